This is an optimization exercise on Yosys and OpenROAD, whose aim is small area, not a production implementation.
Only simulation tests tie the RTL to the original design; equivalence was not proved.
Runs are listed by start time; runs that overlapped did not see each other's results, and the first one shown may already differ from the original design.
Not every run is shown, and edits may drop behaviour that the tests do not exercise.
Power and IR drop assume default switching activity.

<file path="lvl1.mem">
001 001 001 001 001 001 001 001 001 001 001 001 001 001 001 001 001 001 001 001
001 001 001 001 001 001 001 001 001 001 001 001 001 001 001 001 001 001 001 001
001 001 001 000 000 000 000 000 000 000 000 000 000 000 000 000 000 000 001 001
001 001 001 000 000 000 000 000 000 000 000 000 000 000 000 000 000 000 001 001
001 001 001 000 000 000 000 000 000 000 000 000 000 000 000 000 000 000 001 001
001 001 001 000 000 000 000 000 000 000 000 000 000 001 001 011 011 011 001 001
001 001 001 000 000 000 000 000 000 000 000 000 000 001 001 011 011 011 001 001
001 001 001 000 000 000 000 000 000 001 001 001 001 001 001 001 001 001 001 001
001 001 001 010 010 010 010 010 010 001 001 001 001 001 001 001 001 001 001 001
001 001 001 000 000 000 000 000 000 000 000 000 000 001 001 001 001 001 001 001
001 001 001 001 001 001 000 000 000 000 000 000 000 001 001 001 001 001 001 001
001 001 001 001 001 001 001 001 001 001 001 001 001 001 001 001 001 001 001 001
001 001 001 001 001 001 001 001 001 001 001 001 001 001 001 001 001 001 001 001
001 001 001 001 001 001 001 001 001 001 001 001 001 001 001 001 001 001 001 001
001 001 001 001 001 001 001 001 001 001 001 001 001 001 001 001 001 001 001 001
</file>
<file path="lvl2.mem">
001 001 001 001 001 001 001 001 001 001 001 001 001 001 001 001 001 001 001 001
001 001 001 001 001 001 001 001 001 001 001 001 001 001 001 001 001 001 001 001
001 001 001 001 001 001 001 001 001 001 001 001 000 000 000 000 000 000 000 001
001 001 001 001 001 001 001 001 001 001 001 001 000 000 000 000 000 000 000 001
001 001 001 001 001 001 001 001 001 001 001 001 000 000 000 000 000 000 000 001
001 000 000 000 000 000 000 000 000 000 000 000 000 001 010 010 010 010 000 001
001 000 000 000 000 000 000 000 000 000 011 011 011 001 000 000 000 000 000 001
001 000 000 000 000 000 000 000 000 000 011 011 011 001 000 000 000 000 000 001
001 000 000 000 000 000 000 000 000 001 001 001 001 001 000 010 010 010 001 001
001 001 010 010 010 000 000 000 000 000 000 000 000 000 000 000 000 000 001 001
001 001 000 000 000 000 000 000 000 000 000 000 000 000 000 000 000 000 001 001
001 001 001 001 001 010 010 010 010 010 010 001 001 001 001 001 001 001 001 001
001 001 001 001 001 000 000 000 000 000 000 001 001 001 001 001 001 001 001 001
001 001 001 001 001 001 001 001 001 001 001 001 001 001 001 001 001 001 001 001
001 001 001 001 001 001 001 001 001 001 001 001 001 001 001 001 001 001 001 001
</file>
<file path="lvl3.mem">
001 001 001 001 001 001 001 001 001 001 001 001 001 001 001 001 001 001 001 001
001 000 000 000 000 000 000 000 000 000 000 000 000 000 000 000 000 000 000 001
001 000 000 000 000 000 000 000 000 000 000 000 000 000 000 000 000 000 000 001
001 011 011 011 000 000 000 000 000 000 000 000 000 000 000 000 000 000 000 001
001 011 011 011 000 000 000 000 000 000 000 000 000 000 000 000 000 000 000 001
001 001 001 001 010 010 010 010 010 010 000 000 000 010 010 010 010 010 010 001
001 001 001 001 000 000 000 000 000 000 000 000 000 000 000 000 000 000 000 001
001 000 000 000 000 000 000 000 000 000 000 000 000 000 000 000 000 000 000 001
001 000 000 000 000 000 000 000 000 000 000 000 000 000 001 001 001 001 001 001
001 000 000 000 000 000 000 000 000 000 000 000 000 000 001 001 001 001 001 001
001 000 000 000 100 000 000 000 000 000 000 000 000 100 001 001 001 001 001 001
001 000 000 000 000 001 001 001 001 001 001 001 001 000 001 001 001 001 001 001
001 000 000 000 000 001 001 001 001 001 001 001 001 000 001 001 001 001 001 001
001 000 000 000 000 001 001 001 001 001 001 001 001 001 001 001 001 001 001 001
001 001 001 001 001 001 001 001 001 001 001 001 001 001 001 001 001 001 001 001
</file>
<file path="lvl4.mem">
001 001 001 001 001 001 001 001 001 001 001 001 001 001 001 001 001 001 001 001
001 000 000 000 000 000 000 001 001 001 001 001 001 001 001 001 001 001 001 001
001 000 000 000 000 000 000 000 000 001 000 000 000 000 000 000 000 000 000 001
001 010 010 010 001 000 000 000 000 001 000 000 000 000 000 000 000 000 000 001
001 000 000 000 001 000 000 000 000 001 000 000 000 000 000 001 000 000 000 001
001 001 001 001 001 000 000 000 000 001 000 000 000 000 000 001 000 000 000 001
001 000 000 000 001 010 000 000 000 001 000 000 000 000 000 001 000 000 000 001
001 000 000 000 000 000 000 000 000 001 010 010 010 000 000 001 000 000 000 001
001 000 000 001 001 001 001 001 001 001 000 000 000 000 000 001 000 000 000 001
001 000 000 000 000 000 000 000 000 000 000 000 000 000 000 001 000 000 000 001
001 000 000 000 000 000 000 000 000 000 000 000 001 001 001 001 000 000 000 001
001 000 000 000 000 000 000 000 000 000 000 000 001 001 001 001 000 000 000 001
001 000 000 000 000 000 000 000 010 010 010 010 001 011 011 011 000 000 000 001
001 100 000 000 000 000 000 000 000 000 000 100 001 011 011 011 000 000 000 001
001 001 001 001 001 001 001 001 001 001 001 001 001 001 001 001 001 001 001 001
</file>
<file path="run.sh">
#!/bin/bash
# synth_recipe.tcl (not shown) runs the flow's synth.tcl, then flattens the netlist and writes it again
# the make line also repeats each setting of config.mk as NAME=value (left out here)
make -C /OpenROAD-flow-scripts/flow DESIGN_CONFIG=/design/flow/config.mk WORK_HOME=/design/flow/orfs CLKGATE_MAP_FILE= SYNTH_SCRIPT=/design/flow/synth_recipe.tcl finish
</file>
<file path="config.mk">
export PLATFORM = sky130hd
export DESIGN_NAME = sk_top
export DESIGN_NICKNAME = sk_top
export VERILOG_FILES = /design/flow/design.v
export SDC_FILE = /design/flow/constraint.sdc
export NUM_CORES = 4
export LEC_CHECK = 0
export CAP_MARGIN = 20
export CORE_MARGIN = 2
export CORE_UTILIZATION = 40
export SLEW_MARGIN = 20
</file>
<file path="constraint.sdc">
create_clock -name core_clock -period 10.0 [get_ports {ClkPort}]
set_input_delay 2.0000 -clock core_clock [delete_from_list [all_inputs] [get_ports {ClkPort}]]
set_output_delay 2.0000 -clock core_clock [all_outputs]
set_load 0.01 [all_outputs]
</file>
<file path="design.v">
`timescale 1ns / 1ps
module clk(
        input ClkPort,
        input rst,
        output sim_clk,
        output sim_tick
    );
    localparam TICK_BIT = 14;
    reg [26:0] clk_ctr;
    always @(posedge ClkPort)
        if (rst)
            clk_ctr <= 0;
        else
            clk_ctr <= clk_ctr + 1;
    assign sim_clk = clk_ctr[TICK_BIT];
    assign sim_tick = (clk_ctr[TICK_BIT:0] == {1'b0, {TICK_BIT{1'b1}}});
endmodule
`timescale 1ns / 1ps
module set_ptr (
        input [9:0] x, y,
        output [5:0] row_ptr, col_ptr,
        output valid
    );
    localparam ROW_MAX = 14;
    localparam COL_MAX = 19;
    localparam LEFT = 144;
    localparam TOP = 35;
    assign row_ptr = (y - TOP) >> 5;    
    assign col_ptr = (x - LEFT) >> 5;
    assign valid = (row_ptr >= 0 && row_ptr <= ROW_MAX) &&
           (col_ptr >= 0 && col_ptr <= COL_MAX);
endmodule
module level_rd (
        input [2:0] level_num,
        input [9:0] x, y,
        output [2:0] data
    );
    reg [2:0] level1 [0:299];
    reg [2:0] level2 [0:299];
    reg [2:0] level3 [0:299];
    reg [2:0] level4 [0:299];
    initial begin
        $readmemb("lvl1.mem", level1);
        $readmemb("lvl2.mem", level2);
        $readmemb("lvl3.mem", level3);
        $readmemb("lvl4.mem", level4);
    end
    wire [5:0] row_ptr, col_ptr;
    wire valid;
    set_ptr sp(
                .x(x),
                .y(y),
                .row_ptr(row_ptr),
                .col_ptr(col_ptr),
                .valid(valid)
            );
    wire [8:0] addr;
    assign addr = row_ptr * 20 + col_ptr;
    assign data = !valid
           ? 3'd0
           : level_num == 0
           ? level1[addr]
           : level_num == 1
           ? level2[addr]
           : level_num == 2
           ? level3[addr]
           : level4[addr];
endmodule
module level(
        input [2:0] level_num,
        input [9:0] x1,
        input [9:0] y1,
        output [2:0] data1,
        input [9:0] x2,
        input [9:0] y2,
        output [2:0] data2,
        input [9:0] x3,
        input [9:0] y3,
        output [2:0] data3,
        input [9:0] x4,
        input [9:0] y4,
        output [2:0] data4
    );
    level_rd rd1(.level_num(level_num), .x(x1), .y(y1), .data(data1));
    level_rd rd2(.level_num(level_num), .x(x2), .y(y2), .data(data2));
    level_rd rd3(.level_num(level_num), .x(x3), .y(y3), .data(data3));
    level_rd rd4(.level_num(level_num), .x(x4), .y(y4), .data(data4));
endmodule
`timescale 1ns / 1ps
module game_controller(
        input clk,
        input rst,
        input sim_tick,
        input reset,
        input playerWin,
        input levelSelect,
        input [1:0] levelSelectNum,
        output [31:0] initPlayerState,
        output [31:0] initLizardState,
        output [20:0] initBlockState,
        output [31:0] initCampfireState,
        output reg [2:0] level_num,
        output reg nextLevel
    );
    localparam LEFT = 144;
    localparam TOP = 35;
    function [9:0] grid_x;
        input [5:0] col;
        grid_x = ((col - 1) << 5) + LEFT;
    endfunction
    function [9:0] grid_y;
        input [5:0] row;
        grid_y = ((row - 1) << 5) + TOP + 31;
    endfunction
    localparam level1 = 3'd0,
               level2 = 3'd1,
               level3 = 3'd2,
               level4 = 3'd3;
    localparam LVL_MAX = 3'd3;
    wire [2:0] state;
    assign state = level_num;
    reg [9:0] player_xPos, player_yPos;
    reg [4:0] player_xSpeed, player_ySpeed;
    reg player_xDir, player_yDir;
    reg [9:0] lizard_xPos, lizard_yPos;
    reg [4:0] lizard_xSpeed;
    reg lizard_xDir, lizard_yDir;
    reg [9:0] blockX, blockY;
    reg blockVisible;
    reg [9:0] campfireX, campfireY;
    always @(posedge clk) begin
        if (rst) begin
            nextLevel <= 0;
            level_num <= 0;
        end
        else if (sim_tick) begin
            if (levelSelect) begin
                nextLevel <= 0;
                level_num <= {1'b0, levelSelectNum};
            end
            else if (playerWin) begin
                nextLevel <= 1;  
                level_num <= level_num == LVL_MAX
                          ? 0
                          : level_num + 1;
            end
            else
                nextLevel <= 0;
        end
    end
    always @(posedge clk) begin
        if (rst) begin
            player_xPos <= 0;
            player_yPos <= 0;
            player_xSpeed <= 0;
            player_ySpeed <= 0;
            player_xDir <= 0;
            player_yDir <= 0;
            lizard_xPos <= 0;
            lizard_yPos <= 0;
            lizard_xSpeed <= 0;
            lizard_xDir <= 0;
            lizard_yDir <= 0;
            blockX <= 0;
            blockY <= 0;
            blockVisible <= 0;
            campfireX <= 0;
            campfireY <= 0;
        end
        else if (sim_tick && reset) begin
            case (state)
                level1: begin
                    player_xPos <= grid_x(13);
                    player_yPos <= grid_y(11);
                    player_xSpeed <= 5'd4;
                    player_ySpeed <= 5'd0;
                    player_xDir <= 1'b0;
                    player_yDir <= 1'b0;
                    lizard_xPos <= 0;
                    lizard_yPos <= 0;
                    lizard_xSpeed <= 5'd0;
                    lizard_xDir <= 1'b1;
                    blockX <= 0;
                    blockY <= 0;
                    blockVisible <= 1'b0;
                    campfireX <= 0;
                    campfireY <= 0;
                end
                level2: begin
                    player_xPos <= grid_x(6);
                    player_yPos <= grid_y(13);
                    player_xSpeed <= 5'd4;
                    player_ySpeed <= 5'd0;
                    player_xDir <= 1'b0;
                    player_yDir <= 1'b0;
                    lizard_xPos <= 0;
                    lizard_yPos <= 0;
                    lizard_xSpeed <= 5'd0;
                    lizard_xDir <= 1'b1;
                    blockX <= 0;
                    blockY <= 0;
                    blockVisible <= 1'b0;
                    campfireX <= 0;
                    campfireY <= 0;
                end
                level3:  begin
                    player_xPos <= grid_x(2);
                    player_yPos <= grid_y(14);
                    player_xSpeed <= 5'd4;
                    player_ySpeed <= 5'd0;
                    player_xDir <= 1'b1;
                    player_yDir <= 1'b0;
                    lizard_xPos <= grid_x(6);
                    lizard_yPos <= grid_y(11);
                    lizard_xSpeed <= 5'd3;
                    lizard_xDir <= 1'b1;
                    blockX <= grid_x(14);
                    blockY <= grid_y(5);
                    blockVisible <= 1'b0;
                    campfireX <= 0;
                    campfireY <= 0;
                end
                level4: begin
                    player_xPos <= grid_x(4);
                    player_yPos <= grid_y(5);
                    player_xSpeed <= 5'd4;
                    player_ySpeed <= 5'd0;
                    player_xDir <= 1'b0;
                    player_yDir <= 1'b0;
                    lizard_xPos <= grid_x(3);
                    lizard_yPos <= grid_y(14);
                    lizard_xSpeed <= 5'd3;
                    lizard_xDir <= 1'b1;
                    blockX <= grid_x(16);
                    blockY <= grid_y(4);
                    blockVisible <= 1'b0;
                    campfireX <= 0;
                    campfireY <= 0;
                end
            endcase
        end
    end
    assign initPlayerState = {player_xPos, player_yPos, player_xSpeed, player_ySpeed, player_xDir, player_yDir};
    assign initLizardState = {lizard_xPos, lizard_yPos, lizard_xSpeed, 5'b0, lizard_xDir, 1'b0};
    assign initBlockState = {blockX, blockY, blockVisible};
    assign initCampfireState = {campfireX, campfireY, 12'b0};
endmodule
`timescale 1ns / 1ps
module lizard_resolver(
        input clk,
        input rst,
        input en,
        input [9:0] lizard_xPos, lizard_yPos,
        input [4:0] lizard_xSpeed,
        input lizard_xDir,
        input [2:0] blockType,
        output reg [9:0] x, y,
        output reg valid,
        output reg [1:0] col
    );
    localparam LIZARD_WIDTH = 32,
               LIZARD_HEIGHT = 32;
    localparam idle = 2'd0,
               check_left = 2'd1,
               check_right = 2'd2,
               done = 2'd3;
    reg [2:0] state;
    reg [9:0] nextX;
    reg collided;
    always @(posedge clk) begin
        if (rst) begin
            state <= idle;
            x <= 0;
            y <= 0;
            valid <= 0;
            col <= 0;
            nextX = 0;
            collided = 0;
        end
        else begin
            case (state)
                idle: begin
                    if (en) begin
                        col <= 0;
                        valid <= 0;
                        nextX = lizard_xDir == 1'b0
                        ? lizard_xPos - lizard_xSpeed
                        : lizard_xPos + lizard_xSpeed;
                        x <= nextX;
                        y <= lizard_yPos;
                        state <= check_left;
                    end
                end
                check_left: begin
                    state <= check_right;
                    x <= nextX + (LIZARD_WIDTH - 1);
                    y <= lizard_yPos;
                end
                check_right: begin
                    state <= done;
                    valid <= 1;
                end
                done: begin
                    if (!en)
                        state <= idle;
                end
            endcase
            if (state >= check_left && state <= check_right) begin
                case (blockType)
                    3'd1: collided = 1;
                    3'd4: collided = 1;
                    default: collided = 0;
                endcase
                if (collided)
                    if (lizard_xDir == 1'b0)
                        col[1] <= 1;
                    else
                        col[0] <= 1;
            end
        end
    end
endmodule
module blade_resolver(
        input clk,
        input rst,
        input en,
        input [9:0] blade_xPos, blade_yPos,
        input [4:0] blade_xSpeed,
        input blade_xDir,
        input [9:0] block_xPos, block_yPos,
        output reg blockCol,
        input [9:0] lizard_xPos, lizard_yPos,
        output reg lizardKillCol,
        input [2:0] blockType,
        output reg [9:0] x, y,
        output reg valid,
        output reg col
    );
    function detect_AABB_collision;
        input [9:0] x1, y1, x2, y2;
        input [9:0] width1, height1, width2, height2;
        reg AToRightOfB;
        reg AToLeftOfB;
        reg AAboveB;
        reg ABelowB;
        begin
            AToRightOfB = x1 > (x2 + width2 - 1);
            AToLeftOfB = (x1 + width1 - 1) < x2;
            AAboveB = y1 < (y2 - height2 + 1);
            ABelowB = (y1 - height1 + 1) > y2;
            detect_AABB_collision = !(AToRightOfB || AToLeftOfB || AAboveB || ABelowB);
        end
    endfunction
    localparam BLADE_WIDTH = 28,
               BLADE_HEIGHT = 16;
    localparam idle = 3'd0,
               check_bl = 3'd1,
               check_ul = 3'd2,
               check_ur = 3'd3,
               check_br = 3'd4,
               done = 3'd5;
    reg [2:0] state;
    reg [9:0] bNextX;
    reg collided;
    reg collidedWithBlock;
    reg collidedWithLizard;
    always @(posedge clk) begin
        if (rst) begin
            state <= idle;
            x <= 0;
            y <= 0;
            valid <= 0;
            col <= 0;
            blockCol <= 0;
            lizardKillCol <= 0;
            bNextX = 0;
            collided = 0;
            collidedWithBlock = 0;
            collidedWithLizard = 0;
        end
        else begin
            case (state)
                idle: begin
                    if (en) begin
                        col <= 0;
                        blockCol <= 0;
                        lizardKillCol <= 0;
                        valid <= 0;
                        bNextX = blade_xDir == 1'b0
                        ? blade_xPos - blade_xSpeed
                        : blade_xPos + blade_xSpeed;
                        x <= bNextX;
                        y <= blade_yPos;   
                        state <= check_bl;
                    end
                end
                check_bl: begin
                    state <= check_ul;
                    x <= bNextX;
                    y <= blade_yPos - (BLADE_HEIGHT - 1);
                end
                check_ul: begin
                    state <= check_ur;
                    x <= bNextX + (BLADE_WIDTH - 1);
                    y <= blade_yPos - (BLADE_HEIGHT - 1);
                end
                check_ur: begin
                    state <= check_br;
                    x <= bNextX + (BLADE_WIDTH - 1);
                    y <= blade_yPos;
                end
                check_br: begin
                    state <= done;
                    valid <= 1;
                end
                done: begin
                    if (!en)
                        state <= idle;
                end
            endcase
            if (state >= check_bl && state <= check_br) begin
                case (blockType)
                    3'd0: collided = 0;
                    3'd3: collided = 0;
                    3'd4: collided = 0;
                    default: collided = 1;
                endcase
                if (state == check_bl) begin
                    collidedWithBlock = detect_AABB_collision(
                            x, y, block_xPos, block_yPos, BLADE_WIDTH, BLADE_HEIGHT, 32, 32
                        );
                    collidedWithLizard = detect_AABB_collision(
                            x, y, lizard_xPos, lizard_yPos, BLADE_WIDTH, BLADE_HEIGHT, 32, 32
                        );
                end
                if (collided || collidedWithBlock || collidedWithLizard)
                    col <= 1;
                if (collidedWithBlock) begin
                    blockCol <= 1;
                end
                if (collidedWithLizard) begin
                    lizardKillCol <= 1;
                end
            end
        end
    end
endmodule
module player_resolver(
        input clk,
        input rst,
        input en,
        input [9:0] player_xPos, player_yPos,
        input [4:0] player_xSpeed, player_ySpeed,
        input player_xDir, player_yDir,
        input [9:0] block_xPos, block_yPos,
        input [9:0] lizard_xPos, lizard_yPos,
        input [2:0] blockType,
        output reg [9:0] x, y,
        output reg valid,
        output reg [3:0] col,
        output reg playerKill,
        output reg playerWin
    );
    function detect_AABB_collision;
        input [9:0] x1, y1, x2, y2;
        input [9:0] width1, height1, width2, height2;
        reg AToRightOfB;
        reg AToLeftOfB;
        reg AAboveB;
        reg ABelowB;
        begin
            AToRightOfB = x1 > (x2 + width2 - 1);
            AToLeftOfB = (x1 + width1 - 1) < x2;
            AAboveB = y1 < (y2 - height2 + 1);
            ABelowB = (y1 - height1 + 1) > y2;
            detect_AABB_collision = !(AToRightOfB || AToLeftOfB || AAboveB || ABelowB);
        end
    endfunction
    localparam TOP_COL = 4'd3,
               RIGHT_COL = 4'd2,
               BOT_COL = 4'd1,
               LEFT_COL = 4'd0;
    reg [3:0] state;
    reg [9:0] nextX, nextY;
    reg [9:0] xCheck, yCheck;
    reg checkingHor;
    reg collided;
    reg collidedWithBlock;
    reg collidedWithLizard;
    localparam
        idle = 4'd0,
        horizontal = 4'd1,
        vertical = 4'd2,
        check_bl = 4'd3,     
        check_ul = 4'd4,    
        check_ur = 4'd5,    
        check_br = 4'd6,    
        checked = 4'd7,
        done = 4'd8;
    localparam left = 1'b0,
               right = 1'b1,
               down = 1'b0,
               up = 1'b1;
    always @ (posedge clk) begin
        if (rst) begin
            state <= idle;
            x <= 0;
            y <= 0;
            valid <= 0;
            col <= 0;
            playerKill <= 0;
            playerWin <= 0;
            nextX = 0;
            nextY = 0;
            checkingHor <= 0;
            collided = 0;
            collidedWithBlock = 0;
            collidedWithLizard = 0;
        end
        else begin
            case (state)
                idle: begin
                    if (en) begin
                        state <= horizontal;
                        valid <= 0;
                        col <= 4'b0000;
                        playerKill <= 0;
                        playerWin <= 0;
                    end
                end
                horizontal: begin
                    nextX = player_xDir == left
                    ? player_xPos - player_xSpeed
                    : player_xPos + player_xSpeed;
                    nextY = player_yPos;
                    x <= nextX;
                    y <= nextY;
                    state <= check_bl;
                    checkingHor <= 1;
                end
                vertical: begin
                    nextX = player_xPos;
                    nextY = player_yDir == down
                    ? player_yPos + player_ySpeed
                    : player_yPos - player_ySpeed;
                    x <= nextX;            
                    y <= nextY;
                    state <= check_bl;
                    checkingHor <= 0;
                end
                check_bl: begin
                    state <= check_ul;
                    x <= nextX;            
                    y <= nextY - 10'd31;
                end
                check_ul: begin
                    state <= check_ur;
                    x <= nextX + 10'd31;   
                    y <= nextY - 10'd31;
                end
                check_ur: begin
                    state <= check_br;
                    x <= nextX + 10'd31;   
                    y <= nextY;
                end
                check_br: state <= checked;
                checked: begin
                    if (checkingHor == 1)
                        state <= vertical;
                    else begin
                        valid <= 1;
                        state <= done;
                    end
                end
                done: begin
                    if (!en) begin
                        state <= idle;
                    end
                end
            endcase
            if (state >= check_bl && state <= check_br) begin
                case (blockType)
                    3'd1: collided = 1;
                    3'd2: begin
                        if (player_yDir == down)
                            collided = 1;
                        else
                            collided = 0;
                    end
                    3'd3: playerWin <= 1;
                    default: collided = 0;
                endcase
                if (state == check_bl) begin
                    collidedWithBlock = detect_AABB_collision(
                            x, y, block_xPos, block_yPos, 10'd32, 10'd32, 10'd32, 10'd32
                        );
                    collidedWithLizard = detect_AABB_collision(
                            x, y, lizard_xPos, lizard_yPos, 10'd32, 10'd32, 10'd32, 10'd32
                        );
                end
                if (collided || collidedWithBlock)
                    if (checkingHor)
                        if (player_xDir == left)
                            col[LEFT_COL] <= 1;
                        else
                            col[RIGHT_COL] <= 1;
                    else
                        if (player_yDir == down)
                            col[BOT_COL] <= 1;
                        else
                            col[TOP_COL] <= 1;
                if (collidedWithLizard)
                    playerKill <= 1;
            end
        end
    end
endmodule
module collision_resolver(
        input clk,
        input rst,
        input sim_clk,
        input [31:0] playerState,
        output reg [3:0] playerCol,
        output reg playerKill,
        output reg playerWin,
        input [26:0] bladeState,
        output reg bladeCol,
        input [31:0] lizardState,
        output reg [1:0] lizardCol,
        output reg lizardKillCol,
        input [19:0] blockPos,
        output reg blockCol,
        input [2:0] blockType1,
        output [9:0] x1, y1,
        input [2:0] blockType2,
        output [9:0] x2, y2,
        input [2:0] blockType3,
        output [9:0] x3, y3
    );
    reg [9:0] player_xPos, player_yPos;
    reg [4:0] player_xSpeed, player_ySpeed;
    reg player_xDir, player_yDir;
    wire tempPlayerKill;
    wire tempPlayerWin;
    wire [3:0] temp_col;
    reg playerEn;
    wire playerValid;
    reg [9:0] blade_xPos, blade_yPos;
    reg [4:0] blade_xSpeed;
    reg blade_xDir;
    wire tempBladeCol;
    reg bladeEn;
    wire bladeValid;
    reg [9:0] lizard_xPos, lizard_yPos;
    reg [4:0] lizard_xSpeed;
    reg lizard_xDir;
    wire [1:0] tempLizardCol;
    wire tempLizardKillCol;
    reg lizardEn;
    wire lizardValid;
    reg [9:0] lizard_nextX;
    reg [9:0] block_xPos, block_yPos;
    wire tempBlockCol;
    reg sim_clk_s, sim_clk_ss;
    always @(posedge clk) begin
        if (rst) begin
            sim_clk_s <= 0;
            sim_clk_ss <= 0;
        end
        else begin
            sim_clk_s <= sim_clk;
            sim_clk_ss <= sim_clk_s;
        end
    end
    localparam
        init = 3'd0,
        send = 3'd3;
    reg [2:0] state;
    always @(posedge clk) begin
        if (rst) begin
            state <= init;
            playerEn <= 0;
            bladeEn <= 0;
            lizardEn <= 0;
            player_xPos <= 0;
            player_yPos <= 0;
            player_xSpeed <= 0;
            player_ySpeed <= 0;
            player_xDir <= 0;
            player_yDir <= 0;
            blade_xPos <= 0;
            blade_yPos <= 0;
            blade_xSpeed <= 0;
            blade_xDir <= 0;
            lizard_xPos <= 0;
            lizard_yPos <= 0;
            lizard_xSpeed <= 0;
            lizard_xDir <= 0;
            lizard_nextX <= 0;
            block_xPos <= 0;
            block_yPos <= 0;
            playerCol <= 0;
            bladeCol <= 0;
            lizardCol <= 0;
            lizardKillCol <= 0;
            playerKill <= 0;
            playerWin <= 0;
            blockCol <= 0;
        end
        else begin
            case (state)
                init: begin
                    player_xPos <= playerState[31:22];
                    player_yPos <= playerState[21:12];
                    player_xSpeed <= playerState[11:7];
                    player_ySpeed <= playerState[6:2];
                    player_xDir <= playerState[1];
                    player_yDir <= playerState[0];
                    blade_xPos <= bladeState[26:17];
                    blade_yPos <= bladeState[16:7];
                    blade_xSpeed <= bladeState[6:2];
                    blade_xDir <= bladeState[1];
                    lizard_xPos <= lizardState[31:22];
                    lizard_yPos <= lizardState[21:12];
                    lizard_xSpeed <= lizardState[11:7];
                    lizard_xDir <= lizardState[1];
                    lizard_nextX <= lizardState[1] == 1'b0
                    ? lizardState[31:22] - lizardState[11:7]
                    : lizardState[31:22] + lizardState[11:7];
                    block_xPos <= blockPos[19:10];
                    block_yPos <= blockPos[9:0];
                    playerEn <= 1;
                    bladeEn <= 1;
                    lizardEn <= 1;
                    state <= send;
                end
                send: begin
                    if (sim_clk_ss && playerValid && bladeValid && lizardValid) begin
                        playerCol <= temp_col;
                        bladeCol <= tempBladeCol;
                        lizardCol <= tempLizardCol;
                        lizardKillCol <= tempLizardKillCol;
                        playerKill <= tempPlayerKill;
                        playerWin <= tempPlayerWin;
                        blockCol <= tempBlockCol;
                        playerEn <= 0;
                        bladeEn <= 0;
                        lizardEn <= 0;
                        state <= init;
                    end
                end
            endcase
        end
    end
    player_resolver pc(.clk(clk),
                       .rst(rst),
                       .en(playerEn),
                       .player_xPos(player_xPos),
                       .player_yPos(player_yPos),
                       .player_xSpeed(player_xSpeed),
                       .player_ySpeed(player_ySpeed),
                       .player_xDir(player_xDir),
                       .player_yDir(player_yDir),
                       .playerKill(tempPlayerKill),
                       .playerWin(tempPlayerWin),
                       .lizard_xPos(lizard_nextX),
                       .lizard_yPos(lizard_yPos),
                       .block_xPos(block_xPos),
                       .block_yPos(block_yPos),
                       .blockType(blockType1),
                       .valid(playerValid),
                       .col(temp_col),
                       .x(x1),
                       .y(y1));
    blade_resolver br(.clk(clk),
                      .rst(rst),
                      .en(bladeEn),
                      .blade_xPos(blade_xPos),
                      .blade_yPos(blade_yPos),
                      .blade_xSpeed(blade_xSpeed),
                      .blade_xDir(blade_xDir),
                      .lizard_xPos(lizard_nextX),
                      .lizard_yPos(lizard_yPos),
                      .lizardKillCol(tempLizardKillCol),
                      .block_xPos(block_xPos),
                      .block_yPos(block_yPos),
                      .blockCol(tempBlockCol),
                      .blockType(blockType2),
                      .x(x2),
                      .y(y2),
                      .valid(bladeValid),
                      .col(tempBladeCol)
                     );
    lizard_resolver lr(.clk(clk),
                       .rst(rst),
                       .en(lizardEn),
                       .lizard_xPos(lizard_xPos),
                       .lizard_yPos(lizard_yPos),
                       .lizard_xSpeed(lizard_xSpeed),
                       .lizard_xDir(lizard_xDir),
                       .blockType(blockType3),
                       .x(x3),
                       .y(y3),
                       .valid(lizardValid),
                       .col(tempLizardCol)
                      );
endmodule
`timescale 1ns / 1ps
module player(
        input clk,
        input rst,
        input sim_tick,
        input reset,
        input jump_r,
        input playerKill,
        input [3:0] playerCol,
        input [31:0] initPlayerState,
        output [31:0] playerState,
        output reg playerDead
    );
    reg [9:0] xPos, yPos;
    reg [4:0] xSpeed, ySpeed;
    reg xDir, yDir;
    localparam left = 1'b0,
               right = 1'b1,
               down = 1'b0,
               up = 1'b1;
    localparam GRAVITY = 1;
    localparam BOT_COL = 4'd1;
    wire HOR_COL;
    wire VERT_COL;
    assign HOR_COL = playerCol[0] || playerCol[2];
    assign VERT_COL = playerCol[1] || playerCol[3];
    reg airborne;
    always @(posedge clk) begin
        if (rst) begin
            xPos <= 10'd176;
            yPos <= 10'd99;
            xSpeed <= 5'd4;
            ySpeed <= 5'd0;
            xDir <= right;
            yDir <= down;
            airborne <= 0;
            playerDead <= 0;
        end
        else if (sim_tick) begin
        if (reset) begin
            xPos <= initPlayerState[31:22];
            yPos <= initPlayerState[21:12];
            xSpeed <= initPlayerState[11:7];
            ySpeed <= initPlayerState[6:2];
            xDir <= initPlayerState[1];
            yDir <= initPlayerState[0];
            playerDead <= 0;
        end
        else begin
            xPos <= xDir == left
                 ? xPos - xSpeed
                 : xPos + xSpeed;
            yPos <= yDir == down
                 ? yPos + ySpeed:
                 yPos - ySpeed;
            if (jump_r && !airborne && (playerCol[BOT_COL] || ySpeed == 0)) begin
                ySpeed <= 17;  
                yDir <= up;
                airborne <= 1;
            end
            else begin
                if (yDir == down)
                    ySpeed <= ySpeed + GRAVITY;
                else begin
                    if (ySpeed > GRAVITY)
                        ySpeed <= ySpeed - GRAVITY;
                    else begin
                        ySpeed <= 0;
                        yDir <= down;
                    end
                end
            end
            if (HOR_COL) begin
                xPos <= xDir == left
                     ? xPos - xSpeed + (32 - ((xPos - xSpeed - 144) & 31))
                     : xPos + xSpeed - ((xPos + xSpeed - 144) & 31) - 1;
                xDir <= xDir == left ? right : left;
            end
            if (VERT_COL) begin
                if (playerCol[BOT_COL]) begin
                    yPos <= yPos + ySpeed - ((yPos + ySpeed - 35) & 31) - 1;
                    ySpeed <= 0;
                    airborne <= 0;
                end
                else begin
                    yPos <= yPos - ySpeed + (32 - (((yPos - ySpeed - 35) & 31) + 1));
                    ySpeed <= 0;
                    yDir <= down;
                end
            end
            if (playerKill)
                playerDead <= 1;
        end
        end
    end
    assign playerState = {xPos, yPos, xSpeed, ySpeed, xDir, yDir};
endmodule
`timescale 1ns / 1ps
module blade(
        input clk,
        input rst,
        input sim_tick,
        input shoot,
        input [9:0] player_xPos, player_yPos,
        input [4:0] player_xSpeed,
        input player_xDir,
        input bladeCol,
        output [26:0] bladeState
    );
    reg [9:0] xPos, yPos;
    reg [4:0] xSpeed;   
    reg xDir;
    reg isActive;
    reg [9:0] nextX;
    localparam X_OFFSET = 40,
               Y_OFFSET = 8,
               X_SPEED_OFFSET = 8;
    localparam init = 1'b0,
               move = 1'b1;
    reg state;
    always @(posedge clk) begin
        if (rst) begin
            state <= init;
            xPos <= 0;
            yPos <= 0;
            xSpeed <= 0;
            xDir <= 0;
            isActive <= 0;
        end
        else if (sim_tick) begin
        case (state)
            init: begin
                if (shoot) begin
                    xPos <= player_xDir == 1'b0
                    ? player_xPos - X_OFFSET - 28
                    : player_xPos + X_OFFSET;
                    yPos <= player_yPos - Y_OFFSET;
                    xSpeed <= player_xSpeed + X_SPEED_OFFSET;
                    xDir <= player_xDir;
                    isActive <= 1;
                    state <= move;
                end
            end
            move: begin
                nextX = xDir == 1'b0
                ? xPos - xSpeed
                : xPos + xSpeed;
                xPos <= nextX;
                if (nextX < 144 || nextX > 783 || bladeCol) begin
                    xPos <= 0;
                    yPos <= 0;
                    xSpeed <= 0;
                    isActive <= 0;
                    state <= init;
                end
            end
        endcase
        end
    end
    assign bladeState = {xPos, yPos, xSpeed, xDir, isActive};
endmodule
`timescale 1ns / 1ps
module lizard(
        input clk,
        input rst,
        input sim_tick,
        input reset,
        input [1:0] lizardCol,        
        input lizardKillCol,
        input [31:0] initLizardState,
        output [31:0] lizardState     
    );
    reg [9:0] xPos, yPos;             
    reg [4:0] xSpeed;                 
    reg xDir;                         
    localparam left = 1'b0,           
               right = 1'b1;          
    wire HOR_COL;                     
    assign HOR_COL = lizardCol[0] || lizardCol[1];   
    always @(posedge clk) begin
        if (rst) begin
            xPos <= 10'd200;               
            yPos <= 10'd150;               
            xSpeed <= 5'd3;                
            xDir <= right;                 
        end
        else if (sim_tick) begin
        if (reset) begin
            xPos <= initLizardState[31:22];
            yPos <= initLizardState[21:12];
            xSpeed <= initLizardState[11:7];
            xDir <= initLizardState[1];
        end
        else begin
            xPos <= xDir == left
                 ? xPos - xSpeed
                 : xPos + xSpeed;
            if (HOR_COL) begin
                xPos <= xDir == left
                     ? xPos - xSpeed + (32 - ((xPos - xSpeed) & 31))
                     : xPos + xSpeed - ((xPos + xSpeed) & 31) - 1;
                xDir <= ~xDir;   
            end
            if (lizardKillCol) begin
                xPos <= 0;
                yPos <= 0;
                xSpeed <= 0;
            end
        end
        end
    end
    assign lizardState = {xPos, yPos, xSpeed, 5'b0, xDir, 1'b0};
endmodule
`timescale 1ns / 1ps
module campfire(
        input clk,
        input rst,
        input sim_tick,
        input reset,
        input [31:0] initCampfireState,
        output [31:0] campfireState     
    );
    reg [9:0] xPos, yPos;               
    always @(posedge clk) begin
        if (rst) begin
            xPos <= 10'd250;                 
            yPos <= 10'd180;                 
        end
        else if (sim_tick && reset) begin
            xPos <= initCampfireState[31:22];
            yPos <= initCampfireState[21:12];
        end
    end
    assign campfireState = {xPos, yPos, 12'b0};  
endmodule
`timescale 1ns / 1ps
module destroyable_block (
        input clk,
        input rst,
        input sim_tick,
        input reset,
        input col,
        input [20:0] initBlockState,
        output [20:0] blockState
    );
    reg [9:0] blockX, blockY;
    reg blockVisible;
    always @(posedge clk) begin
        if (rst) begin
            blockX <= 10'b0;
            blockY <= 10'b0;
            blockVisible <= 1'b0;
        end
        else if (sim_tick) begin
        if (reset) begin
            blockX <= initBlockState[20:11];
            blockY <= initBlockState[10:1];
            blockVisible <= initBlockState[0];
        end
        if (col) begin
            blockVisible <= 1'b0;
            blockX <= 10'b0;
            blockY <= 10'b0;
        end
        end
    end
    assign blockState = {blockX, blockY, blockVisible};
endmodule
`timescale 1ns / 1ps
module vga_controller(
        input clk,
        input rst,
        output hSync, vSync,
        output frameStart,
        output reg bright,
        output reg [9:0] hCount,
        output reg [9:0] vCount  
    );
    reg pulse;
    reg clk25;
    wire en25;
    assign en25 = ~pulse & ~clk25;
    always @(posedge clk)
        if (rst) begin
            pulse <= 0;
            clk25 <= 0;
        end
        else begin
            pulse <= ~pulse;
            if (~pulse)
                clk25 <= ~clk25;
        end
    always @ (posedge clk)
    begin
        if (rst)
        begin
            hCount <= 0;
            vCount <= 0;
        end
        else if (en25)
        begin
        if (hCount < 10'd799)
        begin
            hCount <= hCount + 1;
        end
        else if (vCount < 10'd524)
        begin
            hCount <= 0;
            vCount <= vCount + 1;
        end
        else
        begin
            hCount <= 0;
            vCount <= 0;
        end
        end
    end
    assign hSync = (hCount < 96) ? 1:0;
    assign vSync = (vCount < 2) ? 1:0;
    assign frameStart = ((vCount == 0) && (hCount == 0)) ? 1:0;
    always @(posedge clk)
    begin
        if (rst)
            bright <= 0;
        else if (en25)
        begin
        if(hCount > 10'd143 && hCount < 10'd784 && vCount > 10'd34 && vCount < 10'd516)
            bright <= 1;
        else
            bright <= 0;
        end
    end
endmodule
`timescale 1ns / 1ps
module display_player(
        input [9:0] x, y, playerX, playerY,
        output playerZone,
        output [11:0] rgb
    );
    localparam PLAYER_SIZE = 32;
    assign playerZone = (x >= playerX && x <= (playerX + PLAYER_SIZE - 1))
           && (y >= (playerY - (PLAYER_SIZE - 1)) && y <= playerY);
    localparam RED = 12'b1111_0000_0000;
    assign rgb = RED;
endmodule
module display_blade(
        input [9:0] x, y, bladeX, bladeY,
        output bladeZone,
        output [11:0] rgb
    );
    localparam BLADE_WIDTH = 28,
               BLADE_HEIGHT = 16;
    assign bladeZone = (x >= bladeX && x <= (bladeX + BLADE_WIDTH - 1))
           && (y >= (bladeY - (BLADE_HEIGHT - 1)) && y <= bladeY);
    localparam CYAN = 12'h6DF;
    assign rgb = CYAN;
endmodule
module display_foreground_block(
        input [2:0] blockType,
        output foregroundBlockZone,
        output [11:0] rgb
    );
    localparam FOREGROUND_BLOCK_ID = 1;
    localparam BLUE = 12'b0000_0000_1111;
    assign foregroundBlockZone = blockType == FOREGROUND_BLOCK_ID;
    assign rgb = BLUE;
endmodule
module display_half_slab(
        input [9:0] x, y,
        input [2:0] blockType,
        output halfSlabZone,
        output [11:0] rgb
    );
    localparam HALF_SLAB_ID = 2;
    wire isHalfSlab;
    assign isHalfSlab = blockType == HALF_SLAB_ID;
    wire isUpperHalf;
    assign isUpperHalf = ((y - 35) & 31) <= 15;
    assign halfSlabZone = isHalfSlab && isUpperHalf;
    localparam GREEN = 12'b0000_1111_0000;
    assign rgb = GREEN;
endmodule
module display_door(
        input [2:0] blockType,
        output doorZone,
        output [11:0] rgb
    );
    localparam DOOR_ID = 3;
    assign doorZone = blockType == 3;
    localparam BROWN = 12'h630;
    assign rgb = BROWN;
endmodule
module display_lizard(
        input [9:0] x, y, lizardX, lizardY,
        output lizardZone,
        output [11:0] rgb
    );
    localparam LIZARD_WIDTH = 32,
               LIZARD_HEIGHT = 32;
    assign lizardZone = (x >= lizardX && x <= (lizardX + LIZARD_WIDTH - 1))
           && (y >= (lizardY - (LIZARD_HEIGHT - 1)) && y <= lizardY);
    localparam ORANGE = 12'b1111_1010_0000;
    assign rgb = ORANGE;
endmodule
module display_destroyable_block(
        input [9:0] x, y, blockX, blockY,
        input blockVisible,
        output blockZone,
        output [11:0] rgb
    );
    localparam BLOCK_SIZE = 32;
    assign blockZone = blockVisible
           && (x >= blockX && x <= (blockX + BLOCK_SIZE - 1))
           && (y >= (blockY - (BLOCK_SIZE - 1)) && y <= blockY);
    localparam PURPLE = 12'h905;
    assign rgb = PURPLE;
endmodule
module display_campfire(
        input [9:0] x, y, campfireX, campfireY,
        output campfireZone,
        output [11:0] rgb
    );
    localparam CAMPFIRE_WIDTH = 20,
               CAMPFIRE_HEIGHT = 20;
    assign campfireZone = (x >= campfireX && x <= (campfireX + CAMPFIRE_WIDTH - 1))
           && (y >= (campfireY - (CAMPFIRE_HEIGHT - 1)) && y <= campfireY);
    localparam FLAME = 12'hF30;
    assign rgb = FLAME;
endmodule
module display_controller(
        input clk,
        input rst,
        input frameStart,
        input bright,
        input [9:0] hCount, vCount,
        input [19:0] playerPos,
        input [3:0] playerCol,
        input [19:0] bladePos,
        input [2:0] blockType,
        input [19:0] lizardPos,
        input [19:0] blockPos,
        input isBlockVisible,
        input [19:0] campfirePos,
        output reg [11:0] rgb
    );
    parameter BLACK = 12'b0000_0000_0000;
    parameter RAND = 12'b1101_1010_1101;
    parameter GREEN = 12'b0000_1111_0000;
    parameter RED = 12'b0011_0000_0000;
    parameter GRAY = 12'b1111_1111_1111;
    parameter ORANGE = 12'b1111_1010_0000;
    reg [9:0] playerX, playerY;
    reg [9:0] bladeX, bladeY;
    reg [9:0] lizardX, lizardY;
    reg [9:0] blockX, blockY;
    reg blockVisible;
    reg [9:0] campfireX, campfireY;
    always @(posedge clk)
    begin
        if (rst)
        begin
            playerX <= 0;
            playerY <= 0;
            bladeX <= 0;
            bladeY <= 0;
            lizardX <= 0;
            lizardY <= 0;
            blockX <= 0;
            blockY <= 0;
            blockVisible <= 0;
            campfireX <= 0;
            campfireY <= 0;
        end
        else if (frameStart)
        begin
            playerX <= playerPos[19:10];
            playerY <= playerPos[9:0];
            bladeX <= bladePos[19:10];
            bladeY <= bladePos[9:0];
            lizardX <= lizardPos[19:10];
            lizardY <= lizardPos[9:0];
            blockX <= blockPos[19:10];
            blockY <= blockPos[9:0];
            blockVisible <= isBlockVisible;
            campfireX <= campfirePos[19:10];
            campfireY <= campfirePos[9:0];
        end
    end
    wire BLADE_ZONE;
    wire [11:0] BLADE_RGB;
    display_blade d_b(.x(hCount),
                      .y(vCount),
                      .bladeX(bladeX),
                      .bladeY(bladeY),
                      .bladeZone(BLADE_ZONE),
                      .rgb(BLADE_RGB)
                     );
    wire PLAYER_ZONE;
    wire [11:0] PLAYER_RGB;
    display_player d_p(
                       .x(hCount),
                       .y(vCount),
                       .playerX(playerX),
                       .playerY(playerY),
                       .playerZone(PLAYER_ZONE),
                       .rgb(PLAYER_RGB)
                   );
    wire FOREGROUND_BLOCK_ZONE;
    wire [11:0] FOREGROUND_BLOCK_RGB;
    display_foreground_block d_fb(.blockType(blockType),
                                  .foregroundBlockZone(FOREGROUND_BLOCK_ZONE),
                                  .rgb(FOREGROUND_BLOCK_RGB));
    wire HALF_SLAB_ZONE;
    wire [11:0] HALF_SLAB_RGB;
    display_half_slab d_hs(
                          .x(hCount),
                          .y(vCount),
                          .blockType(blockType),
                          .halfSlabZone(HALF_SLAB_ZONE),
                          .rgb(HALF_SLAB_RGB)
                      );
    wire DOOR_ZONE;
    wire [11:0] DOOR_RGB;
    display_door d_d(.blockType(blockType),
                     .doorZone(DOOR_ZONE),
                     .rgb(DOOR_RGB));
    wire LIZARD_ZONE, BLOCK_ZONE, CAMPFIRE_ZONE;
    wire [11:0] LIZARD_RGB, BLOCK_RGB, CAMPFIRE_RGB;
    display_lizard d_l(.x(hCount), .y(vCount), .lizardX(lizardX), .lizardY(lizardY),
                       .lizardZone(LIZARD_ZONE), .rgb(LIZARD_RGB));
    display_destroyable_block d_db(.x(hCount),
                                   .y(vCount),
                                   .blockX(blockX),
                                   .blockY(blockY),
                                   .blockVisible(blockVisible),
                                   .blockZone(BLOCK_ZONE),
                                   .rgb(BLOCK_RGB));
    display_campfire d_cf(.x(hCount), .y(vCount), .campfireX(campfireX), .campfireY(campfireY),
                          .campfireZone(CAMPFIRE_ZONE), .rgb(CAMPFIRE_RGB));
    always @(*)
    begin
        if (~bright)
            rgb = BLACK;
        else if (BLADE_ZONE)
            rgb = BLADE_RGB;
        else if (PLAYER_ZONE)
            rgb = PLAYER_RGB;
        else if (LIZARD_ZONE)
            rgb = LIZARD_RGB;
        else if (BLOCK_ZONE)
            rgb = BLOCK_RGB;
        else if (CAMPFIRE_ZONE)
            rgb = CAMPFIRE_RGB;
        else if (FOREGROUND_BLOCK_ZONE)
            rgb = FOREGROUND_BLOCK_RGB;
        else if (HALF_SLAB_ZONE)
            rgb = HALF_SLAB_RGB;
        else if (DOOR_ZONE)
            rgb = DOOR_RGB;
        else
            rgb = GRAY;
    end
endmodule
`timescale 1ns / 1ps
module sk_top(
        input ClkPort,
        input Reset,
        input BtnL, BtnR, BtnD,
        input Sw0, Sw1, Sw2, Sw3, Sw4, Sw5, Sw6, Sw7,
        output hSync, vSync,
        output [3:0] vgaR, vgaB, vgaG,
        output QuadSpiFlashCS
    );
    wire [7:0] adjustableValue;
    assign adjustableValue = {Sw7, Sw6, Sw5, Sw4, Sw3, Sw2, Sw1, Sw0};
    wire fs;
    wire bright;
    wire [9:0] hc, vc;
    wire [11:0] rgb;
    wire sim_clk;
    wire sim_tick;
    clk sc(.ClkPort(ClkPort), .rst(Reset), .sim_clk(sim_clk), .sim_tick(sim_tick));
    wire jump_r;
    assign jump_r = BtnL;
    wire [2:0] level_num;
    wire [31:0] initPlayerState;
    wire [31:0] pState;
    wire [3:0] pCol;
    wire playerKill;
    wire playerDead;
    wire playerWin;
    wire [26:0] bState;
    wire bCol;
    wire [31:0] initLizardState;
    wire [31:0] lizardState;
    wire [1:0] lizardCol;
    wire lizardKillCol;
    wire blockCol;
    wire [20:0] initBlockState;
    wire [20:0] blockState;
    wire [31:0] initCampfireState;
    wire [31:0] campfireState;
    wire nextLevel;
    wire reset;
    assign reset = playerDead || BtnD || nextLevel;
    game_controller gc(.clk(ClkPort),
                       .rst(Reset),
                       .sim_tick(sim_tick),
                       .reset(reset),
                       .initPlayerState(initPlayerState),
                       .initLizardState(initLizardState),
                       .initBlockState(initBlockState),
                       .initCampfireState(initCampfireState),
                       .level_num(level_num),
                       .playerWin(playerWin),
                       .levelSelect(BtnD),
                       .levelSelectNum({Sw1, Sw0}),
                       .nextLevel(nextLevel)
                      );
    wire [2:0] playerBlockType;
    wire [2:0] bladeBlockType;
    wire [2:0] lizardBlockType;
    wire [9:0] colX1, colY1, colX2, colY2, colX3, colY3;
    collision_resolver cr(.clk(ClkPort),
                          .rst(Reset),
                          .sim_clk(sim_clk),
                          .playerState(pState),
                          .playerCol(pCol),
                          .playerKill(playerKill),
                          .playerWin(playerWin),
                          .bladeState(bState),
                          .bladeCol(bCol),
                          .lizardState(lizardState),
                          .lizardCol(lizardCol),
                          .lizardKillCol(lizardKillCol),
                          .blockPos(blockState[20:1]),
                          .blockCol(blockCol),
                          .blockType1(playerBlockType),
                          .x1(colX1),
                          .y1(colY1),
                          .blockType2(bladeBlockType),
                          .x2(colX2),
                          .y2(colY2),
                          .blockType3(lizardBlockType),
                          .x3(colX3),
                          .y3(colY3)
                         );
    wire [2:0] displayBlockType;
    level lvl(.level_num(level_num),
              .x1(hc),
              .y1(vc),
              .data1(displayBlockType),
              .x2(colX1),
              .y2(colY1),
              .data2(playerBlockType),
              .x3(colX2),
              .y3(colY2),
              .data3(bladeBlockType),
              .x4(colX3),
              .y4(colY3),
              .data4(lizardBlockType));
    player p(.clk(ClkPort),
             .rst(Reset),
             .sim_tick(sim_tick),
             .reset(reset),
             .jump_r(jump_r),
             .playerCol(pCol),
             .initPlayerState(initPlayerState),
             .playerState(pState),
             .playerKill(playerKill),
             .playerDead(playerDead));
    blade b(.clk(ClkPort),
            .rst(Reset),
            .sim_tick(sim_tick),
            .shoot(BtnR),
            .player_xPos(pState[31:22]),
            .player_yPos(pState[21:12]),
            .player_xSpeed(pState[11:7]),
            .player_xDir(pState[1]),
            .bladeState(bState),
            .bladeCol(bCol));
    lizard liz(
               .clk(ClkPort),
               .rst(Reset),
               .sim_tick(sim_tick),
               .reset(reset),
               .lizardCol(lizardCol),
               .lizardKillCol(lizardKillCol),
               .initLizardState(initLizardState),
               .lizardState(lizardState)
           );
    campfire cf(
                 .clk(ClkPort),
                 .rst(Reset),
                 .sim_tick(sim_tick),
                 .reset(reset),
                 .initCampfireState(initCampfireState),
                 .campfireState(campfireState)
             );
    destroyable_block db(.clk(ClkPort),
                         .rst(Reset),
                         .sim_tick(sim_tick),
                         .reset(reset),
                         .col(blockCol),
                         .initBlockState(initBlockState),
                         .blockState(blockState)
                        );
    vga_controller vctrl(.clk(ClkPort),
                         .rst(Reset),
                         .frameStart(fs),
                         .hSync(hSync), .vSync(vSync),
                         .bright(bright), .hCount(hc), .vCount(vc));
    display_controller dctrl(
                           .clk(ClkPort),
                           .rst(Reset),
                           .frameStart(fs),
                           .hCount(hc),
                           .vCount(vc),
                           .bright(bright),
                           .rgb(rgb),
                           .playerPos(pState[31:12]),
                           .playerCol(pCol),
                           .bladePos(bState[26:7]),
                           .blockType(displayBlockType),
                           .lizardPos(lizardState[31:12]),
                           .campfirePos(campfireState[31:12]),
                           .blockPos(blockState[20:1]),
                           .isBlockVisible(blockState[0])
                       );
    assign vgaR = rgb[11 : 8];
    assign vgaG = rgb[7  : 4];
    assign vgaB = rgb[3  : 0];
    assign {QuadSpiFlashCS} = 1'b1;
endmodule
</file>
==> key figures, run 1 <==
Yosys
  – Compound-Gate Fraction of Synth Area: 24.1%
  – Top cells by area, synth: dfxtp_1 21%, ha_1 16%, a21oi_1 6.0%
  – Sequential element share of the synthesized area: 20.7%
  – EDFF count, synth: 0
  – Number of library cell types mapped by synthesis: 99
  – Primary FF master, synth: dfxtp_1
  – Largest family of logic cells by synthesized area: compound AO/OA/AOI/OAI gates
  – XOR/XNOR Fraction of Synth Area: 7.57%
  – Multiplexer area fraction after synthesis: 3.86%
  – Adder-cell area share of the yosys netlist: 16.9%
  – Yosys top cell area share: 20.7%
  – Post-synthesis net count: 5,624
  – Area leader, netlist: dfxtp_1
  – Post-synth ARST share: 0%
  – Cell Area, Synth: 38,400 sq um
  – Ys Warns: 14
  – Avg Cell Area, Syn: 7.51 sq um
  – Post-Syn Instances: 5,105
  – Synth Area in Simple Gates: 20.6%
  – Register bit total from synthesis: 397

Timing
  – Setup violators final: 0
  – Actual slew at the worst max-slew pin: 1.20 ns
  – RSZ-0062 raised after global routing: false
  – Setup TNS Final: 0 ns
  – Setup ws final: 1.28 ns
  – Max Slew Vio Count: 0
  – Fin Clk Skew: 0.0160 ns
  – FMAX: 115 MHz
  – Max-slew headroom: 19.7%
  – Tcrit/Tclk final: 87.2%
  – Min Tclk post-route: 8.72 ns
  – Final Hold Fails: 0

Global route
  – Vias in the first global route: 33,641
  – GRT met2 Usage: 36.4%
  – Routing usage on met3: 2.37%
  – Grt peak-use layer: met2
  – GR Overflow Total: 0
  – Global-route wire length before repair: 187,000 microns
  – Largest net degree at the start of global routing: 178
  – Overall global routing resource usage: 23.1%
  – GRT met1 Usage: 33.4%
  – Initial antenna violation count: 3

Clock tree
  – H-tree levels: 2
  – Clock input transition at the sequential cells of the worst setup and hold paths: 0.06 ns
  – CTS tree: done
  – Skew-Pair Late Insertion Delay: 0.58 ns
  – Clock buffer count from CTS: 47
  – CTS sink cnt: 397
  – Hold Buf Count CTS: 0
  – Root Driver: clkbuf_16
  – Post-CTS setup buffers: 0
  – Clk buf depth: 3
  – Post-CTS sizing: 0

Detailed routing
  – Via count: 36,656
  – Routed Antenna Nets: 0
  – Total iterations of the first detailed-routing run: 6
  – Final wirelength: 117,000 microns
  – Drt wl/cell: 18.8 microns
  – Drc violations: 0
  – Vias/cell: 5.90
  – Initial DRC count: 3,900

Placed design
  – Global placement routability congestion: 0.910
  – DP Area: 39,300 sq um
  – Estimated wirelength of the detail-placed design: 84,900 microns
  – PortBufs: 20
  – Dpl ws: 1.80 ns

Cells and area
  – Reg with most FFs: sc.clk_ctr
  – Final Cell Area: 41,000 sq um
  – Commonest cells after routing, fill and taps aside: 557 x nand2_1, 484 x ha_1, 458 x a21oi_1, 454 x nor2_1, 396 x dfxtp_1
  – Syn-to-layout area delta: 6.86%
  – Share of cells above drive strength 1: 4.29%
  – Final nets: 5,430
  – Largest register FFs: 15
  – Commonest non-fill, non-tap cell in the layout: nand2_1

Floorplanning
  – # rows: 113
  – Die width: 314 microns
  – Die H: 314 microns
  – DIE AREA: 98,400 sq um
  – Io pins: 28
  – Initial Utilization: 40.4%
  – CORE AREA: 95,000 sq um

Pwr
  – Leak: 16.6 nW
  – Pwr dens: 288 nW/um^2
  – Peak supply drop: 0.407 mV
  – Overall Power: 11.8 mW

Setup path
  – Worst Path Required: 8.00 ns
  – Startpoint Class: flop
  – Crit path capture type: output pin
  – Worst path top cell family by delay: compound AO/OA/AOI/OAI gates
  – Worst Path Class, Setup: reg -> out
  – Max Fanout on Critical Path: 17
  – CP max-delay cell: clkdlybuf4s50_1
  – Crit-path cells: or3_1 -> o21ai_0 -> xor2_1 -> ha_1 -> ha_1 -> ha_1 -> a21o_1 -> or3_1 -> nand2_1 -> nand2_1 -> o21ai_0 -> nor3_1 -> o41ai_1 -> a41o_1 -> mux2_2 -> a21oi_1 -> clkdlybuf4s50_1
  – Crit-path most repeated cell: ha_1
  – Largest stage delay, worst path: 0.56 ns
  – CP Data Arrival Time: 6.72 ns
  – WP buf/inv: 1

Run status
  – Outcome: no timing/DRC/antenna violations

Flow run
  – Maxcap violations: 0

Worst hold path
  – Worst min path class: reg -> reg
per-stage QoR:
stage | std cells | utilization, % | hold slack, ns
floorplan | 5105 | - | 0.414
global placement | 6127 | 41.4 | 0.426
detailed placement | 6127 | 41.4 | 0.434
CTS | 6208 | 43.1 | 0.442
global route | 6209 | 43.1 | 0.472
finish | 6210 | 43.1 | 0.438
cell usage after synthesis (62+ instances only):
cell and count:
nand3_1 140, nand2_1 558, mux2i_1 123, clkbuf_1 234, ha_1 484, o21ai_0 236, xor2_1 116, a21oi_1 458
nor2_1 457, xnor2_1 200, inv_1 299, a211oi_1 102, o211ai_1 62, dfxtp_1 397, a31oi_1 66, nor3_1 150
area by class of cell:
| class | count | area, sq um |
|---|---|---|
| antenna | 2 | 5.00 |
| inverter | 303 | 1140 |
| clock buffer | 61 | 1330 |
| multi-input combinational | 4095 | 28100 |
| timing repair buffer | 67 | 571 |
| fill | 9859 | 54000 |
| sequential | 397 | 7950 |
| tap | 1265 | 1580 |
| clock inverter | 20 | 299 |
power breakdown:
part | switching, mW | total [mW] | internal, mW
Clock | 0.718 | 1.84 | 1.12
Sequential | 0.172 | 1.84 | 1.66
Combinational | 5.22 | 8.12 | 2.91
Total | 6.11 | 11.8 | 5.69
routing by layer:
layer	wire, microns	part of all wire [%]	vias up
met5	12	0.010	-
met4	2920	2.5	2
met3	6740	5.8	172
met2	51300	44	1175
met1	55700	48	17347
li1	-	-	17960
worst paths after layout:
path | start | end | slack [ns] | cells past startpoint
min | cr.sim_clk_ss | cr.state[0] | 0.44 | 1
max | vctrl.vCount[3] | vgaR[2] | 1.28 | 17
max reg2reg | cr.pc.y[0] | cr.pc.col[1] | 3.74 | 18
min reg2reg | cr.sim_clk_ss | cr.state[0] | 0.44 | 1
logic make-up (layout without fill, tap and decap cells):
| group | Yosys count | in the layout |
|---|---|---|
| buffers and inverters | 613 | 451 |
| DFF | 397 | 397 |
| xor gates and xnor gates | 323 | 323 |
| AOI/OAI and AO/OA | 1417 | 1417 |
| muxes | 142 | 142 |
| and+or+nand+nor | 1706 | 1706 |
| other | 1 | 3 |
| adders and majority gates | 506 | 506 |
--- run 2: outline of the changes from run 1 ---
design.v: 1541 -> 3432 lines; modules unchanged: 0
  sk_top: edited, 170 -> 3432 lines, shown in part
  removed: clk, set_ptr, level_rd, level, game_controller, lizard_resolver, blade_resolver, player_resolver, collision_resolver, player, blade, lizard, campfire, destroyable_block, vga_controller, display_player, display_blade, display_foreground_block, display_half_slab, display_door, display_lizard, display_destroyable_block, display_campfire, display_controller
  code outside the modules changed too, not shown
==> module sk_top as of run 2, first 111 of 3432 lines <==
module sk_top(ClkPort, Reset, BtnL, BtnR, BtnD, Sw0, Sw1, Sw2, Sw3, Sw4, Sw5, Sw6, Sw7, hSync, vSync, vgaR, vgaB, vgaG, QuadSpiFlashCS);
  input ClkPort;
  wire ClkPort;
  input Reset;
  wire Reset;
  input BtnL;
  wire BtnL;
  input BtnR;
  wire BtnR;
  input BtnD;
  wire BtnD;
  input Sw0;
  wire Sw0;
  input Sw1;
  wire Sw1;
  input Sw2;
  wire Sw2;
  input Sw3;
  wire Sw3;
  input Sw4;
  wire Sw4;
  input Sw5;
  wire Sw5;
  input Sw6;
  wire Sw6;
  input Sw7;
  wire Sw7;
  output hSync;
  wire hSync;
  output vSync;
  wire vSync;
  output [3:0] vgaR;
  wire [3:0] vgaR;
  output [3:0] vgaB;
  wire [3:0] vgaB;
  output [3:0] vgaG;
  wire [3:0] vgaG;
  output QuadSpiFlashCS;
  wire QuadSpiFlashCS;
  wire dn0000;
  wire dn0001;
  wire dn0002;
  wire dn0003;
  wire dn0004;
  wire dn0005;
  wire dn0006;
  wire dn0007;
  wire dn0008;
  wire dn0009;
  wire dn0010;
  wire dn0011;
  wire dn0012;
  wire dn0013;
  wire dn0014;
  wire dn0015;
  wire dn0016;
  wire dn0017;
  wire dn0018;
  wire dn0019;
  wire dn0020;
  wire dn0021;
  wire dn0022;
  wire dn0023;
  wire dn0024;
  wire dn0025;
  wire dn0026;
  wire dn0027;
  wire dn0028;
  wire dn0029;
  wire dn0030;
  wire dn0031;
  wire dn0032;
  wire dn0033;
  wire dn0034;
  wire dn0035;
  wire dn0036;
  wire dn0037;
  wire dn0038;
  wire dn0039;
  wire dn0040;
  wire dn0041;
  wire dn0042;
  wire dn0043;
  wire dn0044;
  wire dn0045;
  wire dn0046;
  wire dn0047;
  wire dn0048;
  wire dn0049;
  wire dn0050;
  wire dn0051;
  wire dn0052;
  wire dn0053;
  wire dn0054;
  wire dn0055;
  wire dn0056;
  wire dn0057;
  wire dn0058;
  wire dn0059;
  wire dn0060;
  wire dn0061;
  wire dn0062;
  wire dn0063;
  wire dn0064;
  wire dn0065;
  wire dn0066;
  wire dn0067;
  wire dn0068;
  wire dn0069;
  wire dn0070;
  wire dn0071;
removed: lvl1.mem
removed: lvl2.mem
removed: lvl3.mem
removed: lvl4.mem
removed: run.sh
==> flow/run.sh (new file) <==
#!/bin/bash
# The standard layout (standard.sh), with these changes:
#  - synthesis: the standard flow's synthesis script, except that ABC maps the logic
#    with an area-oriented script (flow/synth_area.tcl, flow/area.abc);
#    flip-flop mapping, flattening and register names are unchanged
#  - clock tree: clkbuf_8 buffers, sink clusters of up to 16 within 50 um,
#    no dummy loads
#  - port buffers: the smallest buffer cell (every port is still buffered)
# Each tool writes its full log under orfs/logs/ (ORFS's per-step logs);
# make's own output goes to standard.log.
set -euo pipefail
here=$(pwd)
bash standard.sh \
  SYNTH_SCRIPT="$here/flow/synth_area.tcl" \
  CTS_ARGS="-sink_clustering_enable -repair_clock_nets -dont_use_dummy_load -buf_list sky130_fd_sc_hd__clkbuf_8 -sink_clustering_size 16 -sink_clustering_max_diameter 50" \
  BUFFER_PORTS_ARGS="-inputs -outputs -buffer_cell sky130_fd_sc_hd__buf_1" \
  finish > standard.log 2>&1
==> flow/area.abc (new file) <==
strash
dch -f
amap
topo
dnsize -c
==> flow/synth_area.tcl (new file) <==
# The standard flow's synthesis (synth_recipe.tcl) with one change: ABC maps the logic
# with the area-oriented script area.abc (next to this file) instead of
# ORFS's. Flip-flop mapping, flattening and naming are unchanged.
set area_abc_script [file join [file dirname [file normalize [info script]]] area.abc]
proc synth {args} { yosys synth -nofsm -noshare {*}$args }
proc abc {args} {
  set i [lsearch -exact $args -script]
  if { $i >= 0 } {
    lset args [expr { $i + 1 }] $::area_abc_script
  }
  yosys abc {*}$args
}
source $::env(SCRIPTS_DIR)/synth.tcl
# left out here: clear keep_hierarchy, flatten, clean up, hide names made inside functions, write 1_2_yosys.v
==> standard.sh (new file) <==
#!/bin/bash
# synth_recipe.tcl (not shown) runs the flow's synth.tcl, then flattens the netlist and writes it again
# the make line also repeats each setting of config.mk as NAME=value (left out here)
make -C /OpenROAD-flow-scripts/flow DESIGN_CONFIG=/design/flow/config.mk WORK_HOME=/design/flow/orfs CLKGATE_MAP_FILE= SYNTH_SCRIPT=/design/flow/synth_recipe.tcl "${@:-finish}"
==> key figures, run 2 <==
Run status
  – Outcome: no timing/DRC/antenna violations

Timing
  – Setup TNS Final: 0 ns (unchanged)
  – Setup violators final: 0 (unchanged)
  – Max-slew headroom: 39.1% (+19 points)
  – FMAX: 145 MHz (+26%)
  – Min Tclk post-route: 6.89 ns (-1.83 ns)
  – Actual slew at the worst max-slew pin: 0.891 ns (-0.311 ns)
  – RSZ-0062 raised after global routing: false
  – Final Hold Fails: 0 (unchanged)
  – Fin Clk Skew: 0.0523 ns (+0.0363 ns)
  – Tcrit/Tclk final: 68.9% (-18 points)
  – Max Slew Vio Count: 0 (unchanged)

Floorplanning
  – CORE AREA: 26,800 sq um (-72%)
  – # rows: 60 (-47%)
  – Die H: 169 microns (-46%)
  – Initial Utilization: 40.6% (+0.19 points)
  – Io pins: 28 (unchanged)
  – DIE AREA: 28,500 sq um (-71%)
  – Die width: 169 microns (-46%)

Clock tree
  – Root Driver: clkbuf_8
  – Post-CTS sizing: 0 (unchanged)
  – CTS sink cnt: 202 (-49%)
  – Clk buf depth: 3 (unchanged)
  – Clock input transition at the sequential cells of the worst setup and hold paths: 0.09 ns (+0.03 ns)
  – Hold Buf Count CTS: 0 (unchanged)
  – H-tree levels: 1 (-1)
  – Clock buffer count from CTS: 26 (-45%)
  – Skew-Pair Late Insertion Delay: 0.57 ns (about the same)
  – Post-CTS setup buffers: 0 (unchanged)
  – CTS tree: done

Worst hold path
  – Worst hold start: cr.row[4]
  – Min-Delay Path Depth: 0 (-1)
  – Worst min path class: reg -> reg
  – Hold Path End: cr.row[3]

Yosys
  – Top-count cell post-synth: nor2_1
  – Post-synth ARST share: 0% (unchanged)
  – Cell Area, Synth: 10,900 sq um (-72%)
  – Ys Warns: 1 (-13)
  – Register bit total from synthesis: 202 (-49%)
  – Area leader, netlist: dfxtp_1
  – EDFF count, synth: 64 (+64)
  – Post-Syn Instances: 1,218 (-76%)
  – Sequential element share of the synthesized area: 43.1% (+22 points)
  – Top cells by area, synth: dfxtp_1 25%, edfxtp_1 18%, ha_1 11%
  – Post-synth top cells: 184 x nor2_1, 160 x clkinv_1, 138 x dfxtp_1, 97 x ha_1, 75 x nand2_1
  – Number of library cell types mapped by synthesis: 51 (-48%)
  – Primary FF master, synth: dfxtp_1
  – Yosys top cell area share: 25.4% (+4.7 points)
  – Avg Cell Area, Syn: 8.92 sq um (+19%)
  – Post-synthesis net count: 1,329 (-76%)

Setup path
  – FF-to-FF path depth: 27 (+9)
  – Startpoint Class: flop
  – Worst Path Required: 10.52 ns (+2.52 ns)
  – Max Fanout on Critical Path: 15 (-2)
  – Worst r2r dst: cr.playerVcol
  – R2R Setup Slk: 3.11 ns (-0.63 ns)
  – Reg2reg start: sc.ctr[0]
  – CP Data Arrival Time: 7.41 ns (+0.69 ns)
  – Worst Path Class, Setup: reg -> reg
  – Crit path capture type: flop

Cells and area
  – Share of cells above drive strength 1: 3.07% (-1.2 points)
  – FF/Latch Area: 4680 sq um (-41%)
  – Commonest non-fill, non-tap cell in the layout: nor2_1
  – Reg with most FFs: sc.ctr
  – Antenna fix cells: 0 (-2)
  – Final nets: 1,382 (-75%)
  – Fin util: 43.9% (+0.79 points)
  – Fillers: 2,639 (-73%)
  – Commonest cells after routing, fill and taps aside: 183 x nor2_1, 160 x clkinv_1, 138 x dfxtp_1, 97 x ha_1, 75 x nand2_1
  – Syn-to-layout area delta: 8.33%
  – Multi-input logic area: 5550 sq um (-80%)
  – Largest register FFs: 15 (unchanged)

Global route
  – Global-route wire length before repair: 49,600 microns (-74%)
  – Initial antenna violation count: 0 (-3)
  – Vias in the first global route: 9,012 (-73%)
  – GR Overflow Total: 0 (unchanged)
  – Overall global routing resource usage: 21.9% (-1.2 points)
  – Largest net degree at the start of global routing: 58 (-67%)

Placed design
  – Estimated wirelength of the detail-placed design: 22,800 microns (-73%)
  – Global placement routability congestion: 0.936 (+2.9%)
  – PortBufs: 20 (unchanged)

Detailed routing
  – Via count: 9,465 (-74%)
  – Vias/cell: 5.88 (-0.40%)
  – Drc violations: 0 (unchanged)
  – Total iterations of the first detailed-routing run: 8 (+2)
  – Initial DRC count: 875 (-78%)
  – Drt wl/cell: 19.5 microns (+3.6%)
  – Final wirelength: 31,300 microns (-73%)
  – Routed Antenna Nets: 0 (unchanged)

Pwr
  – Pwr dens: 156 nW/um^2 (-46%)
  – Overall Power: 1.83 mW (-84%)
  – Peak supply drop: 0.0995 mV (-76%)
  – Leak: 4.27 nW (-74%)

Flow run
  – Maxcap violations: 0 (unchanged)
## run 2: cell count changes after synthesis, sizes merged, moves of 123 or more
cell | previous run | this run
dfxtp | 397 | 138
ha | 484 | 97
xnor2 | 202 | 0
nand3 | 140 | 13
nor2 | 457 | 184
o21ai | 240 | 67
nand2 | 559 | 75
inv | 299 | 0
clkinv | 4 | 160
a21oi | 462 | 68
mux2i | 123 | 0
clkbuf | 234 | 0
## run 2: final cells by class
cell class,count,share of cell area [%]
Clock buffer,26,3.04
Inverter,160,5.10
Multi-Input combinational cell,850,47.1
Sequential cell,202,39.8
Tap cell,341,3.62
Timing Repair Buffer,31,1.35
## run 2: worst max-delay path: stages, from the launching register on
cell      delay [ns]
dfxtp_1         0.29
buf_4           0.19
clkinv_1        0.23
ha_1            0.28
clkinv_1        0.40
nor2_1          0.26
nand2_1         0.12
ha_1            0.25
a31oi_1         0.34
nor3_1          0.11
a21oi_1         0.71
clkinv_1        0.31
ha_1            0.31
nor2_1          0.39
clkinv_1        0.20
nor2_1          0.25
o311ai_0        0.25
o21a_1          0.20
nor3_1          0.18
o21ai_0         0.17
a31oi_1         0.35
clkinv_1        0.19
a21oi_1         0.22
nand2_1         0.07
o21ai_0         0.12
o211ai_1        0.19
nor2_1          0.14
o21a_1          0.12
## run 2: worst max-delay path by stage
stage,startpoint,to,slack (ns)
4_1_cts,sc.ctr[0],cr.playerVcol,3.18
2_1_floorplan,sc.ctr[5],dctrl.bladeX[0],2.24
6_report,sc.ctr[0],cr.playerVcol,3.11
3_3_place_gp,sc.ctr[1],cr.playerVcol,3.19
3_5_place_dp,sc.ctr[0],cr.playerVcol,3.24
5_1_grt,sc.ctr[0],cr.playerVcol,2.46
## run 2: through the flow
| stage | setup WS, ns | cell area (sq um) | instances | hold slack [ns] |
|---|---|---|---|---|
| detailed placement | 3.24 | 11400 | 1584 | 0.338 |
| finish | 3.11 | 11800 | 1610 | 0.343 |
| global placement | 3.19 | 11400 | 1584 | 0.332 |
| global route | 2.46 | 11800 | 1610 | 0.352 |
| CTS | 3.18 | 11800 | 1610 | 0.343 |
| floorplan | 2.24 | 10900 | 1218 | 0.326 |
## run 2: logic make-up after synthesis
kind of cell	Yosys count	synth area share [%]
and+or+nand+nor	391	16.0
AOI/OAI and AO/OA	360	23.6
DFF	202	43.1
buffers and inverters	166	5.94
adders and majority gates	98	11.3
other	1	0.0345
## run 2: layer usage
metal / wire [microns] / GRT usage (%) / share of wire (%) / up-vias
met5: 0 / 0 / 0 / -
met4: 1110 / 7.35 / 3.5 / 0
met2: 13700 / 34.3 / 44 / 372
li1: - / - / - / 4580
met3: 2210 / 3.39 / 7.0 / 85
met1: 14400 / 31.0 / 46 / 4428
## run 2: report_power, final
group / switching, mW / internal [mW]
Clock: 0.283 / 0.229
Sequential: 0.0440 / 0.919
Combinational: 0.243 / 0.116
==> run 3, diff against run 2 <==
--- a/flow/run.sh
+++ b/flow/run.sh
@@ -12,6 +12,6 @@
 here=$(pwd)
 bash standard.sh \
   SYNTH_SCRIPT="$here/flow/synth_area.tcl" \
-  CTS_ARGS="-sink_clustering_enable -repair_clock_nets -dont_use_dummy_load -buf_list sky130_fd_sc_hd__clkbuf_8 -sink_clustering_size 16 -sink_clustering_max_diameter 50" \
+  CTS_ARGS="-sink_clustering_enable -repair_clock_nets -dont_use_dummy_load -buf_list sky130_fd_sc_hd__clkbuf_4 -sink_clustering_size 12 -sink_clustering_max_diameter 40" \
   BUFFER_PORTS_ARGS="-inputs -outputs -buffer_cell sky130_fd_sc_hd__buf_1" \
   finish > standard.log 2>&1
==> key figures, run 3 <==
Detailed routing
  – Routed Antenna Nets: 0 (unchanged)
  – Drc violations: 0 (unchanged)
  – Initial DRC count: 903 (+3.2%)
  – Final wirelength: 31,400 microns (+0.30%)
  – Via count: 9,542 (+0.81%)
  – Vias/cell: 5.89 (+0.13%)
  – Drt wl/cell: 19.4 microns (-0.38%)
  – Total iterations of the first detailed-routing run: 6 (-2)

Yosys
  – Register bit total from synthesis: 202 (unchanged)
  – Avg Cell Area, Syn: 8.92 sq um (unchanged)
  – Yosys top cell area share: 25.4% (unchanged)
  – Top cells by area, synth: dfxtp_1 25%, edfxtp_1 18%, ha_1 11%
  – Top-count cell post-synth: nor2_1
  – Post-synth ARST share: 0% (unchanged)
  – Area leader, netlist: dfxtp_1
  – Number of library cell types mapped by synthesis: 51 (unchanged)
  – Sequential element share of the synthesized area: 43.1% (unchanged)
  – Primary FF master, synth: dfxtp_1
  – Post-Syn Instances: 1,218 (unchanged)
  – EDFF count, synth: 64 (unchanged)
  – Cell Area, Synth: 10,900 sq um (unchanged)
  – Post-synth top cells: 184 x nor2_1, 160 x clkinv_1, 138 x dfxtp_1, 97 x ha_1, 75 x nand2_1
  – Ys Warns: 1 (unchanged)
  – Post-synthesis net count: 1,329 (unchanged)

Cells and area
  – Share of cells above drive strength 1: 3.83% (+0.76 points)
  – Syn-to-layout area delta: 7.55%
  – Fin util: 43.6% (-0.32 points)
  – FF/Latch Area: 4680 sq um (unchanged)
  – Largest register FFs: 15 (unchanged)
  – Fillers: 2,647 (+0.30%)
  – Commonest cells after routing, fill and taps aside: 183 x nor2_1, 160 x clkinv_1, 138 x dfxtp_1, 97 x ha_1, 75 x nand2_1
  – Final Cell Area: 11,700 sq um (-0.72%)
  – Reg with most FFs: sc.ctr
  – Final nets: 1,392 (+0.72%)
  – Commonest non-fill, non-tap cell in the layout: nor2_1
  – Multi-input logic area: 5550 sq um (unchanged)

Global route
  – Initial antenna violation count: 1 (+1)
  – Global-route wire length before repair: 50,000 microns (+0.84%)
  – GR Overflow Total: 0 (unchanged)
  – Largest net degree at the start of global routing: 58 (unchanged)
  – Vias in the first global route: 9,119 (+1.2%)
  – Overall global routing resource usage: 22.2% (+0.28 points)

Pwr
  – Pwr dens: 151 nW/um^2 (-2.9%)
  – Sw Ratio: 32.1% (+1.0 points)
  – Switching power: 0.568 mW (-0.42%)
  – Peak supply drop: 0.0791 mV (-20%)
  – Pint: 1.20 mW (-5.1%)
  – Sequential power share: 54.4% (+1.9 points)
  – Leak: 4.24 nW (-0.50%)
  – Clock share of power: 25.2% (-2.7 points)
  – Comb power frac: 20.3% (+0.7 points)

Floorplanning
  – Die width: 169 microns (unchanged)
  – DIE AREA: 28,500 sq um (unchanged)
  – CORE AREA: 26,800 sq um (unchanged)
  – # rows: 60 (unchanged)
  – Io pins: 28 (unchanged)
  – Die H: 169 microns (unchanged)
  – Initial Utilization: 40.6% (unchanged)

Clock tree
  – Hold Buf Count CTS: 0 (unchanged)
  – CTS tree: done
  – H-tree levels: 2 (+1)
  – Post-CTS sizing: 0 (unchanged)
  – CTS sink cnt: 202 (unchanged)
  – Clk buf depth: 3 (unchanged)
  – Skew-Pair Late Insertion Delay: 0.67 ns (+0.10 ns)
  – Post-CTS setup buffers: 0 (unchanged)
  – Clock input transition at the sequential cells of the worst setup and hold paths: 0.10 ns (about the same)
  – Clock buffer count from CTS: 36 (+38%)
  – Root Driver: clkbuf_4

Timing
  – Setup ws final: 3.07 ns (-0.0341 ns)
  – Setup violators final: 0 (unchanged)
  – Min Tclk post-route: 6.93 ns (+0.0342 ns)
  – Max-slew headroom: 38.0% (-1.1 points)
  – Hold_ws: 0.358 ns (+0.0147 ns)
  – Tcrit/Tclk final: 69.3% (+0.34 points)
  – Actual slew at the worst max-slew pin: 0.907 ns (+0.0161 ns)
  – RSZ-0062 raised after global routing: false
  – Final Hold Fails: 0 (unchanged)
  – FMAX: 144 MHz (-0.49%)
  – Fin Clk Skew: 0.110 ns (+0.0575 ns)
  – Max Slew Vio Count: 0 (unchanged)
  – Setup TNS Final: 0 ns (unchanged)

Run status
  – Outcome: no timing/DRC/antenna violations

Placed design
  – PortBufs: 20 (unchanged)
  – Estimated wirelength of the detail-placed design: 22,800 microns (unchanged)
  – Dpl ws: 3.24 ns (unchanged)
  – DP Area: 11,400 sq um (unchanged)
  – Global placement routability congestion: 0.936 (unchanged)

Setup path
  – Worst path top cell family by delay: compound AO/OA/AOI/OAI gates
  – WP buf/inv: 6 (unchanged)
  – Worst Path Class, Setup: reg -> reg
  – Worst Path Required: 10.60 ns (+0.08 ns)
  – Startpoint Class: flop
  – CP max-delay cell: a21oi_1
  – CP Data Arrival Time: 7.53 ns (+0.12 ns)
  – Crit-path most repeated cell: clkinv_1
  – Largest stage delay, worst path: 0.70 ns (about the same)
  – Crit path capture type: flop
  – Max Fanout on Critical Path: 15 (unchanged)

Worst hold path
  – Worst min path class: reg -> reg

Flow run
  – Maxcap violations: 0 (unchanged)
-- run 3: cell counts after synthesis --
Identical to the previous run, type by type.
-- run 3: path summary, 6_finish.rpt --
path	startpoint	endpoint	cells past startpoint	slack, ns
max	sc.ctr[0]	cr.playerVcol	27	3.07
min	cr.row[1]	cr.row[0]	0	0.36
max reg2reg	sc.ctr[0]	cr.playerVcol	27	3.07
min reg2reg	cr.row[1]	cr.row[0]	0	0.36
-- run 3: logic make-up (layout without fill, tap and decap cells) --
kind of cell / Yosys count / after routing / share of synthesized area (%)
buffers and inverters: 166 / 227 / 5.94
and+or+nand+nor: 391 / 391 / 16.0
AOI/OAI and AO/OA: 360 / 360 / 23.6
DFF: 202 / 202 / 43.1
other: 1 / 2 / 0.0345
adders and majority gates: 98 / 98 / 11.3
-- run 3: power by group through the flow --
stage / Clock, mW / Combinational [mW] / Sequential [mW]
4_1_cts: 0.467 / 0.354 / 0.961
3_3_place_gp: 0 / 0.356 / 0.978
2_1_floorplan: 0 / 0.247 / 0.966
3_5_place_dp: 0 / 0.352 / 0.980
5_1_grt: 0.495 / 0.400 / 0.969
6_report: 0.446 / 0.359 / 0.962
-- run 3: final cells by class --
| type | count | share of cell area, % |
|---|---|---|
| timing repair buffer | 31 | 1.36 |
| antenna | 1 | 0.0214 |
| clock buffer | 36 | 2.31 |
| tap | 341 | 3.65 |
| multi-input combinational | 850 | 47.5 |
| inverter | 160 | 5.14 |
| sequential | 202 | 40.1 |
-- run 3: worst reg2reg max path, cell delays in order (launching register included) --
cell,delay (ns)
dfxtp_1,0.31
buf_4,0.19
clkinv_1,0.23
ha_1,0.28
clkinv_1,0.41
nor2_1,0.26
nand2_1,0.12
ha_1,0.25
a31oi_1,0.36
nor3_1,0.11
a21oi_1,0.70
clkinv_1,0.31
ha_1,0.31
nor2_1,0.40
clkinv_1,0.20
nor2_1,0.25
o311ai_0,0.27
o21a_1,0.20
nor3_1,0.18
o21ai_0,0.17
a31oi_1,0.35
clkinv_1,0.19
a21oi_1,0.22
nand2_1,0.07
o21ai_0,0.12
o211ai_1,0.19
nor2_1,0.14
o21a_1,0.12
-- run 3: routing by layer --
metal | global-route usage [%] | part of all wire (%) | vias to the layer above
met5 | 0 | 0 | -
met4 | 8.43 | 3.5 | 0
met3 | 3.48 | 7.2 | 77
met2 | 34.4 | 44 | 387
met1 | 31.2 | 46 | 4449
li1 | - | - | 4629
-- run 3: stage by stage --
step	std cells	power, mW
floorplan	1218	1.21
global placement	1584	1.33
detailed placement	1584	1.33
CTS	1620	1.78
global route	1621	1.86
finish	1621	1.77
## Run 4: large edit since run 3, in outline
design.v: 3432 -> 3404 lines; modules unchanged: 0
  sk_top: edited, 3432 -> 3404 lines, shown in part
==> module sk_top as of run 4, first 111 of 3404 lines <==
module sk_top(ClkPort, Reset, BtnL, BtnR, BtnD, Sw0, Sw1, Sw2, Sw3, Sw4, Sw5, Sw6, Sw7, hSync, vSync, vgaR, vgaB, vgaG, QuadSpiFlashCS);
  input ClkPort;
  wire ClkPort;
  input Reset;
  wire Reset;
  input BtnL;
  wire BtnL;
  input BtnR;
  wire BtnR;
  input BtnD;
  wire BtnD;
  input Sw0;
  wire Sw0;
  input Sw1;
  wire Sw1;
  input Sw2;
  wire Sw2;
  input Sw3;
  wire Sw3;
  input Sw4;
  wire Sw4;
  input Sw5;
  wire Sw5;
  input Sw6;
  wire Sw6;
  input Sw7;
  wire Sw7;
  output hSync;
  wire hSync;
  output vSync;
  wire vSync;
  output [3:0] vgaR;
  wire [3:0] vgaR;
  output [3:0] vgaB;
  wire [3:0] vgaB;
  output [3:0] vgaG;
  wire [3:0] vgaG;
  output QuadSpiFlashCS;
  wire QuadSpiFlashCS;
  wire dn0000;
  wire dn0001;
  wire dn0002;
  wire dn0003;
  wire dn0004;
  wire dn0005;
  wire dn0006;
  wire dn0007;
  wire dn0008;
  wire dn0009;
  wire dn0010;
  wire dn0011;
  wire dn0012;
  wire dn0013;
  wire dn0014;
  wire dn0015;
  wire dn0016;
  wire dn0017;
  wire dn0018;
  wire dn0019;
  wire dn0020;
  wire dn0021;
  wire dn0022;
  wire dn0023;
  wire dn0024;
  wire dn0025;
  wire dn0026;
  wire dn0027;
  wire dn0028;
  wire dn0029;
  wire dn0030;
  wire dn0031;
  wire dn0032;
  wire dn0033;
  wire dn0034;
  wire dn0035;
  wire dn0036;
  wire dn0037;
  wire dn0038;
  wire dn0039;
  wire dn0040;
  wire dn0041;
  wire dn0042;
  wire dn0043;
  wire dn0044;
  wire dn0045;
  wire dn0046;
  wire dn0047;
  wire dn0048;
  wire dn0049;
  wire dn0050;
  wire dn0051;
  wire dn0052;
  wire dn0053;
  wire dn0054;
  wire dn0055;
  wire dn0056;
  wire dn0057;
  wire dn0058;
  wire dn0059;
  wire dn0060;
  wire dn0061;
  wire dn0062;
  wire dn0063;
  wire dn0064;
  wire dn0065;
  wire dn0066;
  wire dn0067;
  wire dn0068;
  wire dn0069;
  wire dn0070;
  wire dn0071;
--- a/flow/run.sh
+++ b/flow/run.sh
@@ -12,6 +12,6 @@
 here=$(pwd)
 bash standard.sh \
   SYNTH_SCRIPT="$here/flow/synth_area.tcl" \
-  CTS_ARGS="-sink_clustering_enable -repair_clock_nets -dont_use_dummy_load -buf_list sky130_fd_sc_hd__clkbuf_4 -sink_clustering_size 12 -sink_clustering_max_diameter 40" \
+  CTS_ARGS="-sink_clustering_enable -repair_clock_nets -dont_use_dummy_load -buf_list sky130_fd_sc_hd__clkbuf_8 -sink_clustering_size 16 -sink_clustering_max_diameter 50" \
   BUFFER_PORTS_ARGS="-inputs -outputs -buffer_cell sky130_fd_sc_hd__buf_1" \
   finish > standard.log 2>&1
==> flow/area.abc (replaced) <==
strash
dch -f
amap -m
strash
dch -f
amap -m
topo
dnsize -c
==> key figures, run 4 <==
Run status
  – Outcome: no timing/DRC/antenna violations

Setup path
  – FF-to-FF path depth: 30 (+11%)
  – Worst Path Class, Setup: reg -> reg
  – CP max-delay cell: o22ai_1
  – Worst Path Required: 10.51 ns (-0.09 ns)
  – Crit-path most repeated cell: ha_1
  – Reg2reg start: sc.ctr[3]
  – Worst r2r dst: cr.playerVcol
  – Max Fanout on Critical Path: 11 (-4)
  – R2R Setup Slk: 2.84 ns (-0.23 ns)
  – Startpoint Class: flop
  – Crit path capture type: flop
  – Largest stage delay, worst path: 0.62 ns (-0.08 ns)
  – CP Data Arrival Time: 7.67 ns (+0.14 ns)

Worst hold path
  – Worst hold start: cr.row[4]
  – Min-Delay Path Depth: 0 (unchanged)
  – Worst min path class: reg -> reg
  – Hold Path End: cr.row[3]

Flow run
  – Maxcap violations: 0 (unchanged)

Yosys
  – Top-count cell post-synth: nor2_1
  – EDFF count, synth: 64 (unchanged)
  – Register bit total from synthesis: 202 (unchanged)
  – Area leader, netlist: dfxtp_1
  – Primary FF master, synth: dfxtp_1
  – Number of library cell types mapped by synthesis: 54 (+5.9%)
  – Cell Area, Synth: 10,700 sq um (-2.0%)
  – Post-Syn Instances: 1,241 (+1.9%)
  – Ys Warns: 1 (unchanged)
  – Top cells by area, synth: dfxtp_1 26%, edfxtp_1 18%, ha_1 11%
  – Post-synth top cells: 220 x nor2_1, 158 x clkinv_1, 138 x dfxtp_1, 91 x o21ai_0, 90 x ha_1
  – Post-synth ARST share: 0% (unchanged)
  – Yosys top cell area share: 25.9% (+0.52 points)
  – Sequential element share of the synthesized area: 44.0% (+0.88 points)
  – Avg Cell Area, Syn: 8.58 sq um (-3.8%)
  – Post-synthesis net count: 1,344 (+1.1%)

Cells and area
  – Commonest non-fill, non-tap cell in the layout: nor2_1
  – Syn-to-layout area delta: 9.08%
  – Final Non-Filler Cells: 1,632 (+0.68%)
  – Final nets: 1,402 (+0.72%)
  – Commonest cells after routing, fill and taps aside: 219 x nor2_1, 158 x clkinv_1, 138 x dfxtp_1, 90 x o21ai_0, 90 x ha_1
  – Reg with most FFs: sc.ctr
  – FF/Latch Area: 4680 sq um (unchanged)
  – Largest register FFs: 15 (unchanged)
  – Multi-input logic area: 5350 sq um (-3.6%)
  – Fillers: 2,638 (-0.34%)
  – Antenna fix cells: 0 (-1)
  – Share of cells above drive strength 1: 3.55% (-0.28 points)

Clock tree
  – Clock buffer count from CTS: 28 (-22%)
  – Post-CTS sizing: 0 (unchanged)
  – Hold Buf Count CTS: 0 (unchanged)
  – Clk buf depth: 3 (unchanged)
  – Post-CTS setup buffers: 0 (unchanged)
  – Root Driver: clkbuf_8
  – H-tree levels: 1 (-1)
  – CTS tree: done
  – Skew-Pair Late Insertion Delay: 0.59 ns (-0.08 ns)
  – Clock input transition at the sequential cells of the worst setup and hold paths: 0.09 ns (about the same)
  – CTS sink cnt: 202 (unchanged)

Detailed routing
  – Initial DRC count: 832 (-7.9%)
  – Vias/cell: 5.76 (-2.2%)
  – Via count: 9,399 (-1.5%)
  – Final wirelength: 30,000 microns (-4.7%)
  – Drt wl/cell: 18.4 microns (-5.4%)
  – Drc violations: 0 (unchanged)
  – Routed Antenna Nets: 0 (unchanged)
  – Total iterations of the first detailed-routing run: 16 (+10)

Floorplanning
  – Initial Utilization: 40.8% (+0.21 points)
  – CORE AREA: 26,100 sq um (-2.5%)
  – DIE AREA: 28,000 sq um (-1.9%)
  – Io pins: 28 (unchanged)
  – Die H: 167 microns (-0.98%)
  – Die width: 167 microns (-0.98%)
  – # rows: 59 (-1.7%)

Global route
  – Largest net degree at the start of global routing: 55 (-5.2%)
  – Global-route wire length before repair: 47,000 microns (-6.0%)
  – GRT met1 Usage: 29.0% (-2.1 points)
  – Initial antenna violation count: 0 (-1)
  – Grt peak-use layer: met2
  – GR Overflow Total: 0 (unchanged)
  – GRT met2 Usage: 34.0% (-0.38 points)
  – Overall global routing resource usage: 21.1% (-1.1 points)
  – Vias in the first global route: 8,677 (-4.8%)
  – Routing usage on met3: 2.81% (-0.67 points)

Timing
  – Setup violators final: 0 (unchanged)
  – Final Hold Fails: 0 (unchanged)
  – Setup TNS Final: 0 ns (unchanged)
  – RSZ-0062 raised after global routing: false
  – Fin Clk Skew: 0.0712 ns (-0.0386 ns)
  – Actual slew at the worst max-slew pin: 0.862 ns (-0.0449 ns)
  – Min Tclk post-route: 7.16 ns (+0.228 ns)
  – Tcrit/Tclk final: 71.6% (+2.3 points)
  – Max-slew headroom: 41.7% (+3.7 points)
  – Max Slew Vio Count: 0 (unchanged)
  – FMAX: 140 MHz (-3.2%)

Placed design
  – Estimated wirelength of the detail-placed design: 22,000 microns (-3.7%)
  – Placed Instances: 1,604 (+1.3%)
  – Global placement routability congestion: 0.938 (+0.12%)
  – PortBufs: 20 (unchanged)

Pwr
  – Pwr dens: 157 nW/um^2 (+3.9%)
  – Leak: 4.23 nW (-0.40%)
  – Peak supply drop: 0.0568 mV (-28%)
  – Overall Power: 1.82 mW (+3.3%)
## run 4: cell count changes after synthesis, moves of 11 or more
cell and delta:
o221a_1 -30, nor2_1 +36, nor3_1 +11, o22ai_1 +32
o21ai_0 +24
## run 4: critical path: cells and delay by family (launching register included)
family	cells	cell delay [ns]
AND/OR/NAND/NOR	11	1.90
AO/OA/AOI/OAI	8	2.25
adder cells (fa/ha/maj)	7	1.37
flip-flops	1	0.60
buffers and inverters	4	0.99
## run 4: power by group
| part | total, mW | internal (mW) | switching, mW |
|---|---|---|---|
| Sequential | 0.949 | 0.914 | 0.0356 |
| Combinational | 0.345 | 0.116 | 0.229 |
| Clock | 0.531 | 0.245 | 0.286 |
| Total | 1.82 | 1.27 | 0.551 |
## run 4: layout make-up
| class | count | share of cell area, % |
|---|---|---|
| multi-input combinational | 874 | 46.0 |
| sequential | 202 | 40.3 |
| inverter | 158 | 5.10 |
| tap | 335 | 3.61 |
| clock buffer | 28 | 3.32 |
| timing repair buffer | 35 | 1.65 |
## run 4: cell families (layout without fill, tap and decap cells)
| family | after synthesis | count (layout) | synth area share [%] |
|---|---|---|---|
| AOI/OAI and AO/OA | 361 | 361 | 22.0 |
| xor gates and xnor gates | 1 | 1 | 0.0822 |
| adders and majority gates | 90 | 90 | 10.6 |
| buffers and inverters | 165 | 221 | 6.02 |
| DFF | 202 | 202 | 44.0 |
| muxes | 1 | 1 | 0.0940 |
| other | 1 | 1 | 0.0352 |
| and+or+nand+nor | 420 | 420 | 17.2 |
## run 4: worst max path at each step
| stage | from | to | slack (ns) | cells past startpoint |
|---|---|---|---|---|
| floorplan | sc.ctr[7] | liz.yCode[0] | 1.28 | 15 |
| global placement | sc.ctr[3] | cr.playerVcol | 2.90 | 30 |
| detailed placement | sc.ctr[3] | cr.playerVcol | 2.87 | 30 |
| CTS | sc.ctr[3] | cr.playerVcol | 2.89 | 30 |
| global route | sc.ctr[3] | cr.playerHcol | 2.11 | 30 |
| finish | sc.ctr[3] | cr.playerVcol | 2.84 | 30 |
## run 4: stage by stage
step                util [%]  hold slack (ns)  area (sq um)  setup WS (ns)
floorplan                  -            0.326         10700           1.28
global placement        43.0            0.332         11200           2.90
detailed placement      43.0            0.334         11200           2.87
CTS                     44.5            0.334         11600           2.89
global route            44.5            0.326         11600           2.11
finish                  44.5            0.327         11600           2.84
## run 4: per-layer routing
layer | vias to the layer above | wire length [microns]
met2 | 294 | 13400
met1 | 4400 | 13900
li1 | 4638 | -
met5 | - | 0
met3 | 67 | 1660
met4 | 0 | 979
==> run 5, diff against run 4 <==
--- a/flow/run.sh
+++ b/flow/run.sh
@@ -12,6 +12,6 @@
 here=$(pwd)
 bash standard.sh \
   SYNTH_SCRIPT="$here/flow/synth_area.tcl" \
-  CTS_ARGS="-sink_clustering_enable -repair_clock_nets -dont_use_dummy_load -buf_list sky130_fd_sc_hd__clkbuf_8 -sink_clustering_size 16 -sink_clustering_max_diameter 50" \
+  CTS_ARGS="-sink_clustering_enable -repair_clock_nets -dont_use_dummy_load -buf_list {sky130_fd_sc_hd__clkbuf_4 sky130_fd_sc_hd__clkbuf_8} -sink_clustering_size 14 -sink_clustering_max_diameter 45" \
   BUFFER_PORTS_ARGS="-inputs -outputs -buffer_cell sky130_fd_sc_hd__buf_1" \
   finish > standard.log 2>&1
==> key figures, run 5 <==
Run status
  – Outcome: no timing/DRC/antenna violations

Setup path
  – Crit path capture type: flop
  – Startpoint Class: flop
  – Max Fanout on Critical Path: 11 (unchanged)
  – Worst Path Class, Setup: reg -> reg
  – Crit-path most repeated cell: ha_1
  – Worst Path Required: 10.48 ns (-0.03 ns)
  – CP Data Arrival Time: 7.68 ns (about the same)
  – CP max-delay cell: o22ai_1
  – Largest stage delay, worst path: 0.62 ns (about the same)

Detailed routing
  – Drt wl/cell: 18.3 microns (-0.15%)
  – Initial DRC count: 805 (-3.2%)
  – Final wirelength: 29,900 microns (about the same)
  – Vias/cell: 5.74 (-0.27%)
  – Total iterations of the first detailed-routing run: 17 (+1)
  – Via count: 9,385 (-0.15%)
  – Drc violations: 0 (unchanged)
  – Routed Antenna Nets: 0 (unchanged)

Clock tree
  – Root Driver: clkbuf_8
  – Post-CTS sizing: 0 (unchanged)
  – H-tree levels: 1 (unchanged)
  – Hold Buf Count CTS: 0 (unchanged)
  – Post-CTS setup buffers: 0 (unchanged)
  – Clock buffer count from CTS: 30 (+7.1%)
  – Clock input transition at the sequential cells of the worst setup and hold paths: 0.06 ns (-0.03 ns)
  – Skew-Pair Late Insertion Delay: 0.60 ns (about the same)
  – CTS tree: done
  – Clk buf depth: 3 (unchanged)
  – CTS sink cnt: 202 (unchanged)

Timing
  – Max-slew headroom: 40.9% (-0.80 points)
  – Setup TNS Final: 0 ns (unchanged)
  – RSZ-0062 raised after global routing: false
  – Max Slew Vio Count: 0 (unchanged)
  – Setup violators final: 0 (unchanged)
  – Hold_ws: 0.344 ns (+0.0170 ns)
  – Fin Clk Skew: 0.0832 ns (+0.0120 ns)
  – Min Tclk post-route: 7.20 ns (+0.0468 ns)
  – Actual slew at the worst max-slew pin: 0.874 ns (+0.0118 ns)
  – Setup ws final: 2.80 ns (-0.0468 ns)
  – FMAX: 139 MHz (-0.65%)
  – Tcrit/Tclk final: 72.0% (+0.47 points)
  – Final Hold Fails: 0 (unchanged)

Global route
  – Global-route wire length before repair: 47,100 microns (+0.19%)
  – Overall global routing resource usage: 21.1% (about the same)
  – GR Overflow Total: 0 (unchanged)
  – Initial antenna violation count: 0 (unchanged)
  – Largest net degree at the start of global routing: 55 (unchanged)
  – Vias in the first global route: 8,704 (+0.31%)

Yosys
  – Post-synthesis net count: 1,344 (unchanged)
  – Primary FF master, synth: dfxtp_1
  – Post-synth ARST share: 0% (unchanged)
  – Sequential element share of the synthesized area: 44.0% (unchanged)
  – Cell Area, Synth: 10,700 sq um (unchanged)
  – Yosys top cell area share: 25.9% (unchanged)
  – Top-count cell post-synth: nor2_1
  – Register bit total from synthesis: 202 (unchanged)
  – Top cells by area, synth: dfxtp_1 26%, edfxtp_1 18%, ha_1 11%
  – Post-synth top cells: 220 x nor2_1, 158 x clkinv_1, 138 x dfxtp_1, 91 x o21ai_0, 90 x ha_1
  – Post-Syn Instances: 1,241 (unchanged)
  – Ys Warns: 1 (unchanged)
  – EDFF count, synth: 64 (unchanged)
  – Avg Cell Area, Syn: 8.58 sq um (unchanged)
  – Area leader, netlist: dfxtp_1
  – Number of library cell types mapped by synthesis: 54 (unchanged)

Cells and area
  – Syn-to-layout area delta: 9.34%
  – Largest register FFs: 15 (unchanged)
  – Commonest non-fill, non-tap cell in the layout: nor2_1
  – Commonest cells after routing, fill and taps aside: 219 x nor2_1, 158 x clkinv_1, 138 x dfxtp_1, 90 x o21ai_0, 90 x ha_1
  – Final nets: 1,404 (+0.14%)
  – Fillers: 2,639 (+0.038%)
  – FF/Latch Area: 4680 sq um (unchanged)
  – Reg with most FFs: sc.ctr
  – Share of cells above drive strength 1: 3.70% (+0.15 points)
  – Final Non-Filler Cells: 1,634 (+0.12%)
  – Antenna fix cells: 0 (unchanged)
  – Multi-input logic area: 5350 sq um (unchanged)
  – Final Cell Area: 11,600 sq um (+0.24%)
  – Fin util: 44.6% (+0.11 points)

Floorplanning
  – DIE AREA: 28,000 sq um (unchanged)
  – Die width: 167 microns (unchanged)
  – Io pins: 28 (unchanged)
  – Initial Utilization: 40.8% (unchanged)
  – # rows: 59 (unchanged)
  – CORE AREA: 26,100 sq um (unchanged)
  – Die H: 167 microns (unchanged)

Placed design
  – PortBufs: 20 (unchanged)
  – DP Area: 11,200 sq um (unchanged)
  – Global placement routability congestion: 0.938 (unchanged)
  – Estimated wirelength of the detail-placed design: 22,000 microns (unchanged)
  – Placed Instances: 1,604 (unchanged)
  – Dpl ws: 2.87 ns (unchanged)

Worst hold path
  – Worst min path class: reg -> reg

Flow run
  – Maxcap violations: 0 (unchanged)

Pwr
  – Pwr dens: 158 nW/um^2 (+0.75%)
  – Leak: 4.24 nW (+0.34%)
  – Peak supply drop: 0.0888 mV (+56%)
  – Overall Power: 1.84 mW (+0.99%)
==> run 5: final cells by class <==
class / instances / area share, %
well taps: 335 / 3.60
clock buffers: 30 / 3.54
multi-input cells: 874 / 45.9
flip-flops and latches: 202 / 40.2
inverters: 158 / 5.09
repair buffers: 35 / 1.64
==> run 5: worst paths after layout <==
path	to	start	cells after the start	slack, ns
hold reg to reg	cr.col[0]	cr.col[1]	0	0.34
hold / removal	cr.col[0]	cr.col[1]	0	0.34
setup reg to reg	cr.playerVcol	sc.ctr[3]	30	2.80
setup / recovery	cr.playerVcol	sc.ctr[3]	30	2.80
==> run 5: layer usage <==
layer | GRT usage, % | wire length, microns | up-vias
met5 | 0 | 0 | -
met4 | 7.52 | 970 | 0
met3 | 2.53 | 1630 | 69
met2 | 33.9 | 13400 | 271
met1 | 29.3 | 13900 | 4406
li1 | - | - | 4639
==> run 5: report_power, final <==
group | leakage [nW] | internal [mW] | switching [mW]
registers | 1.72 | 0.914 | 0.0353
clock network | 0.216 | 0.262 | 0.289
logic | 2.31 | 0.115 | 0.228
==> run 5: critical path: cells and delay by family (launching register included) <==
kind,cells,cell delay (ns)
AO/OA/AOI/OAI,8,2.27
buffers and inverters,4,1.00
AND/OR/NAND/NOR,11,1.90
flip-flops,1,0.59
adder cells (fa/ha/maj),7,1.37
==> run 5: logic make-up after synthesis <==
| family | share of synthesized area (%) |
|---|---|
| adder cells (fa/ha/maj) | 10.6 |
| multiplexers | 0.0940 |
| AO/OA/AOI/OAI | 22.0 |
| XOR/XNOR | 0.0822 |
| buffers and inverters | 6.02 |
| flip-flops | 44.0 |
| AND/OR/NAND/NOR | 17.2 |
| other | 0.0352 |
==> run 6, diff against run 5 <==
--- a/flow/run.sh
+++ b/flow/run.sh
@@ -12,6 +12,6 @@
 here=$(pwd)
 bash standard.sh \
   SYNTH_SCRIPT="$here/flow/synth_area.tcl" \
-  CTS_ARGS="-sink_clustering_enable -repair_clock_nets -dont_use_dummy_load -buf_list {sky130_fd_sc_hd__clkbuf_4 sky130_fd_sc_hd__clkbuf_8} -sink_clustering_size 14 -sink_clustering_max_diameter 45" \
+  CTS_ARGS="-sink_clustering_enable -repair_clock_nets -dont_use_dummy_load -buf_list sky130_fd_sc_hd__clkbuf_4 -sink_clustering_size 12 -sink_clustering_max_diameter 40" \
   BUFFER_PORTS_ARGS="-inputs -outputs -buffer_cell sky130_fd_sc_hd__buf_1" \
   finish > standard.log 2>&1
==> key figures, run 6 <==
Detailed routing
  – Vias/cell: 5.76 (+0.35%)
  – Routed Antenna Nets: 0 (unchanged)
  – Final wirelength: 30,000 microns (+0.18%)
  – Via count: 9,470 (+0.91%)
  – Drc violations: 0 (unchanged)
  – Initial DRC count: 808 (+0.37%)
  – Drt wl/cell: 18.3 microns (-0.37%)
  – Total iterations of the first detailed-routing run: 16 (-1)

Worst hold path
  – Worst min path class: reg -> reg

Clock tree
  – CTS sink cnt: 202 (unchanged)
  – Skew-Pair Late Insertion Delay: 0.68 ns (+0.08 ns)
  – CTS tree: done
  – Clock input transition at the sequential cells of the worst setup and hold paths: 0.12 ns (+0.06 ns)
  – Clock buffer count from CTS: 38 (+27%)
  – Root Driver: clkbuf_4
  – Post-CTS setup buffers: 0 (unchanged)
  – Clk buf depth: 3 (unchanged)
  – Post-CTS sizing: 0 (unchanged)
  – Hold Buf Count CTS: 0 (unchanged)
  – H-tree levels: 2 (+1)

Timing
  – RSZ-0062 raised after global routing: false
  – FMAX: 140 MHz (+1.2%)
  – Max-slew headroom: 40.3% (-0.65 points)
  – Setup ws final: 2.88 ns (+0.0858 ns)
  – Fin Clk Skew: 0.0975 ns (+0.0143 ns)
  – Final Hold Fails: 0 (unchanged)
  – Actual slew at the worst max-slew pin: 0.883 ns (+0.00962 ns)
  – Max Slew Vio Count: 0 (unchanged)
  – Min Tclk post-route: 7.12 ns (-0.0858 ns)
  – Setup violators final: 0 (unchanged)
  – Setup TNS Final: 0 ns (unchanged)
  – Tcrit/Tclk final: 71.2% (-0.86 points)
  – Hold_ws: 0.346 ns (+0.00179 ns)

Floorplanning
  – Initial Utilization: 40.8% (unchanged)
  – # rows: 59 (unchanged)
  – Die width: 167 microns (unchanged)
  – CORE AREA: 26,100 sq um (unchanged)
  – Io pins: 28 (unchanged)
  – Die H: 167 microns (unchanged)
  – DIE AREA: 28,000 sq um (unchanged)

Global route
  – Grt peak-use layer: met2
  – Global-route wire length before repair: 47,300 microns (+0.47%)
  – Overall global routing resource usage: 21.3% (+0.22 points)
  – GRT met1 Usage: 29.1% (-0.19 points)
  – GRT met2 Usage: 33.6% (-0.36 points)
  – Largest net degree at the start of global routing: 55 (unchanged)
  – Initial antenna violation count: 1 (+1)
  – Vias in the first global route: 8,796 (+1.1%)
  – Routing usage on met3: 3.38% (+0.85 points)
  – GR Overflow Total: 0 (unchanged)

Run status
  – Outcome: no timing/DRC/antenna violations

Yosys
  – Sequential element share of the synthesized area: 44.0% (unchanged)
  – Top cells by area, synth: dfxtp_1 26%, edfxtp_1 18%, ha_1 11%
  – Top-count cell post-synth: nor2_1
  – Primary FF master, synth: dfxtp_1
  – Ys Warns: 1 (unchanged)
  – Post-Syn Instances: 1,241 (unchanged)
  – Post-synthesis net count: 1,344 (unchanged)
  – Yosys top cell area share: 25.9% (unchanged)
  – Register bit total from synthesis: 202 (unchanged)
  – EDFF count, synth: 64 (unchanged)
  – Post-synth top cells: 220 x nor2_1, 158 x clkinv_1, 138 x dfxtp_1, 91 x o21ai_0, 90 x ha_1
  – Cell Area, Synth: 10,700 sq um (unchanged)
  – Area leader, netlist: dfxtp_1
  – Avg Cell Area, Syn: 8.58 sq um (unchanged)
  – Post-synth ARST share: 0% (unchanged)
  – Number of library cell types mapped by synthesis: 54 (unchanged)

Placed design
  – Global placement routability congestion: 0.938 (unchanged)
  – Dpl ws: 2.87 ns (unchanged)
  – Estimated wirelength of the detail-placed design: 22,000 microns (unchanged)
  – PortBufs: 20 (unchanged)

Cells and area
  – Largest register FFs: 15 (unchanged)
  – Reg with most FFs: sc.ctr
  – Commonest non-fill, non-tap cell in the layout: nor2_1
  – Final nets: 1,412 (+0.57%)
  – Syn-to-layout area delta: 8.16%
  – Share of cells above drive strength 1: 4.28% (+0.59 points)
  – Commonest cells after routing, fill and taps aside: 219 x nor2_1, 158 x clkinv_1, 138 x dfxtp_1, 90 x o21ai_0, 90 x ha_1
  – Fillers: 2,644 (+0.19%)

Setup path
  – Crit path capture type: flop
  – Crit-path most repeated cell: ha_1
  – CP max-delay cell: o22ai_1
  – Largest stage delay, worst path: 0.62 ns (about the same)
  – Max Fanout on Critical Path: 11 (unchanged)
  – Startpoint Class: flop
  – Worst Path Required: 10.59 ns (+0.11 ns)
  – Worst Path Class, Setup: reg -> reg
  – CP Data Arrival Time: 7.71 ns (+0.03 ns)

Pwr
  – Leak: 4.20 nW (-0.96%)
  – Overall Power: 1.75 mW (-5.1%)
  – Pwr dens: 152 nW/um^2 (-4.1%)
  – Peak supply drop: 0.0599 mV (-33%)

Flow run
  – Maxcap violations: 0 (unchanged)
run 6: worst paths after layout:
| check | end | slack (ns) | from | cells past startpoint |
|---|---|---|---|---|
| worst max-delay path | cr.playerVcol | 2.88 | sc.ctr[3] | 30 |
| worst min-delay path | cr.col[0] | 0.35 | cr.col[1] | 0 |
| worst max register to register | cr.playerVcol | 2.88 | sc.ctr[3] | 30 |
| worst min register to register | cr.col[0] | 0.35 | cr.col[1] | 0 |
run 6: stage by stage:
stage                     util (%)  area [sq um]  cells
after detailed placement      43.0         11200   1604
after global placement        43.0         11200   1604
after CTS                     44.1         11500   1642
final                         44.1         11500   1643
after floorplan                  -         10700   1241
after global routing          44.1         11500   1643
run 6: area by class of cell:
| cell class | count | area (sq um) | share of cell area [%] |
|---|---|---|---|
| inverters | 158 | 593 | 5.15 |
| clock buffers | 38 | 285 | 2.48 |
| diodes | 1 | 2.50 | 0.0217 |
| flip-flops and latches | 202 | 4680 | 40.7 |
| repair buffers | 35 | 191 | 1.66 |
| multi-input cells | 874 | 5350 | 46.4 |
| well taps | 335 | 419 | 3.64 |
run 6: per-layer routing:
metal | part of all wire [%] | wire [microns]
met5 | 0 | 0
met2 | 45 | 13400
met1 | 45 | 13600
met4 | 3.4 | 1030
met3 | 6.6 | 1970
run 6: logic make-up (layout without fill, tap and decap cells):
group | Yosys count | after routing | share of synthesized area (%)
flip-flops | 202 | 202 | 44.0
buffers and inverters | 165 | 231 | 6.02
other | 1 | 2 | 0.0352
AND/OR/NAND/NOR | 420 | 420 | 17.2
XOR/XNOR | 1 | 1 | 0.0822
multiplexers | 1 | 1 | 0.0940
AO/OA/AOI/OAI | 361 | 361 | 22.0
adder cells (fa/ha/maj) | 90 | 90 | 10.6
run 6: worst max-delay path, delay by kind of cell, from the launching register on:
family / cells / cell delay [ns]
AO/OA/AOI/OAI: 8 / 2.23
AND/OR/NAND/NOR: 11 / 1.90
flip-flops: 1 / 0.60
buffers and inverters: 4 / 1.01
adder cells (fa/ha/maj): 7 / 1.36
run 6: report_power, final:
part / leakage, nW / total (mW) / internal, mW / switching, mW
clock network: 0.175 / 0.456 / 0.174 / 0.282
logic: 2.31 / 0.344 / 0.116 / 0.228
registers: 1.72 / 0.949 / 0.913 / 0.0358
==> run 7, diff against run 6 <==
--- a/flow/run.sh
+++ b/flow/run.sh
@@ -3,7 +3,7 @@
 #  - synthesis: the standard flow's synthesis script, except that ABC maps the logic
 #    with an area-oriented script (flow/synth_area.tcl, flow/area.abc);
 #    flip-flop mapping, flattening and register names are unchanged
-#  - clock tree: clkbuf_8 buffers, sink clusters of up to 16 within 50 um,
+#  - clock tree: clkbuf_4 buffers, sink clusters of up to 12 within 40 um,
 #    no dummy loads
 #  - port buffers: the smallest buffer cell (every port is still buffered)
 # Each tool writes its full log under orfs/logs/ (ORFS's per-step logs);
==> key figures, run 7 <==
Pwr
  – Pwr dens: 152 nW/um^2 (unchanged)
  – Leak: 4.20 nW (unchanged)
  – Peak supply drop: 0.0599 mV (unchanged)

Cells and area
  – Share of cells above drive strength 1: 4.28% (unchanged)
  – Commonest non-fill, non-tap cell in the layout: nor2_1
  – Reg with most FFs: sc.ctr
  – Fin util: 44.1% (unchanged)
  – Commonest cells after routing, fill and taps aside: 219 x nor2_1, 158 x clkinv_1, 138 x dfxtp_1, 90 x o21ai_0, 90 x ha_1
  – FF/Latch Area: 4680 sq um (unchanged)
  – Multi-input logic area: 5350 sq um (unchanged)
  – Syn-to-layout area delta: 8.16% (unchanged)
  – Largest register FFs: 15 (unchanged)
  – Fillers: 2,644 (unchanged)
  – Final nets: 1,412 (unchanged)

Setup path
  – Max Fanout on Critical Path: 11 (unchanged)
  – FF-to-FF path depth: 30 (unchanged)
  – CP startpoint: sc.ctr[3]
  – Startpoint Class: flop
  – Worst Path Required: 10.59 ns (about the same)
  – Worst r2r dst: cr.playerVcol
  – CP max-delay cell: o22ai_1
  – CP Data Arrival Time: 7.71 ns (about the same)
  – Crit-path most repeated cell: ha_1
  – Crit path capture type: flop
  – R2R Setup Slk: 2.88 ns (about the same)
  – Setup crit end: cr.playerVcol
  – Reg2reg start: sc.ctr[3]
  – Worst Path Class, Setup: reg -> reg
  – Largest stage delay, worst path: 0.62 ns (about the same)

Detailed routing
  – WL met2: 13,400 microns (unchanged)
  – Drc violations: 0 (unchanged)
  – Total iterations of the first detailed-routing run: 16 (unchanged)
  – Vias/cell: 5.76 (unchanged)
  – Drt wl/cell: 18.3 microns (unchanged)
  – Routed Antenna Nets: 0 (unchanged)
  – Met3 WL post-DR: 1970 microns (unchanged)
  – Final wirelength: 30,000 microns (unchanged)
  – Initial DRC count: 808 (unchanged)
  – Top Layer Used: met4
  – Via count: 9,470 (unchanged)
  – WL met1: 13,600 microns (unchanged)

Floorplanning
  – Io pins: 28 (unchanged)
  – DIE AREA: 28,000 sq um (unchanged)
  – Die width: 167 microns (unchanged)
  – CORE AREA: 26,100 sq um (unchanged)
  – Initial Utilization: 40.8% (unchanged)
  – # rows: 59 (unchanged)
  – Die H: 167 microns (unchanged)

Run status
  – Outcome: no timing/DRC/antenna violations

Timing
  – Fin Clk Skew: 0.0975 ns (unchanged)
  – Actual slew at the worst max-slew pin: 0.883 ns (unchanged)
  – Max Slew Vio Count: 0 (unchanged)
  – Min Tclk post-route: 7.12 ns (unchanged)
  – Tcrit/Tclk final: 71.2% (unchanged)
  – Hold_ws: 0.346 ns (unchanged)
  – Setup ws final: 2.88 ns (unchanged)
  – RSZ-0062 raised after global routing: false
  – Final Hold Fails: 0 (unchanged)
  – Setup violators final: 0 (unchanged)
  – Max-slew headroom: 40.3% (unchanged)
  – FMAX: 140 MHz (unchanged)
  – Setup TNS Final: 0 ns (unchanged)

Clock tree
  – CTS tree: done
  – Clk buf depth: 3 (unchanged)
  – Skew-Pair Late Insertion Delay: 0.68 ns (about the same)
  – Root Driver: clkbuf_4
  – Hold Buf Count CTS: 0 (unchanged)
  – Post-CTS sizing: 0 (unchanged)
  – CTS sink cnt: 202 (unchanged)
  – Clock buffer count from CTS: 38 (unchanged)
  – Post-CTS setup buffers: 0 (unchanged)
  – Clock input transition at the sequential cells of the worst setup and hold paths: 0.12 ns (about the same)
  – H-tree levels: 2 (unchanged)

Global route
  – Initial antenna violation count: 1 (unchanged)
  – Global-route wire length before repair: 47,300 microns (unchanged)
  – Largest net degree at the start of global routing: 55 (unchanged)
  – Vias in the first global route: 8,796 (unchanged)
  – Overall global routing resource usage: 21.3% (unchanged)
  – GR Overflow Total: 0 (unchanged)

Yosys
  – Ys Warns: 1 (unchanged)
  – Number of library cell types mapped by synthesis: 54 (unchanged)
  – Area leader, netlist: dfxtp_1
  – Post-Syn Instances: 1,241 (unchanged)
  – Yosys top cell area share: 25.9% (unchanged)
  – Primary FF master, synth: dfxtp_1
  – Top cells by area, synth: dfxtp_1 26%, edfxtp_1 18%, ha_1 11%
  – Post-synthesis net count: 1,344 (unchanged)
  – EDFF count, synth: 64 (unchanged)
  – Register bit total from synthesis: 202 (unchanged)
  – Avg Cell Area, Syn: 8.58 sq um (unchanged)
  – Post-synth ARST share: 0% (unchanged)
  – Sequential element share of the synthesized area: 44.0% (unchanged)
  – Top-count cell post-synth: nor2_1
  – Cell Area, Synth: 10,700 sq um (unchanged)
  – Post-synth top cells: 220 x nor2_1, 158 x clkinv_1, 138 x dfxtp_1, 91 x o21ai_0, 90 x ha_1

Flow run
  – Maxcap violations: 0 (unchanged)

Placed design
  – Global placement routability congestion: 0.938 (unchanged)
  – Estimated wirelength of the detail-placed design: 22,000 microns (unchanged)
  – PortBufs: 20 (unchanged)
  – Dpl ws: 2.87 ns (unchanged)

Worst hold path
  – Worst hold start: cr.col[1]
  – Worst min path class: reg -> reg
-- run 7: cell counts in the layout (fill, tap and decap cells not counted) --
Identical to the previous run, type by type.
-- run 7: how the worst min path moves through the flow --
stage	endpoint	slack, ns	depth (start not counted)
4_1_cts	cr.col[0]	0.34	0
3_5_place_dp	cr.col[2]	0.33	0
2_1_floorplan	cr.col[2]	0.33	0
6_report	cr.col[0]	0.35	0
5_1_grt	cr.row[3]	0.34	0
3_3_place_gp	cr.col[2]	0.33	0
-- run 7: worst max-delay path, delay by kind of cell, from the launching register on --
| kind | cells | cell delay (ns) |
|---|---|---|
| adders and majority gates | 7 | 1.36 |
| buffers and inverters | 4 | 1.01 |
| and+or+nand+nor | 11 | 1.90 |
| DFF | 1 | 0.60 |
| AOI/OAI and AO/OA | 8 | 2.23 |
-- run 7: kinds of logic after synthesis --
logic type / count (synthesis) / share of synthesized area [%]
AND/OR/NAND/NOR: 420 / 17.2
AO/OA/AOI/OAI: 361 / 22.0
flip-flops: 202 / 44.0
buffers and inverters: 165 / 6.02
adder cells (fa/ha/maj): 90 / 10.6
other: 1 / 0.0352
XOR/XNOR: 1 / 0.0822
multiplexers: 1 / 0.0940
-- run 7: cell type report --
type	count	area share (%)
inverters	158	5.15
clock buffers	38	2.48
diodes	1	0.0217
repair buffers	35	1.66
multi-input cells	874	46.4
flip-flops and latches	202	40.7
well taps	335	3.64
-- run 7: power breakdown --
part	internal (mW)	leakage, nW	switching (mW)	total [mW]
logic	0.116	2.31	0.228	0.344
registers	0.913	1.72	0.0358	0.949
clock network	0.174	0.175	0.282	0.456
total	1.20	4.20	0.546	1.75
-- run 7: layer usage --
layer / track usage, % / vias to the layer above
li1: - / 4664
met1: 29.1 / 4428
met2: 33.6 / 306
met3: 3.38 / 72
met4: 9.07 / 0
met5: 0 / -
-- run 7: metrics by stage --
step / instances / total power [mW] / instance area, sq um
3_3_place_gp: 1604 / 1.31 / 11200
6_report: 1643 / 1.75 / 11500
4_1_cts: 1642 / 1.76 / 11500
2_1_floorplan: 1241 / 1.19 / 10700
3_5_place_dp: 1604 / 1.31 / 11200
5_1_grt: 1643 / 1.85 / 11500

static timing again, ports no longer ideal:
How much do the figures lean on ideal ports? The routed layouts below were timed once more, with nothing changed but the port constraints.
Step 1 sets driving cells, clkbuf_16 on the clock port and buf_2 on the other inputs (assumed; they add their load-dependent delay and slew).
Step 2 times the ports against the registers' clock, not the clock port: input delays grow and output delays shrink by t, the midpoint of the rising clock arrivals with the driver on.
Three values: no drivers, after step 1, after step 2; two values: the first two.
run	t (ns)	slack for setup (ns)	latest minus earliest clock arrival (ns)
run 1	0.643	1.279 / 1.210 / 1.854	0.017 / 0.017
run 2	0.591	3.106 / 3.106 / 3.106	0.058 / 0.057
run 3	0.661	3.072 / 3.072 / 3.072	0.110 / 0.110
run 4	0.603	2.843 / 2.843 / 2.843	0.071 / 0.071
run 5	0.604	2.796 / 2.796 / 2.796	0.084 / 0.084
run 6	0.672	2.882 / 2.882 / 2.882	0.100 / 0.101
run 7	0.672	2.882 / 2.882 / 2.882	0.100 / 0.101
After both steps setup and hold are still met in every run listed.
